From an optimization exercise on the open Yosys and OpenROAD flow, aimed at small area; shortcuts taken in it are not production practice.
Only simulation tests tie the RTL to the original design; equivalence was not proved.
Order is by start time. A run may have started before the one above it ended, and the first run may already hold edits.
Not every run is shown, and edits may drop behaviour that the tests do not exercise.
Power is estimated from default activity; no workload was simulated.

`config.mk`:
```
export PLATFORM = sky130hd
export DESIGN_NAME = slave_template
export DESIGN_NICKNAME = slave_template
export VERILOG_FILES = /design/flow/design.v
export SDC_FILE = /design/flow/constraint.sdc
export NUM_CORES = 4
export LEC_CHECK = 0
export CAP_MARGIN = 20
export CORE_MARGIN = 2
export CORE_UTILIZATION = 40
export SLEW_MARGIN = 20
```
`constraint.sdc`:
```
create_clock -name core_clock -period 6.0 [get_ports {clk}]
set_input_delay 1.2000 -clock core_clock [delete_from_list [all_inputs] [get_ports {clk}]]
set_output_delay 1.2000 -clock core_clock [all_outputs]
set_load 0.01 [all_outputs]
```
`design.v`:
```
module slave_template (
	clk,
	reset,
	slave_address,
	slave_read,
	slave_write,
	slave_readdata,
	slave_writedata,
	slave_byteenable,
	slave_irq,
	user_dataout_0,
	user_dataout_1,
	user_dataout_2,
	user_dataout_3,
	user_dataout_4,
	user_dataout_5,
	user_dataout_6,
	user_dataout_7,
	user_dataout_8,
	user_dataout_9,
	user_dataout_10,
	user_dataout_11,
	user_dataout_12,
	user_dataout_13,
	user_dataout_14,
	user_dataout_15,
	user_datain_0,
	user_datain_1,
	user_datain_2,
	user_datain_3,
	user_datain_4,
	user_datain_5,
	user_datain_6,
	user_datain_7,
	user_datain_8,
	user_datain_9,
	user_datain_10,
	user_datain_11,
	user_datain_12,
	user_datain_13,
	user_datain_14,
	user_datain_15,
	user_chipselect,
	user_byteenable,
	user_write,
	user_read
);
	parameter DATA_WIDTH = 32;           
	parameter ENABLE_SYNC_SIGNALS = 0;   
	parameter MODE_0 = 2;                
	parameter MODE_1 = 2;                
	parameter MODE_2 = 2;                
	parameter MODE_3 = 2;                
	parameter MODE_4 = 2;                
	parameter MODE_5 = 2;                
	parameter MODE_6 = 2;                
	parameter MODE_7 = 2;                
	parameter MODE_8 = 2;                
	parameter MODE_9 = 2;                
	parameter MODE_10 = 2;                
	parameter MODE_11 = 2;                
	parameter MODE_12 = 2;                
	parameter MODE_13 = 2;                
	parameter MODE_14 = 2;                
	parameter MODE_15 = 2;                
	parameter IRQ_EN = 1;				  
	input clk;
	input reset;
	input [8:0] slave_address;
	input slave_read;
	input slave_write;
	output wire [DATA_WIDTH-1:0] slave_readdata;
	input [DATA_WIDTH-1:0] slave_writedata;
	input [(DATA_WIDTH/8)-1:0] slave_byteenable;
	output wire slave_irq;
	output wire [DATA_WIDTH-1:0] user_dataout_0;
	output wire [DATA_WIDTH-1:0] user_dataout_1;
	output wire [DATA_WIDTH-1:0] user_dataout_2;
	output wire [DATA_WIDTH-1:0] user_dataout_3;
	output wire [DATA_WIDTH-1:0] user_dataout_4;
	output wire [DATA_WIDTH-1:0] user_dataout_5;
	output wire [DATA_WIDTH-1:0] user_dataout_6;
	output wire [DATA_WIDTH-1:0] user_dataout_7;
	output wire [DATA_WIDTH-1:0] user_dataout_8;
	output wire [DATA_WIDTH-1:0] user_dataout_9;
	output wire [DATA_WIDTH-1:0] user_dataout_10;
	output wire [DATA_WIDTH-1:0] user_dataout_11;
	output wire [DATA_WIDTH-1:0] user_dataout_12;
	output wire [DATA_WIDTH-1:0] user_dataout_13;
	output wire [DATA_WIDTH-1:0] user_dataout_14;
	output wire [DATA_WIDTH-1:0] user_dataout_15;
	input [DATA_WIDTH-1:0] user_datain_0;
	input [DATA_WIDTH-1:0] user_datain_1;
	input [DATA_WIDTH-1:0] user_datain_2;
	input [DATA_WIDTH-1:0] user_datain_3;
	input [DATA_WIDTH-1:0] user_datain_4;
	input [DATA_WIDTH-1:0] user_datain_5;
	input [DATA_WIDTH-1:0] user_datain_6;
	input [DATA_WIDTH-1:0] user_datain_7;
	input [DATA_WIDTH-1:0] user_datain_8;
	input [DATA_WIDTH-1:0] user_datain_9;
	input [DATA_WIDTH-1:0] user_datain_10;
	input [DATA_WIDTH-1:0] user_datain_11;
	input [DATA_WIDTH-1:0] user_datain_12;
	input [DATA_WIDTH-1:0] user_datain_13;
	input [DATA_WIDTH-1:0] user_datain_14;
	input [DATA_WIDTH-1:0] user_datain_15;
	output wire [15:0] user_chipselect;
	output wire [(DATA_WIDTH/8)-1:0] user_byteenable;
	output wire user_write;
	output wire user_read;
	wire [(DATA_WIDTH/8)-1:0] internal_byteenable;   
	reg [(DATA_WIDTH/8)-1:0] internal_byteenable_d1;
	wire [15:0] address_decode;
	reg [15:0] address_decode_d1;          
	wire [3:0] address_bank_decode;        
	reg [3:0] address_bank_decode_d1;      
    reg slave_read_d1;                     
    reg slave_read_d2;                     
    reg slave_write_d1;                    
	reg [DATA_WIDTH-1:0] user_datain_0_d1;
	reg [DATA_WIDTH-1:0] user_datain_1_d1;
	reg [DATA_WIDTH-1:0] user_datain_2_d1;
	reg [DATA_WIDTH-1:0] user_datain_3_d1;
	reg [DATA_WIDTH-1:0] user_datain_4_d1;
	reg [DATA_WIDTH-1:0] user_datain_5_d1;
	reg [DATA_WIDTH-1:0] user_datain_6_d1;
	reg [DATA_WIDTH-1:0] user_datain_7_d1;
	reg [DATA_WIDTH-1:0] user_datain_8_d1;
	reg [DATA_WIDTH-1:0] user_datain_9_d1;
	reg [DATA_WIDTH-1:0] user_datain_10_d1;
	reg [DATA_WIDTH-1:0] user_datain_11_d1;
	reg [DATA_WIDTH-1:0] user_datain_12_d1;
	reg [DATA_WIDTH-1:0] user_datain_13_d1;
	reg [DATA_WIDTH-1:0] user_datain_14_d1;
	reg [DATA_WIDTH-1:0] user_datain_15_d1;
	reg [DATA_WIDTH-1:0] mux_first_stage_a;       
	reg [DATA_WIDTH-1:0] mux_first_stage_b;       
	reg [DATA_WIDTH-1:0] mux_first_stage_c;       
	reg [DATA_WIDTH-1:0] mux_first_stage_d;       
	reg [DATA_WIDTH-1:0] int_mux_first_stage_a;       
	reg [DATA_WIDTH-1:0] int_mux_first_stage_b;       
	reg [DATA_WIDTH-1:0] int_mux_first_stage_c;       
	reg [DATA_WIDTH-1:0] int_mux_first_stage_d;       
	reg [DATA_WIDTH-1:0] read_from_user;
	reg [DATA_WIDTH-1:0] read_from_int_regs;
	wire [DATA_WIDTH-1:0] readdata_0;
	wire [DATA_WIDTH-1:0] readdata_1;
	wire [DATA_WIDTH-1:0] readdata_2;
	wire [DATA_WIDTH-1:0] readdata_3;
	wire [DATA_WIDTH-1:0] readdata_4;
	wire [DATA_WIDTH-1:0] readdata_5;
	wire [DATA_WIDTH-1:0] readdata_6;
	wire [DATA_WIDTH-1:0] readdata_7;
	wire [DATA_WIDTH-1:0] readdata_8;
	wire [DATA_WIDTH-1:0] readdata_9;
	wire [DATA_WIDTH-1:0] readdata_10;
	wire [DATA_WIDTH-1:0] readdata_11;
	wire [DATA_WIDTH-1:0] readdata_12;
	wire [DATA_WIDTH-1:0] readdata_13;
	wire [DATA_WIDTH-1:0] readdata_14;
	wire [DATA_WIDTH-1:0] readdata_15;
	wire [15:0] irq_out;
	wire [DATA_WIDTH-1:0] priority_int_src;
	wire user_datain_reg_en;
	wire user_dataout_reg_en;
	wire irq_mask_reg_en;
	wire edge_capture_reg_en;
	reg [1:0] read_sel_d1;                 
	reg [1:0] read_sel_d2;
	reg [1:0] read_sel_d3;
	reg [4:0] priority_int_src_d1;         
	reg [4:0] priority_int_src_d2;
	reg [4:0] priority_int_src_d3;
	generate
		if (DATA_WIDTH == 8)
		begin
			assign internal_byteenable = 1'b1;
		end
		else
		begin
			assign internal_byteenable = slave_byteenable;
		end
	endgenerate
	assign address_decode[0] = (slave_address[7:4] == 4'b0000) & (slave_write | slave_read);
	assign address_decode[1] = (slave_address[7:4] == 4'b0001) & (slave_write | slave_read);
	assign address_decode[2] = (slave_address[7:4] == 4'b0010) & (slave_write | slave_read);
	assign address_decode[3] = (slave_address[7:4] == 4'b0011) & (slave_write | slave_read);
	assign address_decode[4] = (slave_address[7:4] == 4'b0100) & (slave_write | slave_read);
	assign address_decode[5] = (slave_address[7:4] == 4'b0101) & (slave_write | slave_read);
	assign address_decode[6] = (slave_address[7:4] == 4'b0110) & (slave_write | slave_read);
	assign address_decode[7] = (slave_address[7:4] == 4'b0111) & (slave_write | slave_read);
	assign address_decode[8] = (slave_address[7:4] == 4'b1000) & (slave_write | slave_read);
	assign address_decode[9] = (slave_address[7:4] == 4'b1001) & (slave_write | slave_read);
	assign address_decode[10] = (slave_address[7:4] == 4'b1010) & (slave_write | slave_read);
	assign address_decode[11] = (slave_address[7:4] == 4'b1011) & (slave_write | slave_read);
	assign address_decode[12] = (slave_address[7:4] == 4'b1100) & (slave_write | slave_read);
	assign address_decode[13] = (slave_address[7:4] == 4'b1101) & (slave_write | slave_read);
	assign address_decode[14] = (slave_address[7:4] == 4'b1110) & (slave_write | slave_read);
	assign address_decode[15] = (slave_address[7:4] == 4'b1111) & (slave_write | slave_read);
	assign address_bank_decode[0] = (address_decode_d1[3:0] != 0)? 1'b1 : 1'b0;
	assign address_bank_decode[1] = (address_decode_d1[7:4] != 0)? 1'b1 : 1'b0;
	assign address_bank_decode[2] = (address_decode_d1[11:8] != 0)? 1'b1 : 1'b0;
	assign address_bank_decode[3] = (address_decode_d1[15:12] != 0)? 1'b1 : 1'b0;
	assign user_datain_reg_en  = (slave_address[1:0] == 2'b00);
	assign user_dataout_reg_en = (slave_address[1:0] == 2'b01);
	assign irq_mask_reg_en     = (slave_address[1:0] == 2'b10);
	assign edge_capture_reg_en = (slave_address[1:0] == 2'b11);
	always @ (posedge clk or posedge reset)
	begin
		if (reset == 1)
		begin
			slave_read_d1 <= 0;
			slave_read_d2 <= 0;
			slave_write_d1 <= 0;
			address_decode_d1 <= 0;
			address_bank_decode_d1 <= 0;
			internal_byteenable_d1 <= 0;
			user_datain_0_d1 <= 0;
			user_datain_1_d1 <= 0;
			user_datain_2_d1 <= 0;
			user_datain_3_d1 <= 0;
			user_datain_4_d1 <= 0;
			user_datain_5_d1 <= 0;
			user_datain_6_d1 <= 0;
			user_datain_7_d1 <= 0;
			user_datain_8_d1 <= 0;
			user_datain_9_d1 <= 0;
			user_datain_10_d1 <= 0;
			user_datain_11_d1 <= 0;
			user_datain_12_d1 <= 0;
			user_datain_13_d1 <= 0;
			user_datain_14_d1 <= 0;
			user_datain_15_d1 <= 0;
		end
		else
		begin
			slave_read_d1 <= slave_read;
			slave_read_d2 <= slave_read_d1;
			slave_write_d1 <= slave_write;
			internal_byteenable_d1 <= internal_byteenable;
			if((slave_read == 1) | (slave_write == 1))
			begin
				address_decode_d1 <= address_decode;
			end
			if(slave_read_d1 == 1)
			begin
				address_bank_decode_d1 <= address_bank_decode;
			end
			if((address_decode[0] == 1) & (slave_read == 1))
			begin
				user_datain_0_d1 <= user_datain_0;
			end
			if((address_decode[1] == 1) & (slave_read == 1))
			begin
				user_datain_1_d1 <= user_datain_1;
			end
			if((address_decode[2] == 1) & (slave_read == 1))
			begin
				user_datain_2_d1 <= user_datain_2;
			end
			if((address_decode[3] == 1) & (slave_read == 1))
			begin
				user_datain_3_d1 <= user_datain_3;
			end
			if((address_decode[4] == 1) & (slave_read == 1))
			begin
				user_datain_4_d1 <= user_datain_4;
			end
			if((address_decode[5] == 1) & (slave_read == 1))
			begin
				user_datain_5_d1 <= user_datain_5;
			end
			if((address_decode[6] == 1) & (slave_read == 1))
			begin
				user_datain_6_d1 <= user_datain_6;
			end
			if((address_decode[7] == 1) & (slave_read == 1))
			begin
				user_datain_7_d1 <= user_datain_7;
			end
			if((address_decode[8] == 1) & (slave_read == 1))
			begin
				user_datain_8_d1 <= user_datain_8;
			end
			if((address_decode[9] == 1) & (slave_read == 1))
			begin
				user_datain_9_d1 <= user_datain_9;
			end
			if((address_decode[10] == 1) & (slave_read == 1))
			begin
				user_datain_10_d1 <= user_datain_10;
			end
			if((address_decode[11] == 1) & (slave_read == 1))
			begin
				user_datain_11_d1 <= user_datain_11;
			end
			if((address_decode[12] == 1) & (slave_read == 1))
			begin
				user_datain_12_d1 <= user_datain_12;
			end
			if((address_decode[13] == 1) & (slave_read == 1))
			begin
				user_datain_13_d1 <= user_datain_13;
			end
			if((address_decode[14] == 1) & (slave_read == 1))
			begin
				user_datain_14_d1 <= user_datain_14;
			end
			if((address_decode[15] == 1) & (slave_read == 1))
			begin
				user_datain_15_d1 <= user_datain_15;
			end
		end
	end
	generate
	  if ((IRQ_EN == 1) && ((MODE_0 == 1) || (MODE_0 == 2)))
	  begin
	    interrupt_logic interrupt_0 (clk, reset, user_datain_0, slave_write, slave_writedata, address_decode[0], irq_mask_reg_en, edge_capture_reg_en, readdata_0, irq_out[0]);
		  defparam interrupt_0.DATA_WIDTH = DATA_WIDTH;
	  end
	  else
	  begin
	    assign readdata_0 = 0;
	    assign irq_out[0] = 1'b0;
      end
	  if ((IRQ_EN == 1) && ((MODE_1 == 1) || (MODE_1 == 2)))
	  begin
	    interrupt_logic interrupt_1 (clk, reset, user_datain_1, slave_write, slave_writedata, address_decode[1],  irq_mask_reg_en, edge_capture_reg_en, readdata_1, irq_out[1]);
		  defparam interrupt_1.DATA_WIDTH = DATA_WIDTH;
	  end
	  else
	  begin
	    assign readdata_1 = 0;
	    assign irq_out[1] = 1'b0;
      end
	  if ((IRQ_EN == 1) && ((MODE_2 == 1) || (MODE_2 == 2)))
	  begin
	    interrupt_logic interrupt_2 (clk, reset, user_datain_2, slave_write, slave_writedata, address_decode[2], irq_mask_reg_en, edge_capture_reg_en, readdata_2, irq_out[2]);
		  defparam interrupt_2.DATA_WIDTH = DATA_WIDTH;
	  end
	  else
	  begin
	    assign readdata_2 = 0;
	    assign irq_out[2] = 1'b0;
      end
	  if ((IRQ_EN == 1) && ((MODE_3 == 1) || (MODE_3 == 2)))
	  begin
	    interrupt_logic interrupt_3 (clk, reset, user_datain_3, slave_write, slave_writedata, address_decode[3], irq_mask_reg_en, edge_capture_reg_en, readdata_3, irq_out[3]);
		  defparam interrupt_3.DATA_WIDTH = DATA_WIDTH;
	  end
	  else
	  begin
	    assign readdata_3 = 0;
	    assign irq_out[3] = 1'b0;
      end
	  if ((IRQ_EN == 1) && ((MODE_4 == 1) || (MODE_4 == 2)))
	  begin
	    interrupt_logic interrupt_4 (clk, reset, user_datain_4, slave_write, slave_writedata, address_decode[4], irq_mask_reg_en, edge_capture_reg_en, readdata_4, irq_out[4]);
		  defparam interrupt_4.DATA_WIDTH = DATA_WIDTH;
	  end
	  else
	  begin
	    assign readdata_4 = 0;
	    assign irq_out[4] = 1'b0;
      end
	  if ((IRQ_EN == 1) && ((MODE_5 == 1) || (MODE_5 == 2)))
	  begin
	    interrupt_logic interrupt_5 (clk, reset, user_datain_5, slave_write, slave_writedata, address_decode[5], irq_mask_reg_en, edge_capture_reg_en, readdata_5, irq_out[5]);
		  defparam interrupt_5.DATA_WIDTH = DATA_WIDTH;
	  end
	  else
	  begin
	    assign readdata_5 = 0;
	    assign irq_out[5] = 1'b0;
      end
	  if ((IRQ_EN == 1) && ((MODE_6 == 1) || (MODE_6 == 2)))
	  begin
	    interrupt_logic interrupt_6 (clk, reset, user_datain_6, slave_write, slave_writedata, address_decode[6], irq_mask_reg_en, edge_capture_reg_en, readdata_6, irq_out[6]);
		  defparam interrupt_6.DATA_WIDTH = DATA_WIDTH;
	  end
	  else
	  begin
	    assign readdata_6 = 0;
	    assign irq_out[6] = 1'b0;
      end
	  if ((IRQ_EN == 1) && ((MODE_7 == 1) || (MODE_7 == 2)))
	  begin
	    interrupt_logic interrupt_7 (clk, reset, user_datain_7, slave_write, slave_writedata, address_decode[7], irq_mask_reg_en, edge_capture_reg_en, readdata_7, irq_out[7]);
		  defparam interrupt_7.DATA_WIDTH = DATA_WIDTH;
	  end
	  else
	  begin
	    assign readdata_7 = 0;
	    assign irq_out[7] = 1'b0;
      end
	  if ((IRQ_EN == 1) && ((MODE_8 == 1) || (MODE_8 == 2)))
	  begin
	    interrupt_logic interrupt_8 (clk, reset, user_datain_8, slave_write, slave_writedata, address_decode[8], irq_mask_reg_en, edge_capture_reg_en, readdata_8, irq_out[8]);
		  defparam interrupt_8.DATA_WIDTH = DATA_WIDTH;
	  end
	  else
	  begin
	    assign readdata_8 = 0;
	    assign irq_out[8] = 1'b0;
      end
	  if ((IRQ_EN == 1) && ((MODE_9 == 1) || (MODE_9 == 2)))
	  begin
	    interrupt_logic interrupt_9 (clk, reset, user_datain_9, slave_write, slave_writedata, address_decode[9], irq_mask_reg_en, edge_capture_reg_en, readdata_9, irq_out[9]);
		  defparam interrupt_9.DATA_WIDTH = DATA_WIDTH;
	  end
	  else
	  begin
	    assign readdata_9 = 0;
	    assign irq_out[9] = 1'b0;
      end
	  if ((IRQ_EN == 1) && ((MODE_10 == 1) || (MODE_10 == 2)))
	  begin
	    interrupt_logic interrupt_10 (clk, reset, user_datain_10, slave_write, slave_writedata, address_decode[10], irq_mask_reg_en, edge_capture_reg_en, readdata_10, irq_out[10]);
		  defparam interrupt_10.DATA_WIDTH = DATA_WIDTH;
	  end
	  else
	  begin
	    assign readdata_10 = 0;
	    assign irq_out[10] = 1'b0;
      end
	  if ((IRQ_EN == 1) && ((MODE_11 == 1) || (MODE_11 == 2)))
	  begin
	    interrupt_logic interrupt_11 (clk, reset, user_datain_11, slave_write, slave_writedata, address_decode[11], irq_mask_reg_en, edge_capture_reg_en, readdata_11, irq_out[11]);
		  defparam interrupt_11.DATA_WIDTH = DATA_WIDTH;
	  end
	  else
	  begin
	    assign readdata_11 = 0;
	    assign irq_out[11] = 1'b0;
      end
	  if ((IRQ_EN == 1) && ((MODE_12 == 1) || (MODE_12 == 2)))
	  begin
	    interrupt_logic interrupt_12 (clk, reset, user_datain_12, slave_write, slave_writedata, address_decode[12], irq_mask_reg_en, edge_capture_reg_en, readdata_12, irq_out[12]);
		  defparam interrupt_12.DATA_WIDTH = DATA_WIDTH;
	  end
	  else
	  begin
	    assign readdata_12 = 0;
	    assign irq_out[12] = 1'b0;
      end
	  if ((IRQ_EN == 1) && ((MODE_13 == 1) || (MODE_13 == 2)))
	  begin
	    interrupt_logic interrupt_13 (clk, reset, user_datain_13, slave_write, slave_writedata, address_decode[13], irq_mask_reg_en, edge_capture_reg_en, readdata_13, irq_out[13]);
		  defparam interrupt_13.DATA_WIDTH = DATA_WIDTH;
	  end
	  else
	  begin
	    assign readdata_13 = 0;
	    assign irq_out[13] = 1'b0;
      end
	  if ((IRQ_EN == 1) && ((MODE_14 == 1) || (MODE_14 == 2)))
	  begin
	    interrupt_logic interrupt_14 (clk, reset, user_datain_14, slave_write, slave_writedata, address_decode[14], irq_mask_reg_en, edge_capture_reg_en, readdata_14, irq_out[14]);
		  defparam interrupt_14.DATA_WIDTH = DATA_WIDTH;
	  end
	  else
	  begin
	    assign readdata_14 = 0;
	    assign irq_out[14] = 1'b0;
      end
	  if ((IRQ_EN == 1) && ((MODE_15 == 1) || (MODE_15 == 2)))
	  begin
	    interrupt_logic interrupt_15 (clk, reset, user_datain_15, slave_write, slave_writedata, address_decode[15], irq_mask_reg_en, edge_capture_reg_en, readdata_15, irq_out[15]);
		  defparam interrupt_15.DATA_WIDTH = DATA_WIDTH;
	  end
	  else
	  begin
	    assign readdata_15 = 0;
	    assign irq_out[15] = 1'b0;
      end
	endgenerate
	register_with_bytelanes register_0 (clk,reset,slave_writedata,slave_write&address_decode[0]&user_dataout_reg_en,internal_byteenable,user_dataout_0);
		defparam register_0.DATA_WIDTH = DATA_WIDTH;
	register_with_bytelanes register_1 (clk,reset,slave_writedata,slave_write&address_decode[1]&user_dataout_reg_en,internal_byteenable,user_dataout_1);
		defparam register_1.DATA_WIDTH = DATA_WIDTH;
	register_with_bytelanes register_2 (clk,reset,slave_writedata,slave_write&address_decode[2]&user_dataout_reg_en,internal_byteenable,user_dataout_2);
		defparam register_2.DATA_WIDTH = DATA_WIDTH;
	register_with_bytelanes register_3 (clk,reset,slave_writedata,slave_write&address_decode[3]&user_dataout_reg_en,internal_byteenable,user_dataout_3);
		defparam register_3.DATA_WIDTH = DATA_WIDTH;
	register_with_bytelanes register_4 (clk,reset,slave_writedata,slave_write&address_decode[4]&user_dataout_reg_en,internal_byteenable,user_dataout_4);
		defparam register_4.DATA_WIDTH = DATA_WIDTH;
	register_with_bytelanes register_5 (clk,reset,slave_writedata,slave_write&address_decode[5]&user_dataout_reg_en,internal_byteenable,user_dataout_5);
		defparam register_5.DATA_WIDTH = DATA_WIDTH;
	register_with_bytelanes register_6 (clk,reset,slave_writedata,slave_write&address_decode[6]&user_dataout_reg_en,internal_byteenable,user_dataout_6);
		defparam register_6.DATA_WIDTH = DATA_WIDTH;
	register_with_bytelanes register_7 (clk,reset,slave_writedata,slave_write&address_decode[7]&user_dataout_reg_en,internal_byteenable,user_dataout_7);
		defparam register_7.DATA_WIDTH = DATA_WIDTH;
	register_with_bytelanes register_8 (clk,reset,slave_writedata,slave_write&address_decode[8]&user_dataout_reg_en,internal_byteenable,user_dataout_8);
		defparam register_8.DATA_WIDTH = DATA_WIDTH;
	register_with_bytelanes register_9 (clk,reset,slave_writedata,slave_write&address_decode[9]&user_dataout_reg_en,internal_byteenable,user_dataout_9);
		defparam register_9.DATA_WIDTH = DATA_WIDTH;
	register_with_bytelanes register_10 (clk,reset,slave_writedata,slave_write&address_decode[10]&user_dataout_reg_en,internal_byteenable,user_dataout_10);
		defparam register_10.DATA_WIDTH = DATA_WIDTH;
	register_with_bytelanes register_11 (clk,reset,slave_writedata,slave_write&address_decode[11]&user_dataout_reg_en,internal_byteenable,user_dataout_11);
		defparam register_11.DATA_WIDTH = DATA_WIDTH;
	register_with_bytelanes register_12 (clk,reset,slave_writedata,slave_write&address_decode[12]&user_dataout_reg_en,internal_byteenable,user_dataout_12);
		defparam register_12.DATA_WIDTH = DATA_WIDTH;
	register_with_bytelanes register_13 (clk,reset,slave_writedata,slave_write&address_decode[13]&user_dataout_reg_en,internal_byteenable,user_dataout_13);
		defparam register_13.DATA_WIDTH = DATA_WIDTH;
	register_with_bytelanes register_14 (clk,reset,slave_writedata,slave_write&address_decode[14]&user_dataout_reg_en,internal_byteenable,user_dataout_14);
		defparam register_14.DATA_WIDTH = DATA_WIDTH;
	register_with_bytelanes register_15 (clk,reset,slave_writedata,slave_write&address_decode[15]&user_dataout_reg_en,internal_byteenable,user_dataout_15);
		defparam register_15.DATA_WIDTH = DATA_WIDTH;
	always @ (posedge clk)
	begin
			if (slave_read_d1 == 1)   
			begin
				case (address_decode_d1[3:0])
					4'b0001: mux_first_stage_a <= (MODE_0 == 3)? user_dataout_0 : user_datain_0_d1;
					4'b0010: mux_first_stage_a <= (MODE_1 == 3)? user_dataout_1 : user_datain_1_d1;
					4'b0100: mux_first_stage_a <= (MODE_2 == 3)? user_dataout_2 : user_datain_2_d1;
					4'b1000: mux_first_stage_a <= (MODE_3 == 3)? user_dataout_3 : user_datain_3_d1;
				endcase
				case (address_decode_d1[7:4])
					4'b0001: mux_first_stage_b <= (MODE_4 == 3)? user_dataout_4 : user_datain_4_d1;
					4'b0010: mux_first_stage_b <= (MODE_5 == 3)? user_dataout_5 : user_datain_5_d1;
					4'b0100: mux_first_stage_b <= (MODE_6 == 3)? user_dataout_6 : user_datain_6_d1;
					4'b1000: mux_first_stage_b <= (MODE_7 == 3)? user_dataout_7 : user_datain_7_d1;
				endcase
				case (address_decode_d1[11:8])
					4'b0001: mux_first_stage_c <= (MODE_8 == 3)? user_dataout_8 : user_datain_8_d1;
					4'b0010: mux_first_stage_c <= (MODE_9 == 3)? user_dataout_9 : user_datain_9_d1;
					4'b0100: mux_first_stage_c <= (MODE_10 == 3)? user_dataout_10 : user_datain_10_d1;
					4'b1000: mux_first_stage_c <= (MODE_11 == 3)? user_dataout_11 : user_datain_11_d1;
				endcase
				case (address_decode_d1[15:12])
					4'b0001: mux_first_stage_d <= (MODE_12 == 3)? user_dataout_12 : user_datain_12_d1;
					4'b0010: mux_first_stage_d <= (MODE_13 == 3)? user_dataout_13 : user_datain_13_d1;
					4'b0100: mux_first_stage_d <= (MODE_14 == 3)? user_dataout_14 : user_datain_14_d1;
					4'b1000: mux_first_stage_d <= (MODE_15 == 3)? user_dataout_15 : user_datain_15_d1;
				endcase
			end
	end
	always @ (posedge clk or posedge reset)
	begin
		if (reset == 1)
		begin
			read_from_user <= 0;
		end
		else
		begin
			if (slave_read_d2 == 1)   
			begin
				case (address_bank_decode_d1[3:0])
					4'b0001: read_from_user <= mux_first_stage_a;
					4'b0010: read_from_user <= mux_first_stage_b;
					4'b0100: read_from_user <= mux_first_stage_c;
					4'b1000: read_from_user <= mux_first_stage_d;
				endcase
			end
		end
	end
	always @ (posedge clk)
	begin
			if (slave_read_d1 == 1)   
			begin
				case (address_decode_d1[3:0])
					4'b0001: int_mux_first_stage_a <= readdata_0;
					4'b0010: int_mux_first_stage_a <= readdata_1;
					4'b0100: int_mux_first_stage_a <= readdata_2;
					4'b1000: int_mux_first_stage_a <= readdata_3;
				endcase
				case (address_decode_d1[7:4])
					4'b0001: int_mux_first_stage_b <= readdata_4;
					4'b0010: int_mux_first_stage_b <= readdata_5;
					4'b0100: int_mux_first_stage_b <= readdata_6;
					4'b1000: int_mux_first_stage_b <= readdata_7;
				endcase
				case (address_decode_d1[11:8])
					4'b0001: int_mux_first_stage_c <= readdata_8;
					4'b0010: int_mux_first_stage_c <= readdata_9;
					4'b0100: int_mux_first_stage_c <= readdata_10;
					4'b1000: int_mux_first_stage_c <= readdata_11;
				endcase
				case (address_decode_d1[15:12])
					4'b0001: int_mux_first_stage_d <= readdata_12;
					4'b0010: int_mux_first_stage_d <= readdata_13;
					4'b0100: int_mux_first_stage_d <= readdata_14;
					4'b1000: int_mux_first_stage_d <= readdata_15;
				endcase
			end
	end
	always @ (posedge clk or posedge reset)
	begin
		if (reset == 1)
		begin
			read_from_int_regs <= 0;
		end
		else
		begin
			if (slave_read_d2 == 1)   
			begin
				case (address_bank_decode_d1[3:0])
					4'b0001: read_from_int_regs <= int_mux_first_stage_a;
					4'b0010: read_from_int_regs <= int_mux_first_stage_b;
					4'b0100: read_from_int_regs <= int_mux_first_stage_c;
					4'b1000: read_from_int_regs <= int_mux_first_stage_d;
				endcase
			end
		end
	end
    assign priority_int_src = (irq_out[0] == 1) ? 1 :
						  (irq_out[1] == 1) ? 2 :
						  (irq_out[2] == 1) ? 3 :
						  (irq_out[3] == 1) ? 4 :
						  (irq_out[4] == 1) ? 5 :
						  (irq_out[5] == 1) ? 6 :
						  (irq_out[6] == 1) ? 7 :
						  (irq_out[7] == 1) ? 8 :
						  (irq_out[8] == 1) ? 9 :
						  (irq_out[9] == 1) ? 10 :
						  (irq_out[10] == 1) ? 11 :
						  (irq_out[11] == 1) ? 12 :
						  (irq_out[12] == 1) ? 13 :
						  (irq_out[13] == 1) ? 14 :
						  (irq_out[14] == 1) ? 15 :
						  (irq_out[15] == 1) ? 16 : 0;	
	assign user_write = slave_write_d1;   
	assign user_read = slave_read;
	assign user_chipselect = (slave_write_d1 == 1)? address_decode_d1 : address_decode;   
	assign user_byteenable = (slave_write_d1 == 1)? internal_byteenable_d1 : internal_byteenable;   
	always @ (posedge clk or posedge reset)
	begin
		if (reset == 1)
		begin
			read_sel_d1 <= 0;
			read_sel_d2 <= 0;
			read_sel_d3 <= 0;
			priority_int_src_d1 <= 0;
			priority_int_src_d2 <= 0;
			priority_int_src_d3 <= 0;
		end
		else
		begin
			read_sel_d1 <= {(slave_address == 9'h100), user_datain_reg_en};
			read_sel_d2 <= read_sel_d1;
			read_sel_d3 <= read_sel_d2;
			priority_int_src_d1 <= priority_int_src[4:0];
			priority_int_src_d2 <= priority_int_src_d1;
			priority_int_src_d3 <= priority_int_src_d2;
		end
	end
	assign slave_readdata = (read_sel_d3[1] == 1)? {{(DATA_WIDTH-5){1'b0}}, priority_int_src_d3} : (read_sel_d3[0] == 1)? read_from_user : read_from_int_regs;
	assign slave_irq = | (irq_out);
endmodule
module register_with_bytelanes (
	clk,
	reset,
	data_in,
	write,
	byte_enables,
	data_out
);
	parameter DATA_WIDTH = 32;
	input clk;
	input reset;
	input [DATA_WIDTH-1:0] data_in;
	input write;
	input [(DATA_WIDTH/8)-1:0] byte_enables;
	output reg [DATA_WIDTH-1:0] data_out;
	generate
	genvar LANE;
		for(LANE = 0; LANE < (DATA_WIDTH/8); LANE = LANE+1)
		begin: register_bytelane_generation	
			always @ (posedge clk or posedge reset)
			begin
				if(reset == 1)
				begin
					data_out[(LANE*8)+7:(LANE*8)] <= 0;
				end
				else
				begin
					if((byte_enables[LANE] == 1) & (write == 1))
					begin
						data_out[(LANE*8)+7:(LANE*8)] <= data_in[(LANE*8)+7:(LANE*8)];   
					end
				end
			end
		end
	endgenerate
endmodule
module interrupt_logic (
  clk,
  reset,
  data_in,
  write,
  write_data,
  address_decode,
  irq_mask_reg_en,
  edge_capture_reg_en,
  read_data,
  irq_out
);
parameter DATA_WIDTH = 32;
input clk;
input reset;
input [DATA_WIDTH-1:0] data_in;
input write;
input [DATA_WIDTH-1:0] write_data;
input address_decode;
input irq_mask_reg_en;
input edge_capture_reg_en;
output reg [DATA_WIDTH-1:0] read_data;
output wire irq_out;
reg [DATA_WIDTH-1:0] data_in_d1;
reg [DATA_WIDTH-1:0] data_in_d2;
reg [DATA_WIDTH-1:0] data_in_d3;
wire [DATA_WIDTH-1:0] edge_detect;
reg [DATA_WIDTH-1:0] edge_capture;
reg [DATA_WIDTH-1:0] irq_mask;
wire edge_capture_wr_strobe;
wire irq_mask_wr_strobe;
wire [DATA_WIDTH-1:0] readdata_mux;
always @ (posedge clk or posedge reset)
begin
  if (reset == 1)
  begin
    irq_mask <= 0;
  end
  else if (irq_mask_wr_strobe)
  begin
    irq_mask <= write_data;    
  end
end
always @ (posedge clk or posedge reset)
begin
  if (reset == 1)
  begin
    data_in_d1 <= 0;
    data_in_d2 <= 0;
  end
  else
  begin
    data_in_d1 <= data_in;
    data_in_d2 <= data_in_d1;
  end
end
always @ (posedge clk or posedge reset)
begin
  if (reset == 1)
  begin
    data_in_d3 <= 0;
  end
  else
  begin
    data_in_d3 <= data_in_d2;    
  end
end
assign edge_detect = data_in_d2 & ~data_in_d3; 
generate
genvar BIT;
for(BIT = 0; BIT < DATA_WIDTH; BIT = BIT + 1)
begin: edge_capture_generation	
  always @ (posedge clk or posedge reset)
  begin
    if (reset == 1)
    begin
      edge_capture[BIT] <= 0;
    end
    else 
	begin
	  if (edge_capture_wr_strobe && write_data[BIT])
        edge_capture[BIT] <= 0;
	  else if (edge_detect[BIT])
	    edge_capture[BIT] <= 1;
    end
  end
end
endgenerate
always @ (posedge clk or posedge reset)
begin
  if (reset == 1)
  begin
    read_data <= 0;
  end
  else
  begin
    read_data <= readdata_mux;    
  end
end
assign readdata_mux = ({DATA_WIDTH{(irq_mask_reg_en == 1'b1)}} & irq_mask) | ({DATA_WIDTH{(edge_capture_reg_en == 1'b1)}} & edge_capture);
assign irq_mask_wr_strobe = (write == 1'b1) && (address_decode == 1'b1) && (irq_mask_reg_en == 1'b1);
assign edge_capture_wr_strobe = (write == 1'b1) && (address_decode == 1'b1) && (edge_capture_reg_en == 1'b1);
assign irq_out = |(edge_capture & irq_mask);
endmodule
```
`run.sh`:
```
#!/bin/bash
# synth_recipe.tcl (not shown) runs the flow's synth.tcl, then flattens the netlist and writes it again
# the make line also repeats each setting of config.mk as NAME=value (left out here)
make -C /OpenROAD-flow-scripts/flow DESIGN_CONFIG=/design/flow/config.mk WORK_HOME=/design/flow/orfs CLKGATE_MAP_FILE= SYNTH_SCRIPT=/design/flow/synth_recipe.tcl finish
```
==> results of run 1 <==
-- final cells by class --
cell class                      count  area, µm²
Fill cell                       33941     202700
Tap cell                         5242       6559
Clock buffer                      649      13330
Sequential cell                  4464     113000
Clock inverter                    191       2550
Inverter                          516       1941
Antenna cell                       44      110.1
Multi-Input combinational cell   5331      42090
Timing Repair Buffer             1388      13680
-- cells in the final DEF, fill, tap and decap left out, types with 48 or more instances in the layout --
cell,Yosys,final
nand2_2,46,52
clkbuf_16,0,459
mux2_2,1481,1481
clkdlybuf4s50_1,0,1091
nor2b_1,515,514
a22oi_1,248,248
clkbuf_8,0,113
a222oi_1,320,320
mux2i_1,544,544
nand2_1,505,498
nand4_1,59,59
mux2_1,62,62
clkbuf_1,413,77
dfrtp_1,4208,4206
a21o_1,79,79
inv_1,516,515
nor2_1,146,130
buf_4,3,246
edfxtp_1,256,256
a21oi_1,1171,1171
clkinv_2,0,87
bufinv_16,0,48
-- power by group --
part	internal [W]	total, W	switching, W
clock network	0.0175	0.0299	0.0123
registers	0.0330	0.0349	0.00189
logic	0.00307	0.00809	0.00502
total	0.0536	0.0728	0.0192
-- stage by stage --
| step | hold WS, ns | worst slack (ns) |
|---|---|---|
| after floorplan | 0.3312 | -53.85 |
| after global placement | 0.3325 | 0.07795 |
| after detailed placement | 0.3347 | 1.088 |
| after CTS | 0.3192 | 0.1966 |
| after global routing | 0.3255 | 0.2119 |
| final | 0.3150 | 0.3609 |
-- cell families (layout without fill, tap and decap cells) --
group / after synthesis / count (layout) / synth area share
buffers and inverters: 1134 / 2744 / 0.02769
xor gates and xnor gates: 1 / 1 / 0.00005503
muxes: 2087 / 2087 / 0.1434
DFF: 4464 / 4464 / 0.7097
AOI/OAI and AO/OA: 1860 / 1860 / 0.07430
other: 0 / 44 / 0
and+or+nand+nor: 1383 / 1383 / 0.04485
-- layer usage --
| metal | track usage | wire, µm | part of all wire | up-vias |
|---|---|---|---|---|
| met2 | 0.4540 | 276100 | 0.45 | 4760 |
| met5 | 0 | 194 | 0.00031 | - |
| met3 | 0.07545 | 54850 | 0.089 | 1080 |
| met4 | 0.1800 | 41890 | 0.068 | 28 |
| met1 | 0.3954 | 243500 | 0.39 | 53506 |
| li1 | - | - | - | 40757 |
-- timing repair --
action,CTS,global route
hold buffers,0,0
setup endpoints to repair,1,0
endpoints found under the hold margin,0,0
gates resized for setup,1,0
-- worst paths after layout --
check	start	to	slack, ns	depth (start not counted)
worst min register to register	genblk8.interrupt_6.data_in_d1[1]	genblk8.interrupt_6.data_in_d2[1]	0.31	0
worst max-delay path	genblk8.interrupt_6.edge_capture[22]	slave_irq	0.36	8
min in group asynchronous	reset	genblk7.interrupt_5.data_in_d2[8]	1.13	3
worst min-delay path	genblk8.interrupt_6.data_in_d1[1]	genblk8.interrupt_6.data_in_d2[1]	0.31	0
worst max register to register	address_decode_d1[11]	mux_first_stage_c[21]	2.12	6
max in group asynchronous	reset	genblk14.interrupt_12.data_in_d1[10]	3.45	5
==> results_dict.tcl, run 1 <==
set metrics [dict create \
    status "no timing/DRC/antenna violations" \
    crit_chain "a22oi_1, nand4_1, nor3_1, nand4_1, nor2_1, nand3_1, or2_2, clkdlybuf4s50_1" \
    start_kind "flop" \
    drive_above_1_share 0.2139 \
    worst_slew_pin_slew_ns 1.275 \
    synth_edf_count 256 \
    ant_nets 0 \
    slowest_delay_ns 0.52 \
    post-route-period-util 0.9398 \
    pin_count 1128 \
    antenna_found_initial 92 \
    maxSlewViolCount 0 \
    power_density_nw_per_um2 376.8 \
    synth_largest_area_cell "dfrtp_1" \
    cp-end-kind "output pin" \
    cp.required_ns 4.80 \
    place_area_um2 177200 \
    grt_pass1_wl_mm 842.9 \
    rsz0062_at_grt "false" \
    syn_area_per_cell_um2 14.57 \
    synth-seq-cells 4464 \
    synth_top_area_share 0.6615 \
    ys_seq_area_frac 0.7097 \
    overflow 0 \
    cts_tree "built" \
    htreeDepth 5 \
    slew_headroom 0.1501 \
    clockBufferDepth 4 \
    root_buffer "clkbuf_16" \
    syn_area_um2 159200 \
    p_leak_nw 87.69 \
    timing.final.hold_violations 0 \
    fin_crit_ns 5.639 \
    drt_first_pass_iters 12 \
    drc 0 \
    cap_violations 0 \
    cts_inserted_buffers 454 \
    synth.most_common_cell "dfrtp_1" \
    peakVddDrop_mv 0.2772 \
    gp_congestion 0.9692 \
    vias 100131 \
    critPathSlowestCell "nand4_1" \
    synth_commonest_cells "4,208 x dfrtp_1, 1,481 x mux2_2, 1,171 x a21oi_1" \
    fin_area_um2 193200 \
    path_common_cell "nand4_1" \
    grt_usage 0.3016 \
    final.setup.tns_ns 0 \
    fin_skew_ns 0.06070 \
    core_um2 396000 \
    hpwl_mm 444.2 \
    netlist_instances 10929 \
    cp.arrival_ns 4.44 \
    die_w_um 634.9 \
    dp.cells 16937 \
    rows 231 \
    ys.flop_type "dfrtp_1" \
    yosys-top-cells-area "dfrtp_1 66%, mux2_2 10%, edfxtp_1 4.8%" \
    stdcell_count 17825 \
    cts_sinks 4464 \
    syn_nets 11490 \
    fmax_mhz 177.3 \
    path_delay_family "simple AND/OR/NAND/NOR gates" \
    die_h_um 634.9 \
    post_cts_buffers 0 \
    worst-path-buf-inv 1 \
    drt_wl_total_mm 616.6 \
    insertion_delay_ns 1.03 \
    grt_max_degree 212 \
    wl_per_cell_um 34.59 \
    path_class "reg -> out" \
    grt_pass1_vias 103057 \
    utilization 0.4880 \
    clkTransAtPathRegs_ns 0.07 \
    dieArea_um2 403000 \
    start_util 0.4020 \
    setup_viol 0 \
    finalPower_w 0.07281 \
    synthArstFlopShare 0.9427 \
    numPortBuffers 1127 \
    yosysWarningCount 3 \
    synth_cell_types 52 \
    worstHoldPathType "reg -> reg" \
    areaGrowthSynthToFinish_pct 21.39 \
    via_per_inst 5.617 \
    drt_iter0_drc 13225 \
    final_nets 12716 \
    path_max_fanout 3 \
]
==> run 2, diff against run 1 <==
==> design.v (replaced) <==
module slave_template (
	clk,
	reset,
	slave_address,
	slave_read,
	slave_write,
	slave_readdata,
	slave_writedata,
	slave_byteenable,
	slave_irq,
	user_dataout_0,
	user_dataout_1,
	user_dataout_2,
	user_dataout_3,
	user_dataout_4,
	user_dataout_5,
	user_dataout_6,
	user_dataout_7,
	user_dataout_8,
	user_dataout_9,
	user_dataout_10,
	user_dataout_11,
	user_dataout_12,
	user_dataout_13,
	user_dataout_14,
	user_dataout_15,
	user_datain_0,
	user_datain_1,
	user_datain_2,
	user_datain_3,
	user_datain_4,
	user_datain_5,
	user_datain_6,
	user_datain_7,
	user_datain_8,
	user_datain_9,
	user_datain_10,
	user_datain_11,
	user_datain_12,
	user_datain_13,
	user_datain_14,
	user_datain_15,
	user_chipselect,
	user_byteenable,
	user_write,
	user_read
);
	input clk;
	input reset;
	input [8:0] slave_address;
	input slave_read;
	input slave_write;
	output wire [31:0] slave_readdata;
	input [31:0] slave_writedata;
	input [3:0] slave_byteenable;
	output wire slave_irq;
	output wire [31:0] user_dataout_0;
	output wire [31:0] user_dataout_1;
	output wire [31:0] user_dataout_2;
	output wire [31:0] user_dataout_3;
	output wire [31:0] user_dataout_4;
	output wire [31:0] user_dataout_5;
	output wire [31:0] user_dataout_6;
	output wire [31:0] user_dataout_7;
	output wire [31:0] user_dataout_8;
	output wire [31:0] user_dataout_9;
	output wire [31:0] user_dataout_10;
	output wire [31:0] user_dataout_11;
	output wire [31:0] user_dataout_12;
	output wire [31:0] user_dataout_13;
	output wire [31:0] user_dataout_14;
	output wire [31:0] user_dataout_15;
	input [31:0] user_datain_0;
	input [31:0] user_datain_1;
	input [31:0] user_datain_2;
	input [31:0] user_datain_3;
	input [31:0] user_datain_4;
	input [31:0] user_datain_5;
	input [31:0] user_datain_6;
	input [31:0] user_datain_7;
	input [31:0] user_datain_8;
	input [31:0] user_datain_9;
	input [31:0] user_datain_10;
	input [31:0] user_datain_11;
	input [31:0] user_datain_12;
	input [31:0] user_datain_13;
	input [31:0] user_datain_14;
	input [31:0] user_datain_15;
	output wire [15:0] user_chipselect;
	output wire [3:0] user_byteenable;
	output wire user_write;
	output wire user_read;
	wire [3:0] word = slave_address[7:4];
	wire [1:0] rsel = slave_address[1:0];
	wire src_sel = (slave_address == 9'h100);
	wire dout_wr = slave_write & (rsel == 2'd1);
	wire mask_wr = slave_write & (rsel == 2'd2);
	wire clr_wr  = slave_write & (rsel == 2'd3);
	reg slave_write_d1;
	reg [3:0] word_d1;
	reg [3:0] byteenable_d1;
	always @(posedge clk or posedge reset)
		if (reset) slave_write_d1 <= 1'b0;
		else slave_write_d1 <= slave_write;
	always @(posedge clk) begin
		word_d1 <= word;
		byteenable_d1 <= slave_byteenable;
	end
	wire [15:0] dec_now = (slave_read | slave_write) ? (16'd1 << word) : 16'd0;
	wire [15:0] dec_d1 = 16'd1 << word_d1;
	assign user_chipselect = slave_write_d1 ? dec_d1 : dec_now;
	assign user_byteenable = slave_write_d1 ? byteenable_d1 : slave_byteenable;
	assign user_write = slave_write_d1;
	assign user_read = slave_read;
	wire [31:0] din [0:15];
	reg [511:0] dout;
	wire [31:0] mask [0:15];
	wire [31:0] ecap [0:15];
	wire [15:0] irq;
	assign din[0] = user_datain_0;
	assign user_dataout_0 = dout[31:0];
	assign din[1] = user_datain_1;
	assign user_dataout_1 = dout[63:32];
	assign din[2] = user_datain_2;
	assign user_dataout_2 = dout[95:64];
	assign din[3] = user_datain_3;
	assign user_dataout_3 = dout[127:96];
	assign din[4] = user_datain_4;
	assign user_dataout_4 = dout[159:128];
	assign din[5] = user_datain_5;
	assign user_dataout_5 = dout[191:160];
	assign din[6] = user_datain_6;
	assign user_dataout_6 = dout[223:192];
	assign din[7] = user_datain_7;
	assign user_dataout_7 = dout[255:224];
	assign din[8] = user_datain_8;
	assign user_dataout_8 = dout[287:256];
	assign din[9] = user_datain_9;
	assign user_dataout_9 = dout[319:288];
	assign din[10] = user_datain_10;
	assign user_dataout_10 = dout[351:320];
	assign din[11] = user_datain_11;
	assign user_dataout_11 = dout[383:352];
	assign din[12] = user_datain_12;
	assign user_dataout_12 = dout[415:384];
	assign din[13] = user_datain_13;
	assign user_dataout_13 = dout[447:416];
	assign din[14] = user_datain_14;
	assign user_dataout_14 = dout[479:448];
	assign din[15] = user_datain_15;
	assign user_dataout_15 = dout[511:480];
	genvar K, B;
	generate
		for (K = 0; K < 16; K = K + 1) begin : g_word
			for (B = 0; B < 4; B = B + 1) begin : g_lane
				always @(posedge clk or posedge reset)
					if (reset) dout[K*32+B*8+7:K*32+B*8] <= 8'd0;
					else if (dout_wr && word == K && slave_byteenable[B]) dout[K*32+B*8+7:K*32+B*8] <= slave_writedata[B*8+7:B*8];
			end
			interrupt_logic u_irq (
				.clk(clk), .reset(reset), .data_in(din[K]), .write_data(slave_writedata),
				.mask_wr(mask_wr && word == K), .clr_wr(clr_wr && word == K),
				.irq_mask(mask[K]), .edge_capture(ecap[K]), .irq_out(irq[K]));
		end
	endgenerate
	assign slave_irq = |irq;
	reg [4:0] src;
	integer j;
	always @(*) begin
		src = 5'd0;
		for (j = 15; j >= 0; j = j - 1)
			if (irq[j]) src = j + 1;
	end
	reg [31:0] rd_now;
	always @(*) begin
		if (src_sel) rd_now = {27'd0, src};
		else case (rsel)
			2'd0: rd_now = din[word];
			2'd1: rd_now = 32'd0;
			2'd2: rd_now = mask[word];
			default: rd_now = ecap[word];
		endcase
	end
	reg [31:0] rd_d1, rd_d2, rd_d3;
	always @(posedge clk) begin
		rd_d1 <= rd_now;
		rd_d2 <= rd_d1;
		rd_d3 <= rd_d2;
	end
	assign slave_readdata = rd_d3;
endmodule
module interrupt_logic (
	input clk,
	input reset,
	input [31:0] data_in,
	input [31:0] write_data,
	input mask_wr,
	input clr_wr,
	output reg [31:0] irq_mask,
	output reg [31:0] edge_capture,
	output wire irq_out
);
	reg [31:0] data_in_d1, data_in_d2, data_in_d3;
	always @(posedge clk or posedge reset)
		if (reset) begin
			data_in_d1 <= 32'd0;
			data_in_d2 <= 32'd0;
			data_in_d3 <= 32'd0;
		end else begin
			data_in_d1 <= data_in;
			data_in_d2 <= data_in_d1;
			data_in_d3 <= data_in_d2;
		end
	always @(posedge clk or posedge reset)
		if (reset) irq_mask <= 32'd0;
		else if (mask_wr) irq_mask <= write_data;
	always @(posedge clk or posedge reset)
		if (reset) edge_capture <= 32'd0;
		else edge_capture <= (edge_capture | (data_in_d2 & ~data_in_d3)) & ~({32{clr_wr}} & write_data);
	assign irq_out = |(edge_capture & irq_mask);
endmodule
==> run 2 against run 1 <==
Effect of this change:
- the layout now fails its checks (negative setup slack)
- count of clock-buffer cells in the layout shrank 183
- critical path depth grew 1
- global-route usage grew 14 points
- register-to-register slack gained 0.53 ns
- setup slack lost 0.39 ns
- die area shrank 30%
- utilization grew 2.1 points
- cell area shrank 27%
- worst hold slack gained 0.0062 ns
- via count shrank 16%
==> results_dict.tcl, run 2 <==
set metrics [dict create \
    p_leak_nw 61.35 \
    synth_top_area_share 0.6905 \
    rows 193 \
    setup_viol 1 \
    path_class "reg -> out" \
    power_density_nw_per_um2 369.5 \
    slew_headroom 0.08162 \
    cts_sinks 3177 \
    seqPwrFrac 0.469 \
    clkTransAtPathRegs_ns 0.06 \
    vias 84508 \
    path_delay_family "simple AND/OR/NAND/NOR gates" \
    maxSlewViolCount 0 \
    drt_first_pass_iters 10 \
    die_w_um 531.6 \
    final_common_cell "dfrtp_1" \
    p_clk_frac 0.432 \
    netlist_instances 7912 \
    core_um2 276700 \
    drt_wl_total_mm 637.1 \
    timing.final.hold_violations 0 \
    grt_pass1_wl_mm 828.2 \
    syn_nets 8473 \
    grt_pass1_vias 82739 \
    start_kind "flop" \
    synth-seq-cells 3177 \
    yosysWarningCount 2 \
    root_buffer "clkbuf_16" \
    yosys-top-cells-area "dfrtp_1 69%, mux2_2 10%, a21oi_1 4.8%" \
    pin_count 1128 \
    worst_slew_pin_slew_ns 1.378 \
    layout_common_cells "3,073 x dfrtp_1, 1,091 x clkdlybuf4s50_1, 1,078 x a21oi_1, 1,034 x mux2_2, 520 x a22oi_1" \
    clockBufferDepth 4 \
    path_max_fanout 5 \
    syn_area_um2 111400 \
    worst-path-buf-inv 3 \
    dieArea_um2 282600 \
    synthArstFlopShare 0.9673 \
    ys_seq_area_frac 0.7092 \
    final_nets 9793 \
    syn_area_per_cell_um2 14.08 \
    insertion_delay_ns 1.01 \
    slowest_delay_ns 0.64 \
    drive_above_1_share 0.2132 \
    synth_cell_types 62 \
    fin_skew_ns 0.05375 \
    overflow 0 \
    start_util 0.4024 \
    ant_nets 0 \
    worstHoldPathType "reg -> reg" \
    hpwl_mm 464.8 \
    crit_chain "a22oi_1, nand4_1, nor4_1, buf_4, nand4_1, nor4_1, nand2_1, buf_4, clkdlybuf4s50_1" \
    cp.required_ns 4.80 \
    fmax_mhz 165.8 \
    place_area_um2 128600 \
    die_h_um 531.6 \
    cp-end-kind "output pin" \
    cap_violations 0 \
    antenna_found_initial 147 \
    finalPower_w 0.05200 \
    post-route-period-util 1.005 \
    via_per_inst 6.361 \
    areaGrowthSynthToFinish_pct 26.38 \
    rsz0062_at_grt "false" \
    drt_iter0_drc 13207 \
    so.violations "negative setup slack" \
    cp.arrival_ns 4.83 \
    pwr-share-comb 0.099 \
    htreeDepth 5 \
    critPathSlowestCell "a22oi_1" \
    swShare 0.2698 \
    drc 0 \
    grt_usage 0.4460 \
    intPower_w 0.03797 \
    cts_inserted_buffers 337 \
    synth.most_common_cell "dfrtp_1" \
    peakVddDrop_mv 0.2461 \
    wl_per_cell_um 47.95 \
    grt_max_degree 163 \
    fin_area_um2 140700 \
    synth_commonest_cells "3,073 x dfrtp_1, 1,078 x a21oi_1, 1,034 x mux2_2" \
    pre_cts_slack_ns 0.8763 \
    cts_tree "built" \
    p_switching_w 0.01403 \
    setup_ws_ns -0.03008 \
    fin_crit_ns 6.030 \
    synth_edf_count 0 \
    status "finished with violations" \
    ys.flop_type "dfrtp_1" \
    gp_congestion 1.099 \
    numPortBuffers 1127 \
    synth_largest_area_cell "dfrtp_1" \
]
[run 2: metrics by stage]
stage	utilization	hold slack (ns)	cells	setup TNS [ns]
6_report	0.5086	0.3212	13286	-0.03008
2_1_floorplan	-	0.3096	7912	-
3_3_place_gp	0.4643	0.3146	12591	0
4_1_cts	0.5077	0.3193	13208	0
5_1_grt	0.5080	0.3283	13226	0
3_5_place_dp	0.4646	0.3121	12594	0
[run 2: metal layers]
metal | wire length (µm) | vias up | track usage | part of all wire
met5 | 753 | - | 0.003205 | 0.0012
met4 | 61020 | 92 | 0.3437 | 0.096
met3 | 72240 | 1925 | 0.1611 | 0.11
met2 | 273700 | 6479 | 0.6493 | 0.43
met1 | 229300 | 44856 | 0.5387 | 0.36
li1 | - | 31156 | - | -
[run 2: repair_timing]
item	4_1_cts	5_1_grt
setup endpoints to repair	0	1
hold buffers	0	0
setup buffers	0	0
gates resized for setup	0	5
[run 2: cell type report]
cell class / instances / area, µm²
inverters: 517 / 1944
flip-flops and latches: 3177 / 78980
clock buffers: 466 / 9653
multi-input cells: 3750 / 28670
diodes: 74 / 185.2
clock inverters: 148 / 2263
fillers: 23712 / 136000
well taps: 3705 / 4636
repair buffers: 1449 / 14410
[run 2: cells by family (layout without fill, tap and decap cells)]
family / count (synthesis) / count (layout) / synth area share
multiplexers: 1039 / 1039 / 0.1051
flip-flops: 3177 / 3177 / 0.7092
other: 0 / 74 / 0
AND/OR/NAND/NOR: 599 / 599 / 0.02756
buffers and inverters: 985 / 2580 / 0.03584
AO/OA/AOI/OAI: 2112 / 2112 / 0.1223
[run 2: power by group through the flow]
stage	combinational, W	sequential (W)	clock, W
after floorplan	0.00194	0.0242	0
after global placement	0.00495	0.0246	0
after detailed placement	0.00497	0.0246	0
after CTS	0.00499	0.0243	0.0226
after global routing	0.00525	0.0244	0.0235
final	0.00517	0.0244	0.0225
[run 2: path summary, 6_finish.rpt]
check | cells past startpoint | slack, ns | endpoint | from
hold / removal | 0 | 0.32 | rd_d3[29] | rd_d2[29]
min in group asynchronous | 3 | 1.26 | g_word[12].u_irq.irq_mask[13] | reset
hold reg to reg | 0 | 0.32 | rd_d3[29] | rd_d2[29]
max in group asynchronous | 5 | 3.32 | dout[426] | reset
setup / recovery | 9 | -0.03 | slave_irq | g_word[6].u_irq.edge_capture[31]
setup reg to reg | 10 | 2.65 | rd_d1[1] | g_word[14].u_irq.edge_capture[6]
==> run 3, diff against run 2 <==
==> flow/run.sh (new file) <==
#!/bin/bash
# Standard ORFS layout, with small port buffers and no CTS dummy loads.
cp standard.sh standard.sh.txt 2>/dev/null
export BUFFER_PORTS_ARGS="-buffer_cell sky130_fd_sc_hd__buf_1"
export CTS_ARGS="-sink_clustering_enable -repair_clock_nets -dont_use_dummy_load"
bash standard.sh > standard.log 2>&1
==> standard.sh (new file) <==
#!/bin/bash
# synth_recipe.tcl (not shown) runs the flow's synth.tcl, then flattens the netlist and writes it again
# the make line also repeats each setting of config.mk as NAME=value (left out here)
make -C /OpenROAD-flow-scripts/flow DESIGN_CONFIG=/design/flow/config.mk WORK_HOME=/design/flow/orfs CLKGATE_MAP_FILE= SYNTH_SCRIPT=/design/flow/synth_recipe.tcl "${@:-finish}"
removed: run.sh
==> run 3 against run 2 <==
Effect of this change:
- now clean on timing, DRC and antenna
- maximum frequency rose by 2.6%
- synthesized cell count stayed put
- die area is the same
- critical path type unchanged
- largest power group unchanged
- clock power fell by about 20%
- sequential cell count unchanged
- setup slack better by 0.15 ns
- synthesized area unchanged
==> results_dict.tcl, run 3 <==
set metrics [dict create \
    cp.arrival_ns 4.68 \
    ctsResizeCount 0 \
    min_to "rd_d3[22]" \
    ys_seq_area_frac 0.7092 \
    power_density_nw_per_um2 360.3 \
    final.setup.tns_ns 0 \
    rows 193 \
    die_h_um 531.6 \
    synth.most_common_cell "dfrtp_1" \
    worstRegToRegCells 9 \
    maxSlewViolCount 0 \
    vias 85187 \
    start_util 0.4024 \
    reg2reg_to "rd_d1[1]" \
    synth_largest_area_cell "dfrtp_1" \
    worstHoldPathType "reg -> reg" \
    slew_headroom 0.1593 \
    stdcell_count 13052 \
    path_class "reg -> out" \
    fillers 24756 \
    cp.required_ns 4.80 \
    syn_area_per_cell_um2 14.08 \
    holdPathStages 0 \
    yosys-top-cells-area "dfrtp_1 69%, mux2_2 10%, a21oi_1 4.8%" \
    cts_sinks 3177 \
    fmax_mhz 170.1 \
    clkTransAtPathRegs_ns 0.06 \
    fin_skew_ns 0.08647 \
    final_common_cell "dfrtp_1" \
    grt_pass1_vias 82203 \
    layout_common_cells "3,073 x dfrtp_1, 1,090 x buf_1, 1,078 x a21oi_1, 1,034 x mux2_2, 525 x a22oi_1" \
    synthArstFlopShare 0.9673 \
    synth_top_area_share 0.6905 \
    drt_iter0_drc 13379 \
    yosysWarningCount 2 \
    wl_per_cell_um 49.21 \
    ant_nets 0 \
    synthMuxAreaShare 0.1051 \
    dp.cells 12573 \
    overflow 0 \
    clockBufferDepth 4 \
    timing.final.hold_violations 0 \
    setup_viol 0 \
    via_per_inst 6.527 \
    pre_cts_slack_ns 1.276 \
    syn_area_um2 111400 \
    peakVddDrop_mv 0.2573 \
    core_um2 276700 \
    post-route-period-util 0.9800 \
    drc 0 \
    netlist_instances 7912 \
    root_buffer "clkbuf_16" \
    drt_wl_total_mm 642.2 \
    rr_startpoint "g_word[9].u_irq.edge_capture[29]" \
    p_leak_nw 56.84 \
    drt_first_pass_iters 17 \
    synth_top_family_by_area "compound AO/OA/AOI/OAI gates" \
    postCtsHoldBufs 0 \
    areaGrowthSynthToFinish_pct 17.02 \
    cap_violations 0 \
    rrSetupSlack_ns 2.18 \
    dieArea_um2 282600 \
    insertion_delay_ns 1.02 \
    synth_edf_count 0 \
    synthSimpleGateAreaFrac 0.02756 \
    grt_usage 0.4476 \
    gp_congestion 1.163 \
    ys.flop_type "dfrtp_1" \
    hpwl_mm 472.4 \
    cts_tree "built" \
    grt_max_degree 173 \
    path_max_fanout 4 \
    die_w_um 531.6 \
    synth_compound_area_frac 0.1223 \
    post_cts_buffers 0 \
    start_kind "flop" \
    min_from "rd_d2[22]" \
    worst_slew_pin_slew_ns 1.261 \
    syn_nets 8473 \
    drive_above_1_share 0.1942 \
    synth_cell_types 62 \
    synthAdderAreaFrac 0 \
    status "no timing/DRC/antenna violations" \
    synth_commonest_cells "3,073 x dfrtp_1, 1,078 x a21oi_1, 1,034 x mux2_2" \
    htreeDepth 5 \
    fin_crit_ns 5.880 \
    synth_xor_area_frac 0 \
    final_nets 9772 \
    rsz0062_at_grt "false" \
    synth-seq-cells 3177 \
    grt_pass1_wl_mm 828.9 \
    cp-end-kind "output pin" \
    antenna_found_initial 201 \
    pin_count 1128 \
    numPortBuffers 1127 \
    cts_inserted_buffers 339 \
    setup_ws_ns 0.1200 \
]
==> run 3: cell counts after synthesis <==
Identical to the previous run, type by type.
==> run 3: kinds of logic (layout without fill, tap and decap cells) <==
logic type             Yosys count  in the layout
muxes                         1039           1039
buffers and inverters          985           2282
DFF                           3177           3177
other                            0            138
AOI/OAI and AO/OA             2112           2112
and+or+nand+nor                599            599
==> run 3: cell type report <==
| type | instances | area [µm²] | area share |
|---|---|---|---|
| Inverter | 517 | 1944 | 0.01492 |
| Antenna cell | 138 | 345.3 | 0.002650 |
| Tap cell | 3705 | 4636 | 0.03557 |
| Timing Repair Buffer | 1426 | 7311 | 0.05610 |
| Clock buffer | 339 | 8483 | 0.06509 |
| Multi-Input combinational cell | 3750 | 28620 | 0.2196 |
| Sequential cell | 3177 | 78980 | 0.6060 |
==> run 3: report_power, final <==
part | leakage, nW | internal [W] | switching, W | total [W]
sequential | 37.1 | 0.0228 | 0.00165 | 0.0245
clock | 4.18 | 0.00987 | 0.00815 | 0.0180
combinational | 15.6 | 0.00137 | 0.00310 | 0.00447
==> run 3: worst max-delay path: stages (launching register included) <==
cell	delay [ns]
dfrtp_1	0.52
a22oi_1	0.81
nand4_1	0.17
nor4_1	0.88
nand4_1	0.42
nor4_1	0.37
nand2_1	0.16
buf_4	0.22
buf_1	0.15
==> run 3: routing by layer <==
layer / wire length (µm) / vias to the layer above / track usage
met5: 969 / - / 0.01569
met4: 64090 / 90 / 0.3704
met3: 81600 / 2215 / 0.1977
met2: 273200 / 7060 / 0.6414
met1: 222400 / 44854 / 0.5142
li1: - / 30968 / -
==> run 3: worst max path at each step <==
stage | startpoint | depth (start not counted) | endpoint
2_1_floorplan | reset | 1 | dout[0]
3_3_place_gp | slave_address[0] | 8 | dout[234]
3_5_place_dp | slave_address[5] | 12 | rd_d1[22]
4_1_cts | g_word[3].u_irq.edge_capture[26] | 8 | slave_irq
5_1_grt | g_word[3].u_irq.edge_capture[26] | 8 | slave_irq
6_report | g_word[3].u_irq.edge_capture[2] | 8 | slave_irq
==> run 3: stage by stage <==
stage	hold WS (ns)	power [W]	area, µm²	utilization
final	0.2423	0.04696	130300	0.4709
after global routing	0.2746	0.04793	130100	0.4700
after CTS	0.2398	0.04667	130000	0.4696
after detailed placement	0.3128	0.02896	121500	0.4390
after global placement	0.3150	0.02889	121400	0.4385
after floorplan	0.3096	0.02610	111400	-
==> run 4, diff against run 3 <==
--- a/design.v
+++ b/design.v
@@ -171,15 +171,16 @@
 		for (j = 15; j >= 0; j = j - 1)
 			if (irq[j]) src = j + 1;
 	end
+	wire [15:0] wsel = 16'd1 << word;
+	wire [15:0] sel_din  = wsel & {16{~src_sel & (rsel == 2'd0)}};
+	wire [15:0] sel_mask = wsel & {16{rsel == 2'd2}};
+	wire [15:0] sel_ecap = wsel & {16{rsel == 2'd3}};
 	reg [31:0] rd_now;
+	integer m;
 	always @(*) begin
-		if (src_sel) rd_now = {27'd0, src};
-		else case (rsel)
-			2'd0: rd_now = din[word];
-			2'd1: rd_now = 32'd0;
-			2'd2: rd_now = mask[word];
-			default: rd_now = ecap[word];
-		endcase
+		rd_now = {27'd0, src & {5{src_sel}}};
+		for (m = 0; m < 16; m = m + 1)
+			rd_now = rd_now | (din[m] & {32{sel_din[m]}}) | (mask[m] & {32{sel_mask[m]}}) | (ecap[m] & {32{sel_ecap[m]}});
 	end
 	reg [31:0] rd_d1, rd_d2, rd_d3;
 	always @(posedge clk) begin
@@ -198,7 +199,7 @@
 	input clr_wr,
 	output reg [31:0] irq_mask,
 	output reg [31:0] edge_capture,
-	output wire irq_out
+	output reg irq_out
 );
 	reg [31:0] data_in_d1, data_in_d2, data_in_d3;
 	always @(posedge clk or posedge reset)
@@ -211,11 +212,16 @@
 			data_in_d2 <= data_in_d1;
 			data_in_d3 <= data_in_d2;
 		end
+	wire [31:0] irq_mask_nx = mask_wr ? write_data : irq_mask;
+	wire [31:0] edge_capture_nx = (edge_capture | (data_in_d2 & ~data_in_d3)) & ~({32{clr_wr}} & write_data);
 	always @(posedge clk or posedge reset)
-		if (reset) irq_mask <= 32'd0;
-		else if (mask_wr) irq_mask <= write_data;
-	always @(posedge clk or posedge reset)
-		if (reset) edge_capture <= 32'd0;
-		else edge_capture <= (edge_capture | (data_in_d2 & ~data_in_d3)) & ~({32{clr_wr}} & write_data);
-	assign irq_out = |(edge_capture & irq_mask);
+		if (reset) begin
+			irq_mask <= 32'd0;
+			edge_capture <= 32'd0;   
+			irq_out <= 1'b0;
+		end else begin
+			irq_mask <= irq_mask_nx;
+			edge_capture <= edge_capture_nx;
+			irq_out <= |(edge_capture_nx & irq_mask_nx);   
+		end
 endmodule
==> flow/run.sh (replaced) <==
#!/bin/bash
# Standard ORFS layout (standard.sh) with three changes:
#  - ports buffered with buf_1 instead of the default delay buffer,
#  - clock tree built from clkbuf_16 leaf clusters of up to 30 sinks, no dummy loads.
export BUFFER_PORTS_ARGS="-buffer_cell sky130_fd_sc_hd__buf_1"
export CTS_ARGS="-sink_clustering_enable -repair_clock_nets -dont_use_dummy_load -buf_list sky130_fd_sc_hd__clkbuf_16 -sink_clustering_size 30 -sink_clustering_max_diameter 80"
bash standard.sh > standard.log 2>&1
==> run 4 against run 3 <==
Effect of this change:
- still clean
- final cell count fell by 0.13%
- sequential power is 2% lower
- via count is 1.4% lower
- die area increased by 0.66%
- worst hold slack improved by 0.035 ns
- utilization down 1.4 points
- cell area shrank 2.2%
- synthesized cell count up 1.6%
- maximum frequency rose by 23%
- synthesized area is 0.67% higher
- critical path type is now in -> reg
- critical endpoint is now g_word[0].u_irq.irq_out
- largest power group unchanged
- highest routed layer unchanged
==> results_dict.tcl, run 4 <==
set metrics [dict create \
    status "no timing/DRC/antenna violations" \
    worstHoldPathType "reg -> reg" \
    syn_area_um2 112100 \
    cp-end-kind "flop" \
    ys.flop_type "dfrtp_1" \
    final.setup.tns_ns 0 \
    root_buffer "clkbuf_16" \
    final_nets 9812 \
    drive_above_1_share 0.1800 \
    met3WireLength_mm 83.41 \
    grt_usage 0.4144 \
    drt_iter0_drc 13391 \
    synth_top_area_share 0.6895 \
    fmax_mhz 209.2 \
    synth_commonest_cells "3,089 x dfrtp_1, 1,022 x mux2_2, 870 x a21oi_1" \
    insertion_delay_ns 0.96 \
    gp_congestion 1.076 \
    whs_ns 0.2773 \
    syn_area_per_cell_um2 13.95 \
    slowest_delay_ns 1.08 \
    via_per_inst 6.441 \
    start_kind "input port" \
    path_class "in -> reg" \
    worst-path-buf-inv 2 \
    core_um2 279100 \
    cp.required_ns 6.78 \
    final_common_cell "dfrtp_1" \
    postCtsHoldBufs 0 \
    layout_common_cells "3,089 x dfrtp_1, 1,094 x buf_1, 1,022 x mux2_2, 864 x a21oi_1, 856 x a22oi_1" \
    hpwl_mm 446.3 \
    ctsResizeCount 0 \
    cts_sinks 3193 \
    netlist_instances 8039 \
    clockBufferDepth 4 \
    yosysWarningCount 2 \
    crit_chain "buf_1, or4_1, nor2_4, buf_4, a21oi_1, a22oi_1, nand4_1, or4_1" \
    wl_per_cell_um 46.01 \
    synth-seq-cells 3193 \
    timing.final.hold_violations 0 \
    htreeDepth 4 \
    synth.most_common_cell "dfrtp_1" \
    syn_nets 8600 \
    stdcell_count 13035 \
    fin_skew_ns 0.1373 \
    grt_pass1_vias 82074 \
    yosys-top-cells-area "dfrtp_1 69%, mux2_2 10%, a22oi_1 5.7%" \
    ant_nets 0 \
    post-route-period-util 0.7965 \
    setup_viol 0 \
    synth_edf_count 0 \
    areaGrowthSynthToFinish_pct 13.75 \
    cp.arrival_ns 5.56 \
    drt_wl_total_mm 599.7 \
    fin_crit_ns 4.779 \
    critPathSlowestCell "a22oi_1" \
    vias 83963 \
    synth_cell_types 49 \
    start_util 0.4016 \
    overflow 0 \
    rows 194 \
    dp.cells 12812 \
    dieArea_um2 284500 \
    grt_pass1_wl_mm 781.4 \
    grt_max_degree 152 \
    worst_slew_pin_slew_ns 1.375 \
    synth_largest_area_cell "dfrtp_1" \
    peakVddDrop_mv 0.2435 \
    met1Wirelength_mm 207.3 \
    ys_seq_area_frac 0.7081 \
    numPortBuffers 1127 \
    post_cts_buffers 0 \
    maxSlewViolCount 0 \
    p_leak_nw 56.39 \
    clkTransAtPathRegs_ns 0.11 \
    slew_headroom 0.08349 \
    path_delay_family "simple AND/OR/NAND/NOR gates" \
    top_layer "met5" \
    synthArstFlopShare 0.9674 \
    route.met2.wl_mm 249.9 \
    die_w_um 533.4 \
    path_common_cell "or4_1" \
    path_max_fanout 22 \
    antenna_found_initial 143 \
    pin_count 1128 \
    die_h_um 533.4 \
    drt_first_pass_iters 10 \
    cap_violations 0 \
    cts_inserted_buffers 159 \
    rsz0062_at_grt "false" \
    drc 0 \
    cts_tree "built" \
    power_density_nw_per_um2 318.3 \
]
## run 4: changes by cell type in the layout (fill, tap and decap cells not counted), sizes merged, moves of 77 or more
cell,previous run,this run
a21o,0,80
a21oi,1078,870
a221oi,100,8
a222oi,95,13
a22o,109,32
a22oi,525,857
a32o,2,80
and2,8,112
clkbuf,359,192
nand2,131,340
o221ai,90,0
## run 4: final cells by class
type | instances | area [µm²]
fill | 25603 | 151600
sequential | 3193 | 79380
multi-input combinational | 3882 | 29440
timing repair buffer | 1498 | 7958
tap | 3724 | 4659
clock buffer | 159 | 3979
inverter | 517 | 1944
antenna | 62 | 155.1
## run 4: report_power, final
group | internal, W | total (W) | switching [W]
combinational | 0.00138 | 0.00476 | 0.00338
sequential | 0.0229 | 0.0240 | 0.00108
clock | 0.00476 | 0.0118 | 0.00706
total | 0.0291 | 0.0406 | 0.0115
## run 4: stage by stage
step                      setup slack (ns)    util  total power [W]  instance area, µm²
after detailed placement            0.6024  0.4419          0.02888              123400
after floorplan                     -38.20       -          0.02607              112100
final                                1.221  0.4568          0.04059              127500
after global routing                 1.249  0.4564          0.04144              127400
after global placement              0.6358  0.4419          0.02883              123300
after CTS                            1.466  0.4562          0.04035              127300
## run 4: logic make-up after synthesis
logic type,synth area share
flip-flops,0.7081
AO/OA/AOI/OAI,0.1162
AND/OR/NAND/NOR,0.03951
buffers and inverters,0.03289
multiplexers,0.1033
## run 4: worst paths after layout
path                                                 from  slack, ns  cells past startpoint                             end
hold reg to reg            g_word[3].u_irq.data_in_d1[13]       0.28                      0  g_word[3].u_irq.data_in_d2[13]
min in group asynchronous                           reset       0.53                      2   g_word[3].u_irq.data_in_d3[5]
setup reg to reg                 g_word[14].u_irq.irq_out       3.08                      5                        rd_d1[3]
max in group asynchronous                           reset       3.67                      4                       dout[256]
setup / recovery                         slave_address[6]       1.22                      8         g_word[0].u_irq.irq_out
hold / removal             g_word[3].u_irq.data_in_d1[13]       0.28                      0  g_word[3].u_irq.data_in_d2[13]
## run 4: layer usage
| layer | global-route usage | vias up |
|---|---|---|
| met2 | 0.5900 | 7254 |
| met1 | 0.4992 | 43756 |
| met3 | 0.1686 | 1998 |
| li1 | - | 30835 |
| met4 | 0.3220 | 120 |
| met5 | 0.0001666 | - |
==> run 5, diff against run 4 <==
==> flow/run.sh (replaced) <==
#!/bin/bash
# Layout flow: the standard synthesis, an area re-mapping of the logic between the
# registers, then the standard ORFS layout with:
#  - ports buffered with buf_1 instead of the default delay buffer,
#  - clock tree built from clkbuf_16 leaf clusters of up to 30 sinks, no dummy loads.
# Each tool's output goes to a log in this folder.
set -euo pipefail
export BUFFER_PORTS_ARGS="-buffer_cell sky130_fd_sc_hd__buf_1"
export CTS_ARGS="-sink_clustering_enable -repair_clock_nets -dont_use_dummy_load -buf_list sky130_fd_sc_hd__clkbuf_16 -sink_clustering_size 30 -sink_clustering_max_diameter 80"
YOSYS=$(command -v yosys || echo "$FLOW_HOME/../tools/install/yosys/bin/yosys")
R=orfs/results/$FLOW_PLATFORM/slave_template/base

bash standard.sh synth > synth.log 2>&1
cp $R/1_2_yosys.v standard_synth.v
REMAP_IN=standard_synth.v REMAP_OUT=remapped.v "$YOSYS" -c flow/remap.tcl > remap.log 2>&1
cp remapped.v $R/1_2_yosys.v
rm -f $R/1_synth.odb $R/1_synth.sdc
bash standard.sh > standard.log 2>&1
==> flow/remap.abc (new file) <==
strash; dch; map -a; strash; dch; map -a; topo
==> flow/remap.tcl (new file) <==
# Area-oriented re-mapping of the combinational logic of the standard synthesis netlist.
# Registers are kept as they are (same instances, names and cell types); only the logic
# between them is re-mapped with ABC's area mapper.
set lib $::env(FLOW_HOME)/platforms/sky130hd/lib/sky130_fd_sc_hd__tt_025C_1v80.lib
set in  $::env(REMAP_IN)
set out $::env(REMAP_OUT)
yosys read_liberty -ignore_miss_func $lib
yosys read_verilog $in
yosys hierarchy -top $::env(FLOW_TOP)
# every sequential cell the netlist uses stays a black box
set seq {}
foreach c [exec grep -oE {sky130_fd_sc_hd__(df|edf|sdf|dl)[a-z0-9_]*} $in] { if {[lsearch $seq $c] < 0} { lappend seq $c } }
puts "sequential cell types kept: $seq"
yosys blackbox {*}$seq
yosys flatten
yosys rename -hide w:_*_.*
yosys opt_clean -purge
yosys tee -o remap_pre.stat stat -liberty $lib
yosys abc -liberty $lib -dont_use sky130_fd_sc_hd__probe_p_8 -dont_use sky130_fd_sc_hd__probec_p_8 -dont_use sky130_fd_sc_hd__lpflow_* -script flow/remap.abc
yosys splitnets
yosys opt_clean -purge
yosys hilomap -singleton -hicell sky130_fd_sc_hd__conb_1 HI -locell sky130_fd_sc_hd__conb_1 LO
yosys insbuf -buf sky130_fd_sc_hd__buf_4 A X
yosys hierarchy -top $::env(FLOW_TOP)
yosys tee -o remap_post.stat stat -liberty $lib
yosys write_verilog -noattr -nohex -nodec $out
--- a/config.mk
+++ b/config.mk
@@ -5,7 +5,8 @@
 export SDC_FILE = /design/flow/constraint.sdc
 export NUM_CORES = 4
 export LEC_CHECK = 0
-export CAP_MARGIN = 20
+export CAP_MARGIN = 30
 export CORE_MARGIN = 2
-export CORE_UTILIZATION = 40
-export SLEW_MARGIN = 20
+export CORE_UTILIZATION = 55
+export SETUP_SLACK_MARGIN = 0.8
+export SLEW_MARGIN = 30
==> run 5 against run 4 <==
Effect of this change:
- still clean on timing, DRC and antenna
- first-iteration DRC count grew 22%
- global-route usage grew 16 points
- via count is 8.9% higher
- sequential power is essentially flat
==> results_dict.tcl, run 5 <==
set metrics [dict create \
    grt_pass1_vias 84484 \
    clkTransAtPathRegs_ns 0.11 \
    root_buffer "clkbuf_16" \
    fillers 15660 \
    syn_area_um2 107200 \
    route.met2.wl_mm 228.0 \
    worst-path-buf-inv 5 \
    worstHoldPathType "reg -> reg" \
    grt_usage 0.5788 \
    grt_max_degree 173 \
    setup_viol 0 \
    multiInputGateArea_um2 25980 \
    hpwl_mm 424.8 \
    insertion_delay_ns 0.91 \
    met1Wirelength_mm 184.1 \
    drt_wl_total_mm 574.1 \
    path_max_fanout 50 \
    grt_pass1_wl_mm 755.8 \
    path_delay_family "simple AND/OR/NAND/NOR gates" \
    yosysWarningCount 2 \
    final_common_cell "dfrtp_1" \
    postCtsHoldBufs 0 \
    cts_sinks 3193 \
    syn_nets 9196 \
    wl_per_cell_um 44.31 \
    syn_area_per_cell_um2 12.41 \
    top_layer "met5" \
    crit_chain "buf_1, clkinv_1, nor2_2, clkinv_2, buf_4, nor2_4, nand2_2, buf_6, nand2_1, o21ai_0, a22oi_2, nand3_1, a221oi_1, nand3_1, a221oi_1, nand4_1" \
    p_leak_nw 51.12 \
    htreeDepth 4 \
    core_um2 194400 \
    post-route-period-util 0.9277 \
    start_kind "input port" \
    peakVddDrop_mv 0.3315 \
    cts_tree "built" \
    numPortBuffers 1127 \
    path_class "in -> reg" \
    antenna_found_initial 124 \
    overflow 0 \
    cap_violations 0 \
    rows 162 \
    ant_nets 0 \
    met3WireLength_mm 92.08 \
    final.setup.tns_ns 0 \
    drt_iter0_drc 16367 \
    post_cts_buffers 0 \
    final_nets 10854 \
    clockBufferDepth 3 \
    die_w_um 445.5 \
    rsz0062_at_grt "true" \
    cts_inserted_buffers 141 \
    gp_congestion 1.191 \
    drc 0 \
    drive_above_1_share 0.06734 \
    fmax_mhz 179.7 \
    timing.final.hold_violations 0 \
    vias 91462 \
    via_per_inst 7.058 \
    drt_first_pass_iters 13 \
    slew_headroom 0.1521 \
    dieArea_um2 198400 \
    status "no timing/DRC/antenna violations" \
    die_h_um 445.5 \
    fin_crit_ns 5.566 \
    power_density_nw_per_um2 323.4 \
    cp.arrival_ns 6.26 \
    fin_skew_ns 0.07103 \
    netlist_instances 8635 \
    layout_common_cells "3,089 x dfrtp_1, 1,225 x nand2_1, 1,127 x buf_1, 1,052 x a21oi_1, 966 x o21ai_0" \
    critPathSlowestCell "a22oi_2" \
    utilization 0.6315 \
    cp-end-kind "flop" \
    pin_count 1128 \
    start_util 0.5515 \
    areaGrowthSynthToFinish_pct 14.52 \
    cp.required_ns 6.70 \
    seqCellArea_um2 79380 \
    maxSlewViolCount 0 \
    ctsResizeCount 2 \
    worst_slew_pin_slew_ns 1.272 \
    slowest_delay_ns 0.50 \
]
## run 5: area by class of cell
class,instances,share of cell area
antenna,125,0.002548
clock buffer,141,0.02874
sequential,3193,0.6466
multi-input combinational,4809,0.2117
timing repair buffer,1516,0.06493
inverter,632,0.01957
tap,2542,0.02591
## run 5: final timing paths
kind,slack [ns],to,startpoint,depth (start not counted)
setup / recovery,0.43,g_word[9].u_irq.irq_out,slave_address[1],16
hold / removal,0.33,g_word[2].u_irq.data_in_d2[11],g_word[2].u_irq.data_in_d1[11],0
setup reg to reg,2.44,g_word[9].u_irq.irq_out,g_word[9].u_irq.edge_capture[8],8
hold reg to reg,0.33,g_word[2].u_irq.data_in_d2[11],g_word[2].u_irq.data_in_d1[11],0
max in group asynchronous,3.55,g_word[1].u_irq.irq_mask[8],reset,4
min in group asynchronous,0.47,g_word[3].u_irq.data_in_d1[17],reset,2
## run 5: worst register-to-register path, delay by kind of cell, from the launching register on
kind               cells  cell delay (ns)
DFF                    1             0.42
and+or+nand+nor        3             1.17
AOI/OAI and AO/OA      5             1.79
## run 5: through the flow
| step | hold slack [ns] | instances | power (W) | area, µm² | setup WS [ns] |
|---|---|---|---|---|---|
| finish | 0.3282 | 12958 | 0.03970 | 122800 | 0.4340 |
| global route | 0.3347 | 12860 | 0.04039 | 122500 | 0.6624 |
| CTS | 0.3274 | 12824 | 0.03909 | 122200 | 0.8897 |
| detailed placement | 0.3121 | 12683 | 0.02864 | 118700 | -0.4625 |
| global placement | 0.3099 | 12679 | 0.02856 | 118500 | -0.3535 |
| floorplan | 0.3096 | 8635 | 0.02571 | 107200 | -1.821 |
## run 5: power by group
group,internal [W],leakage [nW],switching [W]
clock,0.00424,1.74,0.00675
sequential,0.0229,37.2,0.00116
combinational,0.00107,12.2,0.00354
## run 5: per-layer routing
layer | GRT usage | vias up
met5 | 0.05788 | -
met3 | 0.3128 | 2799
met1 | 0.6674 | 45757
met4 | 0.5318 | 64
li1 | - | 33847
met2 | 0.7600 | 8995
==> run 6, diff against run 5 <==
==> flow/run.sh (replaced) <==
#!/bin/bash
# Standard ORFS layout (standard.sh) with three changes:
#  - ports buffered with buf_1 instead of the default delay buffer,
#  - clock tree built from clkbuf_16 leaf clusters of up to 30 sinks, no dummy loads.
export BUFFER_PORTS_ARGS="-buffer_cell sky130_fd_sc_hd__buf_1"
export CTS_ARGS="-sink_clustering_enable -repair_clock_nets -dont_use_dummy_load -buf_list sky130_fd_sc_hd__clkbuf_16 -sink_clustering_size 30 -sink_clustering_max_diameter 80"
bash standard.sh > standard.log 2>&1
--- a/config.mk
+++ b/config.mk
@@ -8,5 +8,5 @@
 export CAP_MARGIN = 30
 export CORE_MARGIN = 2
 export CORE_UTILIZATION = 55
-export SETUP_SLACK_MARGIN = 0.8
+export SETUP_SLACK_MARGIN = 0.3
 export SLEW_MARGIN = 30
removed: flow/remap.abc
removed: flow/remap.tcl
==> run 6 against run 5 <==
Effect of this change:
- sequential share of layout area fell by 1.6 points
- largest cell class unchanged
- total power grew 0.12%
- clock skew fell by 0.014 ns
- still clean
==> results_dict.tcl, run 6 <==
set metrics [dict create \
    layout_common_cells "3,089 x dfrtp_1, 1,093 x buf_1, 1,022 x mux2_2, 856 x a22oi_1, 853 x a21oi_1" \
    pin_count 1128 \
    final_common_cell "dfrtp_1" \
    grt_usage 0.5458 \
    clkTransAtPathRegs_ns 0.11 \
    yosysWarningCount 2 \
    areaGrowthSynthToFinish_pct 12.33 \
    peakVddDrop_mv 0.3194 \
    cts_sinks 3193 \
    slew_headroom 0.1601 \
    finalPower_w 0.03975 \
    critPathSlowestCell "a22oi_1" \
    cp-end-kind "flop" \
    path_class "in -> reg" \
    synth_largest_area_cell "dfrtp_1" \
    gp_congestion 1.127 \
    maxSlewViolCount 0 \
    path_common_cell "buf_4" \
    cp.required_ns 6.71 \
    setup_ws_ns 0.8583 \
    multiInputGateArea_um2 29510 \
    final_nets 9801 \
    postCtsHoldBufs 0 \
    cts_tree "built" \
    htreeDepth 4 \
    grt_pass1_vias 82813 \
    cts_inserted_buffers 143 \
    start_util 0.5541 \
    clockBufferDepth 3 \
    pre_cts_slack_ns 0.4295 \
    seqCellArea_um2 79380 \
    ctsResizeCount 0 \
    synth_top_area_share 0.6895 \
    holdPathStages 0 \
    path_max_fanout 18 \
    worst_slew_pin_slew_ns 1.260 \
    antenna_found_initial 92 \
    via_per_inst 7.098 \
    root_buffer "clkbuf_16" \
    die_h_um 455.5 \
    dp.cells 11757 \
    grt_use_met3 0.2439 \
    drt_wl_total_mm 567.9 \
    synthArstFlopShare 0.9674 \
    ant_nets 0 \
    setup_viol 0 \
    grtUsageMet1 0.6544 \
    overflow 0 \
    die_w_um 455.5 \
    ys.flop_type "dfrtp_1" \
    ys_seq_area_frac 0.7081 \
    syn_area_um2 112100 \
    drt_first_pass_iters 9 \
    fin_skew_ns 0.05743 \
    drive_above_1_share 0.1807 \
    grt_pass1_wl_mm 752.8 \
    timing.final.hold_violations 0 \
    fin_area_um2 125900 \
    busiest_layer "met2" \
    synth_cell_types 49 \
    fmax_mhz 194.5 \
    post_cts_buffers 0 \
    syn_area_per_cell_um2 13.95 \
    vias 85156 \
    grt_max_degree 158 \
    rows 165 \
    post-route-period-util 0.8569 \
    cap_violations 0 \
    p_leak_nw 56.24 \
    worstRegToRegCells 5 \
    hpwl_mm 423.5 \
    drc 0 \
    fin_crit_ns 5.142 \
    status "no timing/DRC/antenna violations" \
    cp.arrival_ns 5.85 \
    wl_per_cell_um 47.33 \
    stdcell_count 11998 \
    place_area_um2 121900 \
    crit_chain "buf_1, buf_4, nor4b_1, nand2_2, buf_4, mux2_2, a22oi_1, nand4_1, or4_1" \
    synth_edf_count 0 \
    yosys-top-cells-area "dfrtp_1 69%, mux2_2 10%, a22oi_1 5.7%" \
    fillers 15982 \
    worstHoldPathType "reg -> reg" \
    netlist_instances 8039 \
    start_kind "input port" \
    rsz0062_at_grt "false" \
    syn_nets 8600 \
    core_um2 202300 \
    use_met2 0.7495 \
    slowest_delay_ns 0.94 \
    numPortBuffers 1127 \
    synth_commonest_cells "3,089 x dfrtp_1, 1,022 x mux2_2, 870 x a21oi_1" \
    power_density_nw_per_um2 315.7 \
    synth-seq-cells 3193 \
    drt_iter0_drc 14546 \
    dieArea_um2 207500 \
    synth.most_common_cell "dfrtp_1" \
    final.setup.tns_ns 0 \
    insertion_delay_ns 0.88 \
]
-- run 6: cells by family (layout without fill, tap and decap cells) --
kind of cell	after synthesis	after routing	synth area share
flip-flops	3193	3193	0.7081
buffers and inverters	964	2163	0.03289
AO/OA/AOI/OAI	1989	1989	0.1162
other	0	88	0
multiplexers	1028	1028	0.1033
AND/OR/NAND/NOR	865	865	0.03951
-- run 6: worst paths after layout --
check                                            startpoint                       endpoint  slack [ns]
setup / recovery                           slave_address[5]        g_word[1].u_irq.irq_out        0.86
hold / removal                                     rd_d2[1]                       rd_d3[1]        0.32
setup reg to reg           g_word[2].u_irq.edge_capture[19]        g_word[2].u_irq.irq_out        2.88
hold reg to reg                                    rd_d2[1]                       rd_d3[1]        0.32
max in group asynchronous                             reset                      dout[485]        3.61
min in group asynchronous                             reset  g_word[10].u_irq.irq_mask[11]        0.53
-- run 6: power breakdown --
group	total [W]	leakage (nW)	switching [W]	internal (W)
registers	0.0240	37.2	0.00110	0.0229
clock network	0.0111	1.76	0.00679	0.00430
logic	0.00464	17.3	0.00331	0.00133
-- run 6: critical path: cells and delay by family --
| kind | cells | cell delay [ns] |
|---|---|---|
| AO/OA/AOI/OAI | 1 | 0.94 |
| multiplexers | 1 | 0.36 |
| buffers and inverters | 3 | 1.15 |
| AND/OR/NAND/NOR | 4 | 2.13 |
-- run 6: through the flow --
step / hold WS (ns) / utilization
3_5_place_dp: 0.3121 / 0.6024
5_1_grt: 0.3293 / 0.6216
3_3_place_gp: 0.3104 / 0.6013
6_report: 0.3227 / 0.6224
2_1_floorplan: 0.3096 / -
4_1_cts: 0.3220 / 0.6201
-- run 6: layout make-up --
type / instances / share of cell area
Antenna cell: 88 / 0.001749
Tap cell: 2672 / 0.02655
Clock buffer: 143 / 0.02842
Timing Repair Buffer: 1503 / 0.06311
Inverter: 517 / 0.01544
Multi-Input combinational cell: 3882 / 0.2343
Sequential cell: 3193 / 0.6304
-- run 6: layer usage --
metal	vias up	wire length (µm)
li1	30821	-
met1	43936	190300
met2	7908	232000
met3	2447	81260
met4	44	63860
met5	-	448
==> run 7, diff against run 6 <==
--- a/design.v
+++ b/design.v
@@ -199,7 +199,7 @@
 	input clr_wr,
 	output reg [31:0] irq_mask,
 	output reg [31:0] edge_capture,
-	output reg irq_out
+	output wire irq_out
 );
 	reg [31:0] data_in_d1, data_in_d2, data_in_d3;
 	always @(posedge clk or posedge reset)
@@ -212,16 +212,11 @@
 			data_in_d2 <= data_in_d1;
 			data_in_d3 <= data_in_d2;
 		end
-	wire [31:0] irq_mask_nx = mask_wr ? write_data : irq_mask;
-	wire [31:0] edge_capture_nx = (edge_capture | (data_in_d2 & ~data_in_d3)) & ~({32{clr_wr}} & write_data);
-	always @(posedge clk or posedge reset)
-		if (reset) begin
-			irq_mask <= 32'd0;
-			edge_capture <= 32'd0;   
-			irq_out <= 1'b0;
-		end else begin
-			irq_mask <= irq_mask_nx;
-			edge_capture <= edge_capture_nx;
-			irq_out <= |(edge_capture_nx & irq_mask_nx);   
-		end
+	always @(posedge clk or posedge reset)
+		if (reset) irq_mask <= 32'd0;
+		else if (mask_wr) irq_mask <= write_data;
+	always @(posedge clk or posedge reset)
+		if (reset) edge_capture <= 32'd0;
+		else edge_capture <= (edge_capture | (data_in_d2 & ~data_in_d3)) & ~({32{clr_wr}} & write_data);
+	assign irq_out = |(edge_capture & irq_mask);
 endmodule
==> flow/run.sh (replaced) <==
#!/bin/bash
# Layout flow: the standard synthesis, an area re-mapping of the logic between the
# registers, then the standard ORFS layout with:
#  - ports buffered with buf_1 instead of the default delay buffer,
#  - clock tree built from clkbuf_8 leaf clusters of up to 16 sinks, no dummy loads.
# Each tool's output goes to a log in this folder.
set -euo pipefail
export BUFFER_PORTS_ARGS="-buffer_cell sky130_fd_sc_hd__buf_1"
export CTS_ARGS="-sink_clustering_enable -repair_clock_nets -dont_use_dummy_load -buf_list sky130_fd_sc_hd__clkbuf_8 -sink_clustering_size 16 -sink_clustering_max_diameter 60"
YOSYS=$(command -v yosys || echo "$FLOW_HOME/../tools/install/yosys/bin/yosys")
R=orfs/results/$FLOW_PLATFORM/slave_template/base

bash standard.sh synth > synth.log 2>&1
cp $R/1_2_yosys.v standard_synth.v
REMAP_IN=standard_synth.v REMAP_OUT=remapped.v "$YOSYS" -c flow/remap.tcl > remap.log 2>&1
cp remapped.v $R/1_2_yosys.v
rm -f $R/1_synth.odb $R/1_synth.sdc
bash standard.sh > standard.log 2>&1
==> flow/remap.abc (new file) <==
strash; dch; map -a; strash; dch; map -a; topo
==> flow/remap.tcl (new file) <==
# Area-oriented re-mapping of the combinational logic of the standard synthesis netlist.
# Registers are kept as they are (same instances, names and cell types); only the logic
# between them is re-mapped with ABC's area mapper.
set lib $::env(FLOW_HOME)/platforms/sky130hd/lib/sky130_fd_sc_hd__tt_025C_1v80.lib
set in  $::env(REMAP_IN)
set out $::env(REMAP_OUT)
yosys read_liberty -ignore_miss_func $lib
yosys read_verilog $in
yosys hierarchy -top $::env(FLOW_TOP)
# every sequential cell the netlist uses stays a black box
set seq {}
foreach c [exec grep -oE {sky130_fd_sc_hd__(df|edf|sdf|dl)[a-z0-9_]*} $in] { if {[lsearch $seq $c] < 0} { lappend seq $c } }
puts "sequential cell types kept: $seq"
yosys blackbox {*}$seq
yosys flatten
yosys rename -hide w:_*_.*
yosys opt_clean -purge
yosys tee -o remap_pre.stat stat -liberty $lib
yosys abc -liberty $lib -dont_use sky130_fd_sc_hd__probe_p_8 -dont_use sky130_fd_sc_hd__probec_p_8 -dont_use sky130_fd_sc_hd__lpflow_* -script flow/remap.abc
yosys splitnets
yosys opt_clean -purge
yosys hilomap -singleton -hicell sky130_fd_sc_hd__conb_1 HI -locell sky130_fd_sc_hd__conb_1 LO
yosys insbuf -buf sky130_fd_sc_hd__buf_4 A X
yosys hierarchy -top $::env(FLOW_TOP)
yosys tee -o remap_post.stat stat -liberty $lib
yosys write_verilog -noattr -nohex -nodec $out
--- a/config.mk
+++ b/config.mk
@@ -8,5 +8,5 @@
 export CAP_MARGIN = 30
 export CORE_MARGIN = 2
 export CORE_UTILIZATION = 55
-export SETUP_SLACK_MARGIN = 0.3
+export SETUP_SLACK_MARGIN = 0.8
 export SLEW_MARGIN = 30
==> run 7 against run 6 <==
Effect of this change:
- routed wire length up 0.64%
- sequential share of layout area up 1.8 points
- critical path depth unchanged
- total power down 1.9%
- combinational power down 6.9%
- worst hold slack worse by 0.13 ns
- register-to-register slack worse by 0.85 ns
- setup slack worse by 0.30 ns
==> results_dict.tcl, run 7 <==
set metrics [dict create \
    cp-end-kind "output pin" \
    ant_nets 0 \
    status "no timing/DRC/antenna violations" \
    syn_area_um2 106800 \
    met1Wirelength_mm 186.0 \
    htreeDepth 4 \
    crit_chain "a22oi_2, nand4_1, nor3_4, buf_4, nand4_1, nor3_1, nand3_1, buf_4, buf_1" \
    clockBufferDepth 3 \
    worst_slew_pin_slew_ns 1.176 \
    grt_max_degree 181 \
    start_kind "flop" \
    start_util 0.5541 \
    reg2reg_to "rd_d1[4]" \
    drive_above_1_share 0.07394 \
    final.setup.tns_ns 0 \
    cts_tree "built" \
    setup_viol 0 \
    insertion_delay_ns 1.14 \
    areaGrowthSynthToFinish_pct 14.05 \
    critPathSlowestCell "a22oi_2" \
    cts_inserted_buffers 237 \
    worstRegToRegCells 9 \
    power_density_nw_per_um2 320.1 \
    p_leak_nw 50.51 \
    drt_iter0_drc 16676 \
    root_buffer "clkbuf_8" \
    timing.final.hold_violations 0 \
    netlist_instances 8637 \
    path_class "reg -> out" \
    drc 0 \
    dieArea_um2 197700 \
    grt_pass1_wl_mm 755.0 \
    fin_area_um2 121800 \
    fin_skew_ns 0.08664 \
    cp.required_ns 4.80 \
    critPathLaunch "g_word[1].u_irq.edge_capture[12]" \
    wl_per_cell_um 44.20 \
    place_area_um2 117800 \
    gp_congestion 1.103 \
    numPortBuffers 1127 \
    rrSetupSlack_ns 2.03 \
    slew_headroom 0.2142 \
    die_h_um 444.7 \
    top_layer "met5" \
    cap_violations 0 \
    drt_first_pass_iters 11 \
    layout_common_cells "3,063 x dfrtp_1, 1,142 x nand2_1, 1,126 x buf_1, 1,073 x a21oi_1, 984 x o21ai_0" \
    antenna_found_initial 119 \
    overflow 0 \
    whs_ns 0.1932 \
    slowest_delay_ns 0.75 \
    final_common_cell "dfrtp_1" \
    vias 92198 \
    fin_crit_ns 5.441 \
    fmax_mhz 183.8 \
    finalPower_w 0.03900 \
    clkTransAtPathRegs_ns 0.09 \
    multiInputGateArea_um2 26400 \
    grt_usage 0.5778 \
    via_per_inst 7.131 \
    rr_startpoint "g_word[0].u_irq.irq_mask[23]" \
    drt_wl_total_mm 571.5 \
    syn_nets 9198 \
    rsz0062_at_grt "true" \
    fillers 14930 \
    pre_cts_slack_ns 0.7009 \
    grt_pass1_vias 86576 \
    endpoint "slave_irq" \
    core_um2 192800 \
    setup_ws_ns 0.5587 \
    yosysWarningCount 2 \
    post-route-period-util 0.9069 \
    cts_sinks 3177 \
    met3WireLength_mm 91.85 \
    postCtsHoldBufs 0 \
    pin_count 1128 \
    syn_area_per_cell_um2 12.37 \
    maxSlewViolCount 0 \
    path_max_fanout 3 \
    die_w_um 444.7 \
    final_nets 10882 \
    rows 161 \
    route.met2.wl_mm 225.5 \
    hpwl_mm 409.4 \
    seqCellArea_um2 78990 \
    cp.arrival_ns 4.24 \
    worstHoldPathType "in -> reg" \
    peakVddDrop_mv 0.2464 \
]
run 7: through the flow:
step | cells | utilization
2_1_floorplan | 8637 | -
3_3_place_gp | 12598 | 0.6105
3_5_place_dp | 12600 | 0.6108
4_1_cts | 12839 | 0.6295
5_1_grt | 12864 | 0.6311
6_report | 12930 | 0.6319
run 7: repair_timing:
action,CTS,global route
setup endpoints to repair,1,1
pin swaps,15,16
buffers inserted,2,1
gates resized for setup,64,24
run 7: worst max-delay path, delay by kind of cell (launching register included):
family,cells,cell delay (ns)
and+or+nand+nor,5,1.40
AOI/OAI and AO/OA,1,0.75
buffers and inverters,3,0.51
DFF,1,0.48
run 7: power by group:
part	total [W]	leakage [nW]	internal (W)	switching, W
sequential	0.0244	37.0	0.0229	0.00156
combinational	0.00432	11.8	0.00107	0.00326
clock	0.0102	1.70	0.00350	0.00675
total	0.0390	50.5	0.0274	0.0116
run 7: routing by layer:
layer | up-vias | GRT usage
li1 | 33856 | -
met1 | 45705 | 0.6861
met2 | 9475 | 0.7660
met3 | 3076 | 0.2919
met4 | 86 | 0.5108
met5 | - | 0.02589
run 7: area by class of cell:
class                   instances  area share
inverters                     649     0.02029
clock buffers                 237     0.02678
well taps                    2526     0.02594
flip-flops and latches       3177      0.6484
diodes                         85    0.001746
repair buffers               1446     0.06009
multi-input cells            4810      0.2167
run 7: how the worst min path moves through the flow:
stage | start | end | cells after the start
after floorplan | rd_d1[0] | rd_d2[0] | 0
after global placement | rd_d2[25] | rd_d3[25] | 0
after detailed placement | rd_d2[11] | rd_d3[11] | 0
after CTS | user_datain_9[6] | g_word[9].u_irq.data_in_d1[6] | 1
after global routing | user_datain_9[6] | g_word[9].u_irq.data_in_d1[6] | 1
final | user_datain_9[6] | g_word[9].u_irq.data_in_d1[6] | 1
==> run 8, diff against run 7 <==
==> flow/remap.abc (replaced) <==
strash; dch; map -a; strash; dch; map -a; strash; dch; map -a; topo
--- a/config.mk
+++ b/config.mk
@@ -7,6 +7,6 @@
 export LEC_CHECK = 0
 export CAP_MARGIN = 30
 export CORE_MARGIN = 2
-export CORE_UTILIZATION = 55
+export CORE_UTILIZATION = 60
 export SETUP_SLACK_MARGIN = 0.8
 export SLEW_MARGIN = 30
==> run 8 against run 7 <==
Effect of this change:
- total power decreased by 0.45%
- sequential power barely moved
- critical path depth unchanged
- highest routed layer unchanged
- critical path type unchanged
==> results_dict.tcl, run 8 <==
set metrics [dict create \
    cts_sinks 3177 \
    worst_slew_pin_slew_ns 1.214 \
    final_nets 10867 \
    hpwl_mm 415.0 \
    numPortBuffers 1127 \
    cap_violations 0 \
    htreeDepth 4 \
    pwr-share-comb 0.112 \
    stdcell_count 12789 \
    critPathSlowestCell "or4_4" \
    rsz0062_at_grt "true" \
    via_per_inst 7.540 \
    fin_crit_ns 5.482 \
    wl_per_cell_um 45.42 \
    timing.final.hold_violations 0 \
    setup_viol 0 \
    finalPower_w 0.03883 \
    yosysWarningCount 2 \
    drive_above_1_share 0.07541 \
    layout_common_cells "3,058 x dfrtp_1, 1,225 x nand2_1, 1,124 x buf_1, 1,057 x a21oi_1, 1,033 x o21ai_0" \
    cp-end-kind "output pin" \
    swShare 0.2968 \
    areaGrowthSynthToFinish_pct 13.96 \
    slew_headroom 0.1888 \
    pin_count 1128 \
    p_switching_w 0.01152 \
    seqPwrFrac 0.626 \
    grt_pass1_wl_mm 767.5 \
    power_density_nw_per_um2 319.1 \
    clockBufferDepth 3 \
    fin_skew_ns 0.1086 \
    syn_area_um2 106800 \
    fmax_mhz 182.4 \
    worst-path-buf-inv 2 \
    syn_nets 9181 \
    path_delay_family "simple AND/OR/NAND/NOR gates" \
    p_leak_nw 50.66 \
    drt_first_pass_iters 13 \
    p_clk_frac 0.262 \
    cts_inserted_buffers 232 \
    ant_nets 0 \
    grt_max_degree 203 \
    gp_congestion 1.151 \
    final_common_cell "dfrtp_1" \
    post-route-period-util 0.9137 \
    grt_pass1_vias 90952 \
    status "no timing/DRC/antenna violations" \
    antenna_found_initial 133 \
    cp.arrival_ns 4.28 \
    maxSlewViolCount 0 \
    die_w_um 425.8 \
    grt_usage 0.6398 \
    clkTransAtPathRegs_ns 0.10 \
    drt_wl_total_mm 580.9 \
    start_kind "flop" \
    core_um2 176500 \
    peakVddDrop_mv 0.2438 \
    insertion_delay_ns 1.15 \
    utilization 0.6894 \
    drt_iter0_drc 18018 \
    cts_tree "built" \
    whs_ns 0.1572 \
    cp.required_ns 4.80 \
    intPower_w 0.02731 \
    drc 0 \
    worstHoldPathType "in -> reg" \
    die_h_um 425.8 \
    overflow 0 \
    root_buffer "clkbuf_8" \
    dp.cells 12398 \
    rows 154 \
    vias 96430 \
    path_class "reg -> out" \
    start_util 0.6049 \
    syn_area_per_cell_um2 12.39 \
    rrSetupSlack_ns 2.23 \
    slowest_delay_ns 0.70 \
    crit_chain "and2_2, a221oi_1, nand4_1, or4_4, nor3_1, clkinv_1, nor2_1, nand2_2, buf_6" \
    dieArea_um2 181300 \
    netlist_instances 8620 \
    path_max_fanout 3 \
]
## run 8: path summary, 6_finish.rpt
kind                       cells past startpoint                        endpoint                              from
max                                            9                       slave_irq  g_word[6].u_irq.edge_capture[12]
min                                            1  g_word[5].u_irq.data_in_d1[28]                 user_datain_5[28]
max reg2reg                                   13                        rd_d1[1]     g_word[13].u_irq.irq_mask[10]
min reg2reg                                    0   g_word[0].u_irq.data_in_d2[3]     g_word[0].u_irq.data_in_d1[3]
max in group asynchronous                      5     g_word[9].u_irq.irq_mask[3]                             reset
min in group asynchronous                      2   g_word[8].u_irq.data_in_d3[6]                             reset
## run 8: area by class of cell
class	instances	area (µm²)
clock buffers	232	3193
repair buffers	1453	7510
well taps	2340	2928
diodes	145	362.8
flip-flops and latches	3177	79000
inverters	628	2386
multi-input cells	4814	26290
fillers	12100	54830
## run 8: routing by layer
metal  part of all wire  vias up  GRT usage
li1                   -    33856          -
met1               0.30    46927     0.7174
met2               0.39    11406     0.8282
met3               0.17     4165     0.3759
met4               0.13       76     0.6164
met5             0.0030        -    0.05714
## run 8: power by group through the flow
stage | Combinational (W) | Clock [W] | Sequential, W
finish | 0.00436 | 0.0102 | 0.0243
global route | 0.00437 | 0.0108 | 0.0243
CTS | 0.00395 | 0.00995 | 0.0241
detailed placement | 0.00391 | 0 | 0.0245
global placement | 0.00378 | 0 | 0.0244
floorplan | 0.00153 | 0 | 0.0240
## run 8: timing repair
action,CTS,global route
pin swaps,3,15
buffers inserted,0,6
setup endpoints to repair,1,1
resized for setup,32,47
hold buffers,0,0
## run 8: per-stage QoR
| step | setup slack [ns] | instance area, µm² | setup TNS, ns |
|---|---|---|---|
| final | 0.5176 | 121700 | 0 |
| after global routing | 0.7346 | 121400 | 0 |
| after floorplan | -1.786 | 106800 | -5487.89 |
| after detailed placement | 0.7918 | 117600 | 0 |
| after global placement | 0.9294 | 117500 | 0 |
| after CTS | 0.8079 | 120900 | 0 |
==> run 9, diff against run 8 <==
--- a/config.mk
+++ b/config.mk
@@ -5,8 +5,8 @@
 export SDC_FILE = /design/flow/constraint.sdc
 export NUM_CORES = 4
 export LEC_CHECK = 0
-export CAP_MARGIN = 30
+export CAP_MARGIN = 20
 export CORE_MARGIN = 2
 export CORE_UTILIZATION = 60
-export SETUP_SLACK_MARGIN = 0.8
-export SLEW_MARGIN = 30
+export SETUP_SLACK_MARGIN = 0.5
+export SLEW_MARGIN = 20
==> run 9 against run 8 <==
Effect of this change:
- synthesized area is the same
- critical path depth grew 3
- global-route usage rose by 0.23 points
- largest cell class unchanged
- largest power group unchanged
==> results_dict.tcl, run 9 <==
set metrics [dict create \
    maxSlewViolCount 0 \
    place_area_um2 117500 \
    seqCellArea_um2 78980 \
    finalPower_w 0.03879 \
    drt_first_pass_iters 12 \
    clockBufferDepth 3 \
    gp_congestion 1.151 \
    status "no timing/DRC/antenna violations" \
    fin_crit_ns 5.635 \
    final_common_cell "dfrtp_1" \
    netlist_instances 8620 \
    cts_inserted_buffers 230 \
    rsz0062_at_grt "false" \
    dp.cells 12396 \
    cap_violations 0 \
    syn_area_um2 106800 \
    core_um2 176500 \
    grt_pass1_wl_mm 769.6 \
    slowest_delay_ns 0.76 \
    final_nets 10855 \
    numPortBuffers 1127 \
    htreeDepth 4 \
    yosysWarningCount 2 \
    multiInputGateArea_um2 26150 \
    clkTransAtPathRegs_ns 0.10 \
    grt_usage 0.6421 \
    stdcell_count 12764 \
    die_w_um 425.8 \
    rrSetupSlack_ns 1.92 \
    p_leak_nw 50.53 \
    vias 96385 \
    antenna_found_initial 141 \
    power_density_nw_per_um2 319.9 \
    syn_area_per_cell_um2 12.39 \
    insertion_delay_ns 1.15 \
    crit_chain "a22oi_2, nand2_1, nor2_2, nand3_2, a221oi_4, buf_4, nand4_1, nor4_2, nand3_1, nor2_1, nand2_2, buf_6" \
    layout_common_cells "3,072 x dfrtp_1, 1,228 x nand2_1, 1,125 x buf_1, 1,057 x a21oi_1, 1,033 x o21ai_0" \
    critPathSlowestCell "a22oi_2" \
    timing.final.hold_violations 0 \
    path_max_fanout 3 \
    hpwl_mm 415.1 \
    worstHoldPathType "in -> async" \
    whs_ns 0.1804 \
    drt_iter0_drc 18247 \
    cp.required_ns 4.80 \
    drt_wl_total_mm 582.2 \
    wl_per_cell_um 45.61 \
    grt_pass1_vias 91353 \
    drive_above_1_share 0.07044 \
    fin_skew_ns 0.07987 \
    cts_tree "built" \
    peakVddDrop_mv 0.2565 \
    ant_nets 0 \
    drc 0 \
    root_buffer "clkbuf_8" \
    dieArea_um2 181300 \
    start_util 0.6049 \
    overflow 0 \
    cp.arrival_ns 4.44 \
    setup_viol 0 \
    post-route-period-util 0.9392 \
    cts_sinks 3177 \
    areaGrowthSynthToFinish_pct 13.57 \
    fmax_mhz 177.5 \
    path_class "reg -> out" \
    slew_headroom 0.07687 \
    final.setup.tns_ns 0 \
    grt_max_degree 203 \
    fin_area_um2 121300 \
    start_kind "flop" \
    fillers 12149 \
    pin_count 1128 \
    cp-end-kind "output pin" \
    rows 154 \
    via_per_inst 7.551 \
    die_h_um 425.8 \
    worst_slew_pin_slew_ns 1.383 \
    syn_nets 9181 \
]
-- run 9: cell type report --
class                           instances  share of cell area
Tap cell                             2340             0.02415
Sequential cell                      3177              0.6514
Inverter                              628             0.01966
Clock buffer                          230             0.02611
Antenna cell                          132            0.002724
Timing Repair Buffer                 1443             0.06034
Multi-Input combinational cell       4814              0.2157
-- run 9: timing repair --
item / in CTS / in global routing
endpoints found under the setup margin: 1 / 1
setup buffers: 0 / 4
gates cloned: 0 / 0
pin swaps: 2 / 9
hold buffers: 0 / 0
gates resized for setup: 11 / 29
-- run 9: metal layers --
layer / wire (µm) / share of wire / global-route usage / vias to the layer above
met2: 225800 / 0.39 / 0.8274 / 11449
li1: - / - / - / 33796
met4: 77260 / 0.13 / 0.6290 / 78
met3: 101600 / 0.17 / 0.3757 / 4086
met1: 176400 / 0.30 / 0.7211 / 46976
met5: 1215 / 0.0021 / 0.04947 / -
-- run 9: through the flow --
| stage | util | worst slack (ns) |
|---|---|---|
| after floorplan | - | -1.786 |
| after global placement | 0.6657 | 0.9294 |
| after detailed placement | 0.6658 | 0.8702 |
| after CTS | 0.6840 | 0.5065 |
| after global routing | 0.6858 | 0.4883 |
| final | 0.6870 | 0.3648 |
-- run 9: where the power goes --
part / switching (W) / internal [W] / total (W) / leakage [nW]
combinational: 0.00329 / 0.00104 / 0.00434 / 11.8
clock: 0.00675 / 0.00341 / 0.0102 / 1.65
sequential: 0.00149 / 0.0228 / 0.0243 / 37.1
total: 0.0115 / 0.0273 / 0.0388 / 50.5
-- run 9: critical path, delay by kind of cell (launching register included) --
family	cells	cell delay, ns
AND/OR/NAND/NOR	8	1.45
AO/OA/AOI/OAI	2	1.05
buffers and inverters	2	0.34
flip-flops	1	0.44
-- run 9: final timing paths --
path / from / endpoint / cells past startpoint
max in group asynchronous: reset / g_word[3].u_irq.irq_mask[3] / 4
min: reset / g_word[11].u_irq.edge_capture[10] / 2
min in group core_clock: user_datain_6[20] / g_word[6].u_irq.data_in_d1[20] / 1
max: g_word[9].u_irq.edge_capture[5] / slave_irq / 12
max reg2reg: g_word[13].u_irq.edge_capture[10] / rd_d1[1] / 13
min reg2reg: rd_d2[28] / rd_d3[28] / 0

-- afterwards: timing with drivers on the ports --
In the flow no input, the clock included, has a driving cell. The finished layouts below were timed again as built, in two steps. Step 1: set_driving_cell puts a clkbuf_16 on clk and a buf_2 on each other input, an assumption about the parent block. Step 2 also shifts input and output timing later by t, the mid clock arrival at the registers, as if the neighbouring blocks saw the same clock. Three values: ideal ports, drivers, drivers and shift; two values: the first two.
| run | shift t [ns] | setup WS [ns] | latest minus earliest clock arrival (ns) | slew at the worst register clock pin (ns) | pins driven straight from the clock port |
|---|---|---|---|---|---|
| run 1 | 1.124 | 0.361 / 0.236 / 0.980 | 0.068 / 0.068 | 0.07 / 0.07 | 1 |
| run 2 | 1.112 | -0.030 / -0.152 / 0.654 | 0.062 / 0.063 | 0.07 / 0.07 | 1 |
| run 3 | 1.107 | 0.120 / -0.006 / 0.915 | 0.111 / 0.110 | 0.07 / 0.07 | 1 |
| run 4 | 0.993 | 1.221 / 1.161 / 0.216 | 0.139 / 0.139 | 0.12 / 0.12 | 1 |
| run 5 | 0.983 | 0.434 / 0.516 / -0.467 | 0.080 / 0.080 | 0.12 / 0.12 | 1 |
| run 6 | 0.957 | 0.858 / 0.937 / -0.019 | 0.075 / 0.075 | 0.12 / 0.12 | 1 |
| run 7 | 1.195 | 0.559 / 0.452 / 0.168 | 0.110 / 0.109 | 0.12 / 0.12 | 1 |
| run 8 | 1.200 | 0.518 / 0.416 / 0.216 | 0.132 / 0.131 | 0.11 / 0.11 | 1 |
| run 9 | 1.205 | 0.365 / 0.269 / 0.279 | 0.097 / 0.098 | 0.12 / 0.12 | 1 |
Met with ideal ports but missed after step 2: setup timing in run 5 and run 6. For run 4, which loses most, drivers alone change the setup slack by -0.060 ns; drivers and shift together by -1.005 ns.
